This is an optimization exercise on Yosys and OpenROAD, whose aim is small area and a short achievable clock period, not a production implementation. RTL that was checked went through simulation tests only; none was proved equivalent to the original. Runs are listed by start time; runs that overlapped did not see each other's results, and the first one shown may already differ from the original design. The series may have gaps, and a smaller design here may also do less where the tests do not look. Only the layout flow was run in run 1; the RTL was not checked for function there. Power and IR drop assume default switching activity.

==> flow/run.sh <==
#!/bin/bash
# synth_recipe.tcl (not shown) runs the flow's synth.tcl, then flattens the netlist and writes it again
# the make line also repeats each setting of config.mk as NAME=value (left out here)
make -C /OpenROAD-flow-scripts/flow DESIGN_CONFIG=/design/flow/config.mk WORK_HOME=/design/flow/orfs CLKGATE_MAP_FILE= SYNTH_SCRIPT=/design/flow/synth_recipe.tcl finish
==> flow/config.mk <==
export PLATFORM = sky130hd
export DESIGN_NAME = core
export DESIGN_NICKNAME = core
export VERILOG_FILES = /design/flow/design.v
export SDC_FILE = /design/flow/constraint.sdc
export NUM_CORES = 4
export LEC_CHECK = 0
export CAP_MARGIN = 20
export CORE_MARGIN = 2
export CORE_UTILIZATION = 40
export SLEW_MARGIN = 20
==> flow/constraint.sdc <==
create_clock -name core_clock -period 11.0 [get_ports {clock}]
set_input_delay 2.2000 -clock core_clock [delete_from_list [all_inputs] [get_ports {clock}]]
set_output_delay 2.2000 -clock core_clock [all_outputs]
set_load 0.01 [all_outputs]
==> flow/design.v <==
module adder(input [31:0] a, 
	     input [31:0] b,
	     output [31:0] result);
	assign result = (a + b);
endmodule
module bit_shift_left(input [31:0] in, input [31:0] n, output [31:0] out);
	assign out = in << n;
endmodule
module sign_ext(input [15:0] in, output[31:0] out);
	assign out = {{16{in[15]}}, {in[15:0]}};
endmodule
module mux_two_inputs(input sel, 
		      input [31:0] in_1, 
		      input [31:0] in_2,
		      output [31:0] out);
	assign out = (sel) ? in_2 : in_1;
endmodule
module program_counter(input clock, 
		       input reset, 
		       input jump_enable,
		       input [31:0] jump_address,
		       output  [31:0] pc_value);
	reg [31:0] register_pc;
	wire [31:0] pc_plus_four; 
	always @(posedge clock or posedge reset) begin
		if(reset) begin
			register_pc <= 0;
		end 
		else begin
			register_pc <= (jump_enable) ? jump_address : pc_plus_four;
		end
	end
	assign pc_plus_four = register_pc + 32'd4;
	assign pc_value = register_pc;
endmodule
module pipeline_register_IF_ID(input clock,
			       input reset,
			       input [31:0] IF_instruction, 
			       input [31:0] IF_pc_register,
			       output reg [31:0] ID_instruction,
			       output reg [31:0] ID_pc_register);
	always @(posedge clock or posedge reset) begin
		if(reset) begin
			ID_instruction <= 0;
			ID_pc_register <= 0;
		end
		else begin
			ID_instruction <= IF_instruction;
			ID_pc_register <= IF_pc_register;
		end
	end
endmodule
module pipeline_register_ID_EX(input clock,
			       input reset,
			       input [4:0] ID_rs, 
			       input [4:0] ID_rt, 
			       input [4:0] ID_rd,
			       input [4:0] ID_sa,
			       input [31:0] ID_imm,
			       input [31:0] ID_read_data_1, 
			       input [31:0] ID_read_data_2,
			       input [1:0] ID_alu_operand_source,
			       input [5:0] ID_alu_control,
			       input ID_dm_write_enable,
			       input ID_rm_write_data_source,
			       input ID_rm_write_enable,
			       output reg [4:0] EX_rs, 
			       output reg [4:0] EX_rt, 
			       output reg [4:0] EX_rd,
			       output reg [4:0] EX_sa,
			       output reg [31:0] EX_imm,
			       output reg [31:0] EX_write_data_1,
			       output reg [31:0] EX_write_data_2,
			       output reg [1:0] EX_alu_operand_source,
			       output reg [5:0] EX_alu_control,
			       output reg EX_dm_write_enable,
			       output reg EX_rm_write_data_source,
			       output reg EX_rm_write_enable);
	always @(posedge clock or posedge reset) begin
		if(reset) begin
			EX_rs <= 0;
			EX_rt <= 0;
			EX_rd <= 0;
			EX_sa <= 0;
			EX_imm <= 0;
			EX_write_data_1 <= 0;
			EX_write_data_2 <= 0;
			EX_alu_operand_source <= 0;
			EX_alu_control <= 0;
			EX_dm_write_enable <= 0;
			EX_rm_write_data_source <= 0;
			EX_rm_write_enable <= 0;
		end
		else begin
			EX_rs <= ID_rs;
			EX_rt <= ID_rt;
			EX_rd <= ID_rd;
			EX_sa <= ID_sa;
			EX_imm <= ID_imm;
			EX_write_data_1 <= ID_read_data_1;
			EX_write_data_2 <= ID_read_data_2;
			EX_alu_operand_source <= ID_alu_operand_source;
			EX_alu_control <= ID_alu_control;
			EX_dm_write_enable <= ID_dm_write_enable;
			EX_rm_write_data_source <= ID_rm_write_data_source;
			EX_rm_write_enable <= ID_rm_write_enable;
		end	
	end
endmodule
module pipeline_register_EX_MEM(input clock,
				input reset, 
				input [31:0] EX_alu_result,
				input [31:0] EX_read_data_2,
				input [4:0] EX_write_reg_1,
				input EX_dm_write_enable,
				input EX_rm_write_data_source,
				input EX_rm_write_enable,
				output reg [31:0] MEM_alu_result,
				output reg [31:0] MEM_read_data_2,
				output reg [4:0] MEM_write_reg_1,
				output reg MEM_dm_write_enable,
				output reg MEM_rm_write_data_source,
				output reg MEM_rm_write_enable);
	always @(posedge clock or posedge reset) begin
		if(reset) begin
			MEM_alu_result <= 0;
			MEM_read_data_2 <= 0;
			MEM_write_reg_1 <= 0;
			MEM_dm_write_enable <= 0;
			MEM_rm_write_data_source <= 0;
			MEM_rm_write_enable <= 0;
		end
		else begin
			MEM_alu_result <= EX_alu_result;
			MEM_read_data_2 <= EX_read_data_2;
			MEM_write_reg_1 <= EX_write_reg_1;
			MEM_dm_write_enable <= EX_dm_write_enable;
			MEM_rm_write_data_source <= EX_rm_write_data_source;
			MEM_rm_write_enable <= EX_rm_write_enable;
		end
	end
endmodule
module pipeline_register_MEM_WB(input clock,
				input reset,
				input [4:0] MEM_write_reg_1,
				input [31:0] MEM_alu_result,
				input [31:0] MEM_dm_read_data,
				input MEM_rm_write_data_source,
				input MEM_rm_write_enable,
				output reg [4:0] WB_write_reg_1,
				output reg [31:0] WB_alu_result,
				output reg [31:0] WB_dm_read_data,
				output reg WB_rm_write_data_source,
				output reg WB_rm_write_enable);
	always @(posedge clock or posedge reset) begin
		if(reset) begin
			WB_write_reg_1 <= 0;
			WB_alu_result <= 0;
			WB_dm_read_data <= 0;
			WB_rm_write_data_source <= 0;
			WB_rm_write_enable <= 0;
		end 
		else begin
			WB_write_reg_1 <= MEM_write_reg_1;
			WB_alu_result <= MEM_alu_result;
			WB_dm_read_data <= MEM_dm_read_data;
			WB_rm_write_data_source <= MEM_rm_write_data_source;
			WB_rm_write_enable <= MEM_rm_write_enable;
		end
	end
endmodule
module alu(input [31:0] operand_a,
	input [31:0] operand_b,
	input [5:0] control,
	output reg signed [31:0] result,
	output operands_are_equal,
	output result_is_zero);
	wire [31:0] result_wire;
	always @(*) begin 
		case(control) 
			6'd1: result = operand_a + operand_b;
			6'd2: result = operand_a & operand_b;
			6'd3:  result = operand_a | operand_b;
			6'd4: result = operand_a - operand_b;
			6'd5: result = operand_a ^ operand_b;
			default: result = 32'h0;
		endcase
	end
	assign operands_are_equal = (operand_a == operand_b) ? 1 : 0;
	assign result_is_zero = (result == 0) ? 1 : 0;
endmodule
module control_unit(input [5:0] instruction_opcode,
		    input [5:0] instruction_func,
		    output reg pc_jump_enable,
		    output reg pc_conditional_branch,
		    output reg [1:0] alu_operand_source,
		    output reg [5:0] alu_control,
		    output reg dm_write_enable, 
		    output reg rm_write_data_source,
		    output reg rm_write_enable); 
	always @(*) begin
		pc_jump_enable = 0;
		pc_conditional_branch = 0;
		alu_operand_source = 2'b01;
		alu_control = 6'd0;
		dm_write_enable = 0;
		rm_write_data_source = 1'b0;
		rm_write_enable = 0;
		case(instruction_opcode) 
			6'h0: decode_r_type_instruction();
			6'b001000: decode_i_type_instruction_addi();
			6'b001100: decode_i_type_instruction_andi();
			6'b000100: decode_i_type_instruction_beq();
			6'b101011: decode_i_type_instruction_sw();
			6'b100011: decode_i_type_instruction_lw();
			default: ;
		endcase
	end
	task decode_r_type_instruction;
		begin	
			case(instruction_func)
				6'b100000: begin
					dm_write_enable = 0;
					pc_jump_enable = 0;
					rm_write_enable = 1;
					alu_control = 6'd1;
				end
				6'b100100: begin 
					dm_write_enable = 0;
					pc_jump_enable = 0;
					rm_write_enable = 1;
					alu_control = 6'd2;
				end
				6'b001000: begin
					dm_write_enable = 0;
					pc_jump_enable = 1;
					pc_conditional_branch = 0;
					rm_write_enable = 0;
					alu_control = 6'd1;
				end
				6'b100010: begin
					dm_write_enable = 0;
					pc_jump_enable = 0;
					rm_write_enable = 1;
				       	alu_control = 6'd4;
				end
				6'b100110: begin 
					dm_write_enable = 0;
					pc_jump_enable = 0;
					rm_write_enable = 1;
					alu_control = 6'd5;
				end
				6'b000000: begin
					dm_write_enable = 0;
					pc_jump_enable = 0;
					rm_write_enable = 0;
					alu_control = 6'd0;
				end
				default: ;
			endcase
		end
	endtask
	task decode_i_type_instruction_addi;
		begin
			dm_write_enable = 0;
			pc_jump_enable = 0;
			rm_write_enable = 1;
			rm_write_data_source = 1'b0;
			alu_operand_source = 2'b10;
			alu_control = 6'd1;
		end
	endtask
	task decode_i_type_instruction_andi;
		begin
			dm_write_enable = 0;
			pc_jump_enable = 0;
			rm_write_enable = 1;
			rm_write_data_source = 1'b0;
			alu_operand_source = 2'b10;
			alu_control = 6'd2;
		end
	endtask
	task decode_i_type_instruction_beq;
		begin
			dm_write_enable = 0;
			pc_jump_enable = 1;
			pc_conditional_branch = 1;
			rm_write_enable = 0;
			rm_write_data_source = 1'b0;
			alu_operand_source = 2'b10;
			alu_control = 6'd0;
		end
	endtask
	task decode_i_type_instruction_sw;
		begin
			dm_write_enable = 1;
			pc_jump_enable = 0;
			rm_write_enable = 0;
			alu_operand_source = 2'b10;
			alu_control = 6'd1;
		end
	endtask
	task decode_i_type_instruction_lw;
		begin
			dm_write_enable = 0;
			pc_jump_enable = 0;
			rm_write_enable = 1;
			rm_write_data_source = 1'b1;
			alu_operand_source = 2'b10;
			alu_control = 6'd1;
		end
	endtask
endmodule
module registers_memory(input clock,
			input reset,
			input [4:0] read_reg_1,
		        input [4:0] read_reg_2, 
			input [4:0] write_reg,
			input [31:0] write_data,
			input write_enable, 
			output [31:0] read_data_1,
			output [31:0] read_data_2);	
	reg [31:0] registers [1:31];
	parameter REGISTERS_N = 32;
	parameter REGISTER_RZERO = 0;
	integer i;
	always @(negedge clock) begin
		if(reset) begin
			for(i=1; i < REGISTERS_N; i=i+1) begin
				registers[i] <= 0;
			end	
		end
		else begin 
			if(write_enable && write_reg != REGISTER_RZERO) begin
				registers[write_reg] <= write_data;
			end
		end
	end
	assign read_data_1 = (read_reg_1 == REGISTER_RZERO) ? 32'h0000_0000 : registers[read_reg_1];
	assign read_data_2 = (read_reg_2 == REGISTER_RZERO) ? 32'h0000_0000 : registers[read_reg_2];
endmodule
module core(input clock,
	    input reset,
	    input [31:0] IF_instruction,
	    output [31:0] pc_register,
	    output [31:0] dmem_address,
	    output [31:0] dmem_write_data,
	    output dmem_write_enable,
	    output dmem_read_enable,
	    input [31:0] dmem_read_data,
	    output wb_enable,
	    output [4:0] wb_register,
	    output [31:0] wb_data);
	wire pc_jump_enable;
	wire cu_pc_jump_enable;
        wire [31:0] pc_jump_address;
	program_counter pc(clock,
	       		   reset, 
			   pc_jump_enable, 
			   pc_jump_address, 
			   pc_register);
	wire [31:0] ID_instruction;
	wire [31:0] ID_pc_register;
	pipeline_register_IF_ID IF_ID(clock,
				      reset,
				      IF_instruction,
				      pc_register,
				      ID_instruction,
				      ID_pc_register);
	wire [4:0] rm_read_reg_1 = ID_instruction[25:21];
	wire [4:0] rm_read_reg_2 = ID_instruction[20:16];
	wire [4:0] rm_write_reg_1;
	wire [31:0] rm_write_data;
	wire rm_write_enable;
	wire [31:0] rm_read_data_1;
	wire [31:0] rm_read_data_2;
	registers_memory rm(clock, 
			    reset,
	       		    rm_read_reg_1,
	       		    rm_read_reg_2,
	       		    rm_write_reg_1,
	       		    rm_write_data, 
			    rm_write_enable, 
			    rm_read_data_1, 
			    rm_read_data_2);
	wire [1:0] cu_alu_operand_source;
	wire [5:0] cu_alu_control;
	wire cu_dm_write_enable;
	wire cu_rm_write_data_source;
	wire cu_rm_write_enable;
	wire cu_pc_conditional_branch_sel;
	control_unit cu(ID_instruction[31:26],
			ID_instruction[5:0],
			cu_pc_jump_enable,
			cu_pc_conditional_branch_sel,
			cu_alu_operand_source,
			cu_alu_control, 
			cu_dm_write_enable,
			cu_rm_write_data_source,
			cu_rm_write_enable);
	assign pc_jump_enable = cu_pc_jump_enable &
				(~cu_pc_conditional_branch_sel | (rm_read_data_1 == rm_read_data_2));
	wire [31:0] ID_imm;
	sign_ext se16to32b(ID_instruction[15:0],
	       		   ID_imm);
	wire [31:0] pc_branch_address;
	wire [31:0] ID_imm_shifted;
	bit_shift_left bsl(ID_imm, 
			   2, 
			   ID_imm_shifted);
	adder pcadd(ID_pc_register,  
		    ID_imm_shifted,
		    pc_branch_address);
	mux_two_inputs m1(cu_pc_conditional_branch_sel,
			  rm_read_data_1,
			  pc_branch_address,
			  pc_jump_address);
	wire [4:0] EX_rs;
	wire [4:0] EX_rt;
	wire [4:0] EX_rd;
	wire [4:0] EX_sa;
	wire [31:0] EX_imm;
	wire [31:0] EX_rm_read_data_1;
	wire [31:0] EX_rm_read_data_2;
	wire [1:0] EX_alu_operand_source;
	wire [5:0] EX_alu_control;
	wire EX_dm_write_enable;
	wire EX_rm_write_data_source;
	wire EX_rm_write_enable;
	pipeline_register_ID_EX ID_EX(clock,
				      reset,
				      ID_instruction[25:21],
				      ID_instruction[20:16],
				      ID_instruction[15:11],
				      ID_instruction[10:6],
				      ID_imm,
				      rm_read_data_1,
				      rm_read_data_2,
				      cu_alu_operand_source,
				      cu_alu_control,
				      cu_dm_write_enable,
				      cu_rm_write_data_source,
				      cu_rm_write_enable,
				      EX_rs,
				      EX_rt,
				      EX_rd,
				      EX_sa,
				      EX_imm,
				      EX_rm_read_data_1,
				      EX_rm_read_data_2,
				      EX_alu_operand_source,
				      EX_alu_control,
				      EX_dm_write_enable,
				      EX_rm_write_data_source,
				      EX_rm_write_enable);
	reg [31:0] alu_operand_a;
	reg [31:0] alu_operand_b;
	reg [4:0] dst_register;
	wire [31:0] alu_result;
	wire operands_are_equal;
	wire result_is_zero;
	always @(*) begin
		case(EX_alu_operand_source) 
			2'b10: begin
				alu_operand_a = EX_rm_read_data_1;
				alu_operand_b = EX_imm;
				dst_register = EX_rt;
			end
			default: begin
				alu_operand_a = EX_rm_read_data_1;
				alu_operand_b = EX_rm_read_data_2;
				dst_register = EX_rd;
			end
		endcase
	end
	alu alu32b(alu_operand_a,
	       	   alu_operand_b,
	           EX_alu_control, 
		   alu_result, 
		   operands_are_equal, 
		   result_is_zero);
	wire [31:0] MEM_alu_result;
	wire [31:0] MEM_rm_read_data_2;
	wire [4:0] MEM_rm_write_reg_1;
	wire MEM_dm_write_enable;
	wire MEM_rm_write_data_source;
	wire MEM_rm_write_enable;
	pipeline_register_EX_MEM EX_MEM(clock,
					reset,
					alu_result,
					EX_rm_read_data_2,
					dst_register,
					EX_dm_write_enable,
					EX_rm_write_data_source,
					EX_rm_write_enable,
					MEM_alu_result,
					MEM_rm_read_data_2,
					MEM_rm_write_reg_1,
					MEM_dm_write_enable,
					MEM_rm_write_data_source,
					MEM_rm_write_enable);	
	wire [31:0] dm_read_data = dmem_read_data;
	assign dmem_address = MEM_alu_result;
	assign dmem_write_data = MEM_rm_read_data_2;
	assign dmem_write_enable = MEM_dm_write_enable;
	assign dmem_read_enable = MEM_rm_write_enable & MEM_rm_write_data_source;
	wire [31:0] WB_alu_result;
	wire [31:0] WB_dm_read_data;
	wire [4:0] WB_rm_write_reg_1;
	wire WB_rm_write_data_source;
	wire WB_rm_write_enable;
	pipeline_register_MEM_WB MEM_WB(clock,
					reset,
					MEM_rm_write_reg_1,
					MEM_alu_result,
					dm_read_data,
					MEM_rm_write_data_source,
					MEM_rm_write_enable,
					WB_rm_write_reg_1,
					WB_alu_result,
					WB_dm_read_data,
					WB_rm_write_data_source,
					WB_rm_write_enable);
	assign rm_write_enable = WB_rm_write_enable;
	assign wb_enable = WB_rm_write_enable;
	assign wb_register = WB_rm_write_reg_1;
	assign wb_data = rm_write_data;
	assign rm_write_reg_1 = WB_rm_write_reg_1;
	mux_two_inputs m2(WB_rm_write_data_source,
			  WB_alu_result,
			  WB_dm_read_data,
			  rm_write_data);
endmodule
==> results of run 1 <==
worst max-delay path: stages, from the launching register on:
cell,delay [ns]
edfxtp_1,0.39
mux4_2,0.48
a22o_1,0.28
a31oi_1,0.53
o211ai_1,0.53
xor2_1,0.53
nor4_1,0.15
nand3_1,0.15
nor4_1,0.07
buf_4,0.16
nor2_4,0.79
buf_4,0.31
mux2i_1,0.18
cell type report:
type / instances / area (um2)
diodes: 1 / 2.502
well taps: 2218 / 2775
multi-input cells: 3309 / 27160
repair buffers: 379 / 3711
inverters: 144 / 548.0
clock inverters: 1121 / 4725
clock buffers: 187 / 4282
flip-flops and latches: 1353 / 38990
fillers: 14890 / 86710
where the power goes:
group          internal, mW  leakage, nW  total (mW)  switching (mW)
sequential             5.76         14.8        5.95           0.194
clock                  3.54         7.99        6.73            3.20
combinational         0.670         11.8        1.72            1.05
cell usage in the layout, fill, tap and decap left out, drive strengths merged, types with 40 or more instances in the layout:
cell type / instances
dfrtp: 332
edfxtp: 1021
ha: 123
xnor2: 74
xor2: 60
nand4: 40
nor2: 1093
clkbuf: 187
mux2i: 372
mux4: 394
a21oi: 101
a22oi: 224
inv: 1205
buf: 178
o21ai: 113
nand2: 221
nand3: 77
clkdlybuf4s50: 201
how the worst min path moves through the flow:
stage | from | endpoint | depth (start not counted)
floorplan | ID_EX.EX_dm_write_enable | EX_MEM.MEM_dm_write_enable | 0
global placement | ID_EX.EX_dm_write_enable | EX_MEM.MEM_dm_write_enable | 0
detailed placement | ID_EX.EX_dm_write_enable | EX_MEM.MEM_dm_write_enable | 0
CTS | ID_EX.EX_rm_write_enable | EX_MEM.MEM_rm_write_enable | 0
global route | ID_EX.EX_dm_write_enable | EX_MEM.MEM_dm_write_enable | 0
finish | ID_EX.EX_rm_write_enable | EX_MEM.MEM_rm_write_enable | 0
per-layer routing:
| layer | vias to the layer above | wire, um |
|---|---|---|
| met2 | 3015 | 106400 |
| met3 | 393 | 28130 |
| met5 | - | 28 |
| met4 | 4 | 9035 |
| met1 | 25750 | 89120 |
| li1 | 21680 | - |
cell families after synthesis:
kind of cell	Yosys count
buffers and inverters	577
other	1
adder cells (fa/ha/maj)	125
flip-flops	1353
AND/OR/NAND/NOR	1591
multiplexers	779
XOR/XNOR	134
AO/OA/AOI/OAI	651
stage by stage:
| step | total power [mW] | hold slack [ns] | util | instances | cell area [um2] |
|---|---|---|---|---|---|
| after detailed placement | 8.241 | 0.3347 | 0.4333 | 7404 | 73190 |
| after CTS | 14.51 | 0.3454 | 0.4866 | 8711 | 82190 |
| final | 14.40 | 0.3455 | 0.4866 | 8712 | 82190 |
| after floorplan | 7.525 | 0.3312 | - | 5239 | 68010 |
| after global placement | 8.213 | 0.3325 | 0.4333 | 7404 | 73190 |
| after global routing | 15.12 | 0.3514 | 0.4866 | 8711 | 82190 |
==> metrics.yaml, run 1 <==
outcome:
  outcome: "timing/DRC/antenna clean"
final_layout:
  num-nets-final: 6555
  regMostFlops: "rm.registers"
  areaGrowthSynthToFinish_pct: 21.08
  drive_above_1_share: 0.1429
  largest_register_ffs: 1021
power_and_ir_drop:
  ir_drop_uv: 141.9
  power.leakage_nw: 34.58
  p_per_area_mw_per_mm2: 175.2
setup_path:
  crit_type: "register to register"
  required_ns: 11.70
  rr_endpoint: "pc.register_pc[22]"
  r2r_setup_slack_ns: 0.80
  crit_end: "pc.register_pc[22]"
  worstPathArrival_ns: 10.90
  reg2regPathDepth: 12
  crit_fanout: 26
  startpoint: "rm.registers[30][20]"
  end_kind: "register"
  reg2reg_from: "rm.registers[30][20]"
  startpoint_type: "register"
synthesis:
  yosysTopAreaCellShare: 0.4517
  synth_xor_area_frac: 0.01729
  synth_seq_cells: 1353
  synthMuxAreaShare: 0.1880
  synth_area_mm2: 0.06788
  ys_seq_area_frac: 0.5741
  synth-adder-area-share: 0.02326
  synth_top_cell_by_area: "edfxtp_1"
  synthCells: 5211
  synth_top_family_by_area: "multiplexers"
  yosys_most_used_dff: "edfxtp_1"
  synth_area_leaders: "edfxtp_1 (45%), mux4_2 (13%), dfrtp_1 (12%)"
  synth_cell_types: 69
  post-synth-top-count-cell: "nor2_1"
  synth.avg_cell_area_um2: 13.03
  yosys_warnings: 9
  synth-simple-area-share: 0.09727
  synth_compound_area_frac: 0.06459
  synth_common_cells: "nor2_1 (1092), edfxtp_1 (1021), mux4_2 (394)"
  synth-async-reset-ratio: 0.2454
  synth_edf_count: 1021
clock_network:
  clk_path_buf_depth: 3
  cts_resized: 0
  cts_buffers: 156
  htreeDepth: 4
  post_cts_buffers: 0
  cts_tree: "built"
  hold_buffers: 0
  worstSkewPairLatency_ns: 0.81
  clk_pin_slew_ns: 0.06
  clock_sinks: 1353
  cts-root-buf: "clkbuf_16"
route:
  ant_nets: 0
  post_drt_via_cell_ratio: 5.836
  first_pass_iters: 5
  wire_per_inst_um: 26.72
  routed-via-count: 50840
  drt-initial-drc-count: 6711
  drc: 0
  detail_route.wirelength_um: 232800
placement:
  io_buffers: 201
  place_congestion: 0.9135
  dp_slack_ns: 0.5280
  hpwl_um: 155000
die:
  die_w_um: 416.0
  initial_utilization: 0.4019
  die_h_um: 416.0
  fp-row-count: 151
  core_mm2: 0.1689
  die_area_mm2: 0.1730
  io_pins: 202
global_routing:
  grt_pass1_wl_um: 334300
  grtUsageMet2: 0.4026
  track_usage: 0.2655
  antenna_found_initial: 7
  grt_max_degree: 114
  grt-ovfl-total: 0
  grt.busiest_layer: "met2"
  grt_use_met1: 0.3430
  grt_pass1_vias: 52000
  grtUsageMet3: 0.08874
sta:
  finalHoldViolCount: 0
  rsz0062_at_grt: "false"
  tightest_slew_ns: 1.143
  finalClockSkew_ns: 0.05490
  slew_violations: 0
  finalSetupViolCount: 0
  slew_headroom: 0.2298
  fin_ws_ns: 0.7978
  tns_ns: 0
hold_path:
  hold_path_class: "register to register"
job:
  cap_violations: 0
==> run 2, diff against run 1 <==
==> flow/design.v (replaced) <==
module core(input clock,
	    input reset,
	    input [31:0] IF_instruction,
	    output [31:0] pc_register,
	    output [31:0] dmem_address,
	    output [31:0] dmem_write_data,
	    output dmem_write_enable,
	    output dmem_read_enable,
	    input [31:0] dmem_read_data,
	    output wb_enable,
	    output [4:0] wb_register,
	    output [31:0] wb_data);
	integer i;
	reg [31:0] pc;
	reg        id_jr, id_beq, id_we, id_load, id_store, id_use_imm;
	reg [1:0]  id_alu;           
	reg [4:0]  id_dst;
	reg [15:0] id_imm;
	reg [31:0] id_pc;
	reg [31:1] id_sel1, id_sel2;  
	reg        id_byp1, id_byp2;  
	reg        ex_we, ex_load, ex_store, ex_use_imm;
	reg [1:0]  ex_alu;
	reg [4:0]  ex_dst;
	reg [15:0] ex_imm;
	reg [31:0] ex_a, ex_b;
	reg        mem_we, mem_re, mem_dwe;
	reg [4:0]  mem_dst;
	reg [31:0] mem_res, mem_sd;
	reg        wb_en;
	reg [4:0]  wb_reg;
	reg [31:0] wb_val;
	reg [31:0] rf [1:31];
	reg [31:1] rf_valid;
	reg [31:1] rf_wen;
	always @(*) begin
		for (i = 1; i < 32; i = i + 1)
			rf_wen[i] = wb_en & (wb_reg == i);
	end
	always @(posedge clock) begin
		for (i = 1; i < 32; i = i + 1)
			if (rf_wen[i]) rf[i] <= wb_val;
	end
	always @(posedge clock or posedge reset) begin
		if (reset) rf_valid <= 0;
		else rf_valid <= rf_valid | rf_wen;
	end
	wire [5:0] f_op = IF_instruction[31:26];
	wire [5:0] f_fn = IF_instruction[5:0];
	wire [4:0] f_rs = IF_instruction[25:21];
	wire [4:0] f_rt = IF_instruction[20:16];
	wire [4:0] f_rd = IF_instruction[15:11];
	wire f_rtype = (f_op == 6'h0);
	wire f_add  = f_rtype & (f_fn == 6'b100000);
	wire f_and  = f_rtype & (f_fn == 6'b100100);
	wire f_sub  = f_rtype & (f_fn == 6'b100010);
	wire f_xor  = f_rtype & (f_fn == 6'b100110);
	wire f_jr   = f_rtype & (f_fn == 6'b001000);
	wire f_addi = (f_op == 6'b001000);
	wire f_andi = (f_op == 6'b001100);
	wire f_beq  = (f_op == 6'b000100);
	wire f_lw   = (f_op == 6'b100011);
	wire f_sw   = (f_op == 6'b101011);
	wire f_itype = f_addi | f_andi | f_lw | f_sw;
	wire f_we = f_add | f_and | f_sub | f_xor | f_addi | f_andi | f_lw;
	wire [31:1] rf_valid_next = rf_valid | rf_wen;
	reg [31:1] f_keep;
	reg [31:1] f_sel1, f_sel2;
	always @(*) begin
		for (i = 1; i < 32; i = i + 1) begin
			f_keep[i] = rf_valid_next[i] & ~(mem_we & (mem_dst == i));
			f_sel1[i] = (f_rs == i) & f_keep[i];
			f_sel2[i] = (f_rt == i) & f_keep[i];
		end
	end
	wire f_byp1 = mem_we & (mem_dst == f_rs) & (f_rs != 5'd0);
	wire f_byp2 = mem_we & (mem_dst == f_rt) & (f_rt != 5'd0);
	always @(posedge clock or posedge reset) begin
		if (reset) begin
			id_jr <= 0;
			id_beq <= 0;
			id_we <= 0;
			id_load <= 0;
			id_store <= 0;
		end else begin
			id_jr <= f_jr;
			id_beq <= f_beq;
			id_we <= f_we;
			id_load <= f_lw;
			id_store <= f_sw;
		end
	end
	always @(posedge clock) begin
		id_use_imm <= f_itype;
		id_alu <= {f_and | f_andi | f_xor, f_sub | f_xor};
		id_dst <= f_itype ? f_rt : f_rd;
		id_imm <= IF_instruction[15:0];
		id_pc <= pc;
		id_sel1 <= f_sel1;
		id_sel2 <= f_sel2;
		id_byp1 <= f_byp1;
		id_byp2 <= f_byp2;
	end
	reg [31:0] rd1, rd2;
	always @(*) begin
		rd1 = id_byp1 ? wb_val : 32'h0;
		rd2 = id_byp2 ? wb_val : 32'h0;
		for (i = 1; i < 32; i = i + 1) begin
			rd1 = rd1 | (id_sel1[i] ? rf[i] : 32'h0);
			rd2 = rd2 | (id_sel2[i] ? rf[i] : 32'h0);
		end
	end
	wire [31:0] br_target = id_pc + {{14{id_imm[15]}}, id_imm, 2'b00};
	wire taken = id_beq & (rd1 == rd2);
	always @(posedge clock or posedge reset) begin
		if (reset) pc <= 0;
		else if (id_jr) pc <= rd1;
		else if (taken) pc <= br_target;
		else pc <= pc + 32'd4;
	end
	always @(posedge clock or posedge reset) begin
		if (reset) begin
			ex_we <= 0;
			ex_load <= 0;
			ex_store <= 0;
		end else begin
			ex_we <= id_we;
			ex_load <= id_load;
			ex_store <= id_store;
		end
	end
	always @(posedge clock) begin
		ex_use_imm <= id_use_imm;
		ex_alu <= id_alu;
		ex_dst <= id_dst;
		ex_imm <= id_imm;
		ex_a <= rd1;
		ex_b <= rd2;
	end
	wire [31:0] opb = ex_use_imm ? {{16{ex_imm[15]}}, ex_imm} : ex_b;
	wire [31:0] opb_x = opb ^ {32{ex_alu[0]}};
	wire [32:0] sum = {ex_a, 1'b1} + {opb_x, ex_alu[0]};
	wire [31:0] res = ex_alu[1] ? (ex_alu[0] ? (ex_a ^ opb) : (ex_a & opb)) : sum[32:1];
	always @(posedge clock or posedge reset) begin
		if (reset) begin
			mem_we <= 0;
			mem_re <= 0;
			mem_dwe <= 0;
		end else begin
			mem_we <= ex_we;
			mem_re <= ex_we & ex_load;
			mem_dwe <= ex_store;
		end
	end
	always @(posedge clock) begin
		mem_dst <= ex_dst;
		mem_res <= res;
		mem_sd <= ex_b;
	end
	assign dmem_address = mem_res;
	assign dmem_write_data = mem_sd;
	assign dmem_write_enable = mem_dwe;
	assign dmem_read_enable = mem_re;
	always @(posedge clock or posedge reset) begin
		if (reset) wb_en <= 0;
		else wb_en <= mem_we;
	end
	always @(posedge clock) begin
		wb_reg <= mem_dst;
		wb_val <= mem_re ? dmem_read_data : mem_res;
	end
	assign wb_enable = wb_en;
	assign wb_register = wb_reg;
	assign wb_data = wb_val;
	assign pc_register = pc;
endmodule
==> run 2 against run 1 <==
Compared with the run above:
- setup slack improved by 5.1 ns
- highest routed layer unchanged
- largest power group is now registers
- largest cell class unchanged
- clock power decreased by 26%
- via count decreased by 9.5%
- area after synthesis decreased by 16%
- final area decreased by 19%
- critical path type unchanged
==> metrics.yaml, run 2 <==
outcome:
  outcome: "timing/DRC/antenna clean"
final_layout:
  drive_above_1_share: 0.1396  # -0.003367
  num-nets-final: 4496  # -31%
  largest_register_ffs: 992  # -2.8%
  layout_commonest_cell: "edfxtp_1"
  final_cell_mix: "edfxtp_1 (992), a22oi_1 (982), nand4_1 (251)"
  multiInputGateArea_mm2: 0.01790  # -34%
  fin_cells: 6353  # -27%
  regMostFlops: "rf"
  areaGrowthSynthToFinish_pct: 16.82
  seqCellArea_mm2: 0.03806  # -2.4%
  fillers: 12130  # -19%
route:
  post_drt_via_cell_ratio: 7.240  # +24%
  routed-via-count: 46000  # -9.5%
  ant_nets: 0  # unchanged
  dr_wl_met3_um: 44990  # +60%
  detail_route.wirelength_um: 260900  # +12%
  dr_wl_met2_um: 106500  # about the same
  drt-initial-drc-count: 11040  # +65%
  wire_per_inst_um: 41.07  # +54%
  wl_met1_um: 86200  # -3.3%
  first_pass_iters: 15  # +10
  drc: 0  # unchanged
  top_layer_used: "met5"
power_and_ir_drop:
  pwr-share-clk: 0.430  # -0.037
  power.switching_mw: 2.765  # -38%
  power_mw: 11.67  # -19%
  power_frac_comb: 0.074  # -0.045
  power.leakage_nw: 25.07  # -27%
  ir_drop_uv: 144.9  # +2.1%
  seq_power_share: 0.496  # +0.083
  p_int_mw: 8.908  # -11%
  switching_share: 0.2369  # -0.07120
  p_per_area_mw_per_mm2: 175.7  # +0.26%
setup_path:
  rr_endpoint: "pc[30]"
  reg2regPathDepth: 12  # unchanged
  cp_top_family: "simple AND/OR/NAND/NOR gates"
  critical_path_depth: 12  # unchanged
  cp_common_cell: "buf_4"
  reg2reg_from: "id_sel1[9]"
  path_cells: "buf_4, a22oi_1, nand4_1, nor4_2, xnor2_1, nor4_1, and3b_1, nand4b_1, or4b_2, buf_4, nor2_2, a41oi_1"
  cp_num_buf_inv: 2  # unchanged
  slowest_delay_ns: 1.03  # +0.24 ns
  crit_end: "pc[30]"
  crit_type: "register to register"
  required_ns: 11.62  # -0.08 ns
  worstPathArrival_ns: 5.72  # -5.18 ns
  r2r_setup_slack_ns: 5.90  # +5.10 ns
  end_kind: "register"
  crit_fanout: 52  # +100%
  startpoint: "id_sel1[9]"
  critPathSlowestCell: "nor4_2"
  startpoint_type: "register"
die:
  die_w_um: 381.1  # -8.4%
  die_area_mm2: 0.1452  # -16%
  die_h_um: 381.1  # -8.4%
  initial_utilization: 0.4022  # about the same
  fp-row-count: 138  # -8.6%
  core_mm2: 0.1414  # -16%
  io_pins: 202  # unchanged
synthesis:
  synth_top_cell_by_area: "edfxtp_1"
  yosys_most_used_dff: "edfxtp_1"
  yosys_warnings: 2  # -7
  synth_seq_cells: 1381  # +2.1%
  synth_cell_types: 71  # +2.9%
  synth_area_mm2: 0.05688  # -16%
  synth_edf_count: 992  # -2.8%
  ys_seq_area_frac: 0.6672  # +0.09319
  synth.avg_cell_area_um2: 13.84  # +6.2%
  post-synth-top-count-cell: "edfxtp_1"
  synthCells: 4110  # -21%
  synth_common_cells: "edfxtp_1 (992), a22oi_1 (982), dfxtp_1 (314)"
  synth_area_leaders: "edfxtp_1 (52%), a22oi_1 (13%), dfxtp_1 (11%)"
  yosysTopAreaCellShare: 0.5237  # +0.07206
  synth-async-reset-ratio: 0.05431  # -0.1911
global_routing:
  grt_max_degree: 61  # -46%
  grt_pass1_wl_um: 350500  # +4.8%
  grt-ovfl-total: 0  # unchanged
  antenna_found_initial: 9  # +2
  grt_pass1_vias: 43370  # -17%
  track_usage: 0.3479  # +0.08246
job:
  cap_violations: 0  # unchanged
clock_network:
  cts-root-buf: "clkbuf_16"
  post_cts_buffers: 0  # unchanged
  worstSkewPairLatency_ns: 0.81  # about the same
  clk_path_buf_depth: 3  # unchanged
  cts_buffers: 145  # -7.1%
  htreeDepth: 4  # unchanged
  cts_resized: 0  # unchanged
  hold_buffers: 0  # unchanged
  clock_sinks: 1381  # +2.1%
  clk_pin_slew_ns: 0.06  # about the same
  cts_tree: "built"
placement:
  post-place-cells: 6078  # -18%
  hpwl_um: 139700  # -9.9%
  io_buffers: 201  # unchanged
  place_congestion: 0.9457  # +3.5%
hold_path:
  hold_path_class: "register to register"
sta:
  rsz0062_at_grt: "false"
  fin_worst_hold_slack_ns: 0.3080  # -0.03750 ns
  fmax_ghz: 0.1962
  slew_violations: 0  # unchanged
  finalSetupViolCount: 0  # unchanged
  slew_headroom: 0.1821  # -0.04770
  tightest_slew_ns: 1.227  # +0.08364 ns
  period_needed_ns: 5.098
  tns_ns: 0  # unchanged
  fin_crit_sh: 0.4634
  finalClockSkew_ns: 0.03410  # -0.02080 ns
  finalHoldViolCount: 0  # unchanged
## run 2: changes by cell type in the layout (fill, tap and decap cells not counted), sizes merged, moves of 34 or more
cell | previous run | this run
a22oi | 224 | 982
buf | 178 | 138
dfrtp | 332 | 75
dfxtp | 0 | 314
inv | 1205 | 70
mux2 | 13 | 59
mux2i | 372 | 34
mux4 | 394 | 0
nand2 | 221 | 53
nand4 | 40 | 251
nor2 | 1093 | 120
nor3 | 24 | 66
nor4 | 15 | 64
or4 | 3 | 37
## run 2: logic make-up after synthesis
logic type,count (synthesis),synth area share
compound gates,1312,0.1704
xor+xnor,149,0.02294
fa+ha+maj,94,0.02081
buf+inv,320,0.02299
flops,1381,0.6672
mux,93,0.01766
simple gates,761,0.07794
## run 2: final cells by class
type / instances / area share
Clock inverter: 80 / 0.01179
Antenna cell: 6 / 0.0002260
Multi-Input combinational cell: 2409 / 0.2694
Inverter: 59 / 0.003371
Clock buffer: 188 / 0.06088
Timing Repair Buffer: 340 / 0.04598
Tap cell: 1890 / 0.03559
Sequential cell: 1381 / 0.5728
## run 2: power groups by stage
| stage | sequential [mW] | clock (mW) | combinational (mW) |
|---|---|---|---|
| finish | 5.79 | 5.01 | 0.867 |
| global route | 5.80 | 5.23 | 0.939 |
| CTS | 5.79 | 5.03 | 0.861 |
| detailed placement | 5.90 | 0 | 0.853 |
| global placement | 5.90 | 0 | 0.853 |
| floorplan | 5.88 | 0 | 0.510 |
## run 2: layer usage
| layer | vias to the layer above | GRT usage |
|---|---|---|
| li1 | 17250 | - |
| met1 | 21950 | 0.4186 |
| met2 | 5159 | 0.5014 |
| met3 | 1629 | 0.1647 |
| met4 | 14 | 0.2140 |
| met5 | - | 0.01190 |
## run 2: worst min path at each step
stage	start	to	slack [ns]	depth (start not counted)
floorplan	id_alu[0]	ex_alu[0]	0.31	0
global placement	id_dst[1]	ex_dst[1]	0.31	0
detailed placement	ex_dst[4]	mem_dst[4]	0.31	0
CTS	ex_dst[3]	mem_dst[3]	0.31	0
global route	ex_dst[3]	mem_dst[3]	0.33	0
finish	ex_dst[3]	mem_dst[3]	0.31	0
## run 2: per-stage QoR
stage,utilization,setup slack [ns],cell area [um2]
4_1_cts,0.4696,6.046,66410
6_report,0.4699,5.902,66450
2_1_floorplan,-,6.890,56880
5_1_grt,0.4698,5.843,66430
3_3_place_gp,0.4355,6.117,61580
3_5_place_dp,0.4355,6.139,61580
## run 2: worst reg2reg max path: stages (launching register included)
cell and delay, ns:
dfxtp_2 0.47, buf_4 0.45, a22oi_1 0.32, nand4_1 0.16, nor4_2 1.03, xnor2_1 0.14, nor4_1 0.29, and3b_1 0.23
nand4b_1 0.09, or4b_2 0.64, buf_4 0.35, nor2_2 0.55, a41oi_1 0.21
==> run 3, diff against run 2 <==
--- a/flow/design.v
+++ b/flow/design.v
@@ -17,7 +17,7 @@
 	reg [4:0]  id_dst;
 	reg [15:0] id_imm;
 	reg [31:0] id_pc;
-	reg [31:1] id_sel1, id_sel2;  
+	reg [31:0] id_rd1, id_rd2;    
 	reg        id_byp1, id_byp2;  
 	reg        ex_we, ex_load, ex_store, ex_use_imm;
 	reg [1:0]  ex_alu;
@@ -63,14 +63,17 @@
 	wire f_sw   = (f_op == 6'b101011);
 	wire f_itype = f_addi | f_andi | f_lw | f_sw;
 	wire f_we = f_add | f_and | f_sub | f_xor | f_addi | f_andi | f_lw;
-	wire [31:1] rf_valid_next = rf_valid | rf_wen;
 	reg [31:1] f_keep;
-	reg [31:1] f_sel1, f_sel2;
+	reg [31:0] f_rd1, f_rd2;
 	always @(*) begin
+		f_rd1 = (wb_en & (wb_reg == f_rs)) ? wb_val : 32'h0;
+		f_rd2 = (wb_en & (wb_reg == f_rt)) ? wb_val : 32'h0;
+		if (f_rs == 5'd0) f_rd1 = 32'h0;
+		if (f_rt == 5'd0) f_rd2 = 32'h0;
 		for (i = 1; i < 32; i = i + 1) begin
-			f_keep[i] = rf_valid_next[i] & ~(mem_we & (mem_dst == i));
-			f_sel1[i] = (f_rs == i) & f_keep[i];
-			f_sel2[i] = (f_rt == i) & f_keep[i];
+			f_keep[i] = rf_valid[i] & ~rf_wen[i];
+			f_rd1 = f_rd1 | (((f_rs == i) & f_keep[i]) ? rf[i] : 32'h0);
+			f_rd2 = f_rd2 | (((f_rt == i) & f_keep[i]) ? rf[i] : 32'h0);
 		end
 	end
 	wire f_byp1 = mem_we & (mem_dst == f_rs) & (f_rs != 5'd0);
@@ -96,20 +99,13 @@
 		id_dst <= f_itype ? f_rt : f_rd;
 		id_imm <= IF_instruction[15:0];
 		id_pc <= pc;
-		id_sel1 <= f_sel1;
-		id_sel2 <= f_sel2;
+		id_rd1 <= f_rd1;
+		id_rd2 <= f_rd2;
 		id_byp1 <= f_byp1;
 		id_byp2 <= f_byp2;
 	end
-	reg [31:0] rd1, rd2;
-	always @(*) begin
-		rd1 = id_byp1 ? wb_val : 32'h0;
-		rd2 = id_byp2 ? wb_val : 32'h0;
-		for (i = 1; i < 32; i = i + 1) begin
-			rd1 = rd1 | (id_sel1[i] ? rf[i] : 32'h0);
-			rd2 = rd2 | (id_sel2[i] ? rf[i] : 32'h0);
-		end
-	end
+	wire [31:0] rd1 = id_byp1 ? wb_val : id_rd1;
+	wire [31:0] rd2 = id_byp2 ? wb_val : id_rd2;
 	wire [31:0] br_target = id_pc + {{14{id_imm[15]}}, id_imm, 2'b00};
 	wire taken = id_beq & (rd1 == rd2);
 	always @(posedge clock or posedge reset) begin
==> run 3 against run 2 <==
Compared with the run above:
- still clean
- clock power is 2% lower
- clock-buffer cell count is 3 higher
- maximum frequency is 5.0% higher
- setup slack better by 0.24 ns
- critical endpoint is now id_rd2[15]
- highest routed layer unchanged
==> metrics.yaml, run 3 <==
synthesis:
  synth.avg_cell_area_um2: 13.60  # -1.7%
  synth_edf_count: 992  # unchanged
  synthCells: 4270  # +3.9%
  synth_top_cell_by_area: "edfxtp_1"
  synth_area_mm2: 0.05809  # +2.1%
  synth_cell_types: 76  # +7.0%
  yosys_warnings: 2  # unchanged
  yosysTopAreaCellShare: 0.5128  # -0.01095
  post-synth-top-count-cell: "edfxtp_1"
  synth_common_cells: "edfxtp_1 (992), a22oi_1 (587), dfxtp_1 (316)"
  synth_area_leaders: "edfxtp_1 (51%), dfxtp_1 (11%), a22oi_1 (7.6%)"
  yosys_most_used_dff: "edfxtp_1"
  synth-async-reset-ratio: 0.05423  # -0.00007854
  synth_seq_cells: 1383  # +0.14%
  ys_seq_area_frac: 0.6540  # -0.01326
clock_network:
  hold_buffers: 0  # unchanged
  cts_tree: "built"
  worstSkewPairLatency_ns: 0.79  # -0.02 ns
  htreeDepth: 4  # unchanged
  clk_path_buf_depth: 3  # unchanged
  post_cts_buffers: 0  # unchanged
  clock_sinks: 1383  # +0.14%
  cts-root-buf: "clkbuf_16"
  cts_buffers: 143  # -1.4%
  cts_resized: 0  # unchanged
  clk_pin_slew_ns: 0.06  # about the same
setup_path:
  cp_num_buf_inv: 2  # unchanged
  crit_type: "primary input to register"
  cp_common_cell: "or3_1"
  end_kind: "register"
  worstPathArrival_ns: 5.58  # -0.14 ns
  slowest_delay_ns: 0.80  # -0.23 ns
  path_cells: "clkdlybuf4s50_1, or3_1, nor3_2, buf_4, a22o_1, a221oi_1, nand4_1, or3_1"
  required_ns: 11.72  # +0.10 ns
  startpoint_type: "primary input"
  critPathSlowestCell: "buf_4"
  crit_fanout: 28  # -46%
  cp_top_family: "simple AND/OR/NAND/NOR gates"
global_routing:
  grt_pass1_wl_um: 354700  # +1.2%
  grt-ovfl-total: 0  # unchanged
  grt_pass1_vias: 43950  # +1.3%
  grt_max_degree: 65  # +6.6%
  antenna_found_initial: 7  # -2
  track_usage: 0.3473  # -0.0006596
placement:
  dpl_cell_area_mm2: 0.06314  # +2.5%
  io_buffers: 201  # unchanged
  hpwl_um: 141100  # +0.98%
  place_congestion: 0.9567  # +1.2%
sta:
  finalHoldViolCount: 0  # unchanged
  finalSetupViolCount: 0  # unchanged
  slew_headroom: 0.1795  # -0.002569
  fin_crit_sh: 0.4412  # -0.02223
  tightest_slew_ns: 1.228  # +0.0009392 ns
  slew_violations: 0  # unchanged
  fmax_ghz: 0.2060  # +5.0%
  rsz0062_at_grt: "false"
  tns_ns: 0  # unchanged
  finalClockSkew_ns: 0.03046  # -0.003636 ns
  period_needed_ns: 4.853  # -0.2445 ns
die:
  die_area_mm2: 0.1483  # +2.1%
  core_mm2: 0.1438  # +1.7%
  initial_utilization: 0.4039  # +0.001690
  die_h_um: 385.1  # +1.1%
  fp-row-count: 139  # +0.72%
  io_pins: 202  # unchanged
  die_w_um: 385.1  # +1.1%
job:
  cap_violations: 0  # unchanged
route:
  detail_route.wirelength_um: 263400  # +0.97%
  wire_per_inst_um: 40.30  # -1.9%
  drt-initial-drc-count: 10310  # -6.6%
  post_drt_via_cell_ratio: 7.137  # -1.4%
  drc: 0  # unchanged
  routed-via-count: 46650  # +1.4%
  ant_nets: 0  # unchanged
  first_pass_iters: 11  # -4
power_and_ir_drop:
  power.leakage_nw: 25.64  # +2.3%
  ir_drop_uv: 144.3  # -0.40%
  p_per_area_mw_per_mm2: 172.5  # -1.8%
hold_path:
  hold_path_class: "register to register"
final_layout:
  largest_register_ffs: 992  # unchanged
  num-nets-final: 4677  # +4.0%
  areaGrowthSynthToFinish_pct: 16.80  # about the same
  stdcell_area_mm2: 0.06786  # +2.1%
  drive_above_1_share: 0.1396  # about the same
  fillers: 12510  # +3.1%
  final_cell_mix: "edfxtp_1 (992), a22oi_1 (587), dfxtp_1 (312)"
  regMostFlops: "rf"
  layout_commonest_cell: "edfxtp_1"
outcome:
  outcome: "timing/DRC/antenna clean"
[run 3: changes by cell type in the layout (fill, tap and decap cells not counted), sizes merged, moves of 27 or more]
cell and delta:
buf +27, nand4 -83, a222oi +32, a221oi +155, a22o +164, mux2 +53, nand2 +120, nand3 +34
nor4 -50, nor3 +42, a22oi -395
[run 3: power breakdown]
| part | switching [mW] | internal [mW] |
|---|---|---|
| registers | 0.135 | 5.70 |
| logic | 0.532 | 0.426 |
| clock network | 2.09 | 2.82 |
[run 3: worst reg2reg max path, cell delays in order (launching register included)]
cell and delay (ns):
dfxtp_2 0.31, buf_4 0.45, mux2i_1 0.71, xnor2_1 0.21, nor4_1 0.62, nand3_1 0.17, nor3_2 0.27, nand4_4 0.72
nor2_1 0.73, o2111a_1 0.30, a221oi_1 0.06
[run 3: worst paths after layout]
| path | cells past startpoint | startpoint | slack (ns) | to |
|---|---|---|---|---|
| worst max register to register | 10 | id_byp1 | 6.29 | pc[24] |
| worst min-delay path | 0 | ex_dst[4] | 0.32 | mem_dst[4] |
| max in group asynchronous | 3 | reset | 8.13 | mem_re |
| worst max-delay path | 8 | IF_instruction[19] | 6.15 | id_rd2[15] |
| min in group asynchronous | 2 | reset | 1.69 | pc[20] |
| worst min register to register | 0 | ex_dst[4] | 0.32 | mem_dst[4] |
[run 3: layer usage]
metal	share of wire	vias to the layer above	global-route usage
li1	-	17810	-
met1	0.34	22410	0.4192
met5	0.00073	-	0.008772
met3	0.17	1377	0.1674
met4	0.081	11	0.2162
met2	0.41	5040	0.4957
[run 3: cell type report]
| class | instances | area, um2 | share of cell area |
|---|---|---|---|
| clock buffers | 191 | 4079 | 0.06011 |
| flip-flops and latches | 1383 | 38000 | 0.5600 |
| clock inverters | 66 | 626.9 | 0.009238 |
| multi-input cells | 2556 | 19250 | 0.2837 |
| inverters | 67 | 260.3 | 0.003835 |
| repair buffers | 366 | 3251 | 0.04791 |
| diodes | 4 | 10.01 | 0.0001475 |
| well taps | 1903 | 2381 | 0.03509 |
[run 3: cell families after synthesis]
logic type / count (synthesis) / share of synthesized area
flip-flops: 1383 / 0.6540
AO/OA/AOI/OAI: 1322 / 0.1729
AND/OR/NAND/NOR: 801 / 0.07243
buffers and inverters: 331 / 0.02287
XOR/XNOR: 180 / 0.02714
multiplexers: 159 / 0.03035
adder cells (fa/ha/maj): 94 / 0.02037
[run 3: through the flow]
stage / instances / hold WS, ns / utilization / worst slack (ns) / power [mW]
final: 6536 / 0.3226 / 0.4718 / 6.147 / 11.70
after detailed placement: 6275 / 0.3121 / 0.4390 / 5.649 / 6.885
after floorplan: 4270 / 0.3096 / - / 6.763 / 6.490
after global routing: 6533 / 0.3313 / 0.4717 / 6.094 / 12.02
after CTS: 6532 / 0.3243 / 0.4717 / 6.251 / 11.70
after global placement: 6275 / 0.3106 / 0.4390 / 5.698 / 6.875
==> run 4, diff against run 3 <==
--- a/flow/design.v
+++ b/flow/design.v
@@ -18,12 +18,10 @@
 	reg [15:0] id_imm;
 	reg [31:0] id_pc;
 	reg [31:0] id_rd1, id_rd2;    
-	reg        id_byp1, id_byp2;  
-	reg        ex_we, ex_load, ex_store, ex_use_imm;
+	reg        ex_we, ex_load, ex_store, ex_cin;
 	reg [1:0]  ex_alu;
 	reg [4:0]  ex_dst;
-	reg [15:0] ex_imm;
-	reg [31:0] ex_a, ex_b;
+	reg [31:0] ex_p, ex_g, ex_sd;
 	reg        mem_we, mem_re, mem_dwe;
 	reg [4:0]  mem_dst;
 	reg [31:0] mem_res, mem_sd;
@@ -33,13 +31,14 @@
 	reg [31:0] rf [1:31];
 	reg [31:1] rf_valid;
 	reg [31:1] rf_wen;
+	wire [31:0] mem_wd = mem_re ? dmem_read_data : mem_res;
 	always @(*) begin
 		for (i = 1; i < 32; i = i + 1)
-			rf_wen[i] = wb_en & (wb_reg == i);
+			rf_wen[i] = mem_we & (mem_dst == i);
 	end
 	always @(posedge clock) begin
 		for (i = 1; i < 32; i = i + 1)
-			if (rf_wen[i]) rf[i] <= wb_val;
+			if (rf_wen[i]) rf[i] <= mem_wd;
 	end
 	always @(posedge clock or posedge reset) begin
 		if (reset) rf_valid <= 0;
@@ -66,8 +65,8 @@
 	reg [31:1] f_keep;
 	reg [31:0] f_rd1, f_rd2;
 	always @(*) begin
-		f_rd1 = (wb_en & (wb_reg == f_rs)) ? wb_val : 32'h0;
-		f_rd2 = (wb_en & (wb_reg == f_rt)) ? wb_val : 32'h0;
+		f_rd1 = (mem_we & (mem_dst == f_rs)) ? mem_wd : 32'h0;
+		f_rd2 = (mem_we & (mem_dst == f_rt)) ? mem_wd : 32'h0;
 		if (f_rs == 5'd0) f_rd1 = 32'h0;
 		if (f_rt == 5'd0) f_rd2 = 32'h0;
 		for (i = 1; i < 32; i = i + 1) begin
@@ -76,8 +75,6 @@
 			f_rd2 = f_rd2 | (((f_rt == i) & f_keep[i]) ? rf[i] : 32'h0);
 		end
 	end
-	wire f_byp1 = mem_we & (mem_dst == f_rs) & (f_rs != 5'd0);
-	wire f_byp2 = mem_we & (mem_dst == f_rt) & (f_rt != 5'd0);
 	always @(posedge clock or posedge reset) begin
 		if (reset) begin
 			id_jr <= 0;
@@ -101,11 +98,9 @@
 		id_pc <= pc;
 		id_rd1 <= f_rd1;
 		id_rd2 <= f_rd2;
-		id_byp1 <= f_byp1;
-		id_byp2 <= f_byp2;
 	end
-	wire [31:0] rd1 = id_byp1 ? wb_val : id_rd1;
-	wire [31:0] rd2 = id_byp2 ? wb_val : id_rd2;
+	wire [31:0] rd1 = id_rd1;
+	wire [31:0] rd2 = id_rd2;
 	wire [31:0] br_target = id_pc + {{14{id_imm[15]}}, id_imm, 2'b00};
 	wire taken = id_beq & (rd1 == rd2);
 	always @(posedge clock or posedge reset) begin
@@ -125,18 +120,38 @@
 			ex_store <= id_store;
 		end
 	end
+	wire [31:0] opb = id_use_imm ? {{16{id_imm[15]}}, id_imm} : rd2;
+	wire [31:0] opb_x = opb ^ {32{id_alu[0] & ~id_alu[1]}};
 	always @(posedge clock) begin
-		ex_use_imm <= id_use_imm;
 		ex_alu <= id_alu;
 		ex_dst <= id_dst;
-		ex_imm <= id_imm;
-		ex_a <= rd1;
-		ex_b <= rd2;
+		ex_cin <= id_alu[0] & ~id_alu[1];
+		ex_p <= rd1 ^ opb_x;
+		ex_g <= rd1 & opb_x;
+		ex_sd <= rd2;
 	end
-	wire [31:0] opb = ex_use_imm ? {{16{ex_imm[15]}}, ex_imm} : ex_b;
-	wire [31:0] opb_x = opb ^ {32{ex_alu[0]}};
-	wire [32:0] sum = {ex_a, 1'b1} + {opb_x, ex_alu[0]};
-	wire [31:0] res = ex_alu[1] ? (ex_alu[0] ? (ex_a ^ opb) : (ex_a & opb)) : sum[32:1];
+	reg [31:0] kg [0:5];
+	reg [31:0] kp [0:5];
+	integer l;
+	always @(*) begin
+		kg[0] = ex_g;
+		kp[0] = ex_p;
+		kg[0][0] = ex_g[0] | (ex_p[0] & ex_cin);
+		for (l = 0; l < 5; l = l + 1) begin
+			for (i = 0; i < 32; i = i + 1) begin
+				if (i >= (1 << l)) begin
+					kg[l+1][i] = kg[l][i] | (kp[l][i] & kg[l][i - (1 << l)]);
+					kp[l+1][i] = kp[l][i] & kp[l][i - (1 << l)];
+				end else begin
+					kg[l+1][i] = kg[l][i];
+					kp[l+1][i] = kp[l][i];
+				end
+			end
+		end
+	end
+	wire [31:0] carry = {kg[5][30:0], ex_cin};
+	wire [31:0] sum = ex_p ^ carry;
+	wire [31:0] res = ex_alu[1] ? (ex_alu[0] ? ex_p : ex_g) : sum;
 	always @(posedge clock or posedge reset) begin
 		if (reset) begin
 			mem_we <= 0;
@@ -151,7 +166,7 @@
 	always @(posedge clock) begin
 		mem_dst <= ex_dst;
 		mem_res <= res;
-		mem_sd <= ex_b;
+		mem_sd <= ex_sd;
 	end
 	assign dmem_address = mem_res;
 	assign dmem_write_data = mem_sd;
@@ -163,7 +178,7 @@
 	end
 	always @(posedge clock) begin
 		wb_reg <= mem_dst;
-		wb_val <= mem_re ? dmem_read_data : mem_res;
+		wb_val <= mem_wd;
 	end
 	assign wb_enable = wb_en;
 	assign wb_register = wb_reg;
==> flow/flow/run.sh (new file) <==
#!/bin/bash
set -euo pipefail
bash standard.sh SETUP_SLACK_MARGIN=7.5 finish > standard_flow.log 2>&1
==> flow/standard.sh (new file) <==
#!/bin/bash
# synth_recipe.tcl (not shown) runs the flow's synth.tcl, then flattens the netlist and writes it again
# the make line also repeats each setting of config.mk as NAME=value (left out here)
make -C /OpenROAD-flow-scripts/flow DESIGN_CONFIG=/design/flow/config.mk WORK_HOME=/design/flow/orfs CLKGATE_MAP_FILE= SYNTH_SCRIPT=/design/flow/synth_recipe.tcl "${@:-finish}"
removed: flow/run.sh
==> run 4 against run 3 <==
Compared with the run above:
- critical endpoint is now mem_res[30]
- sequential cell count rose by 14
- area after synthesis decreased by 2.8%
- register-to-register slack improved by 1.0 ns
- non-clock buffer count grew 120
- sequential power rose by 4.8%
- power increased by 8.2%
- still clean
==> metrics.yaml, run 4 <==
sta:
  tightest_slew_ns: 1.196  # -0.03185 ns
  fin_ws_ns: 7.298  # +1.151 ns
  finalClockSkew_ns: 0.03485  # +0.004385 ns
  slew_headroom: 0.2027  # +0.02317
  rsz0062_at_grt: "true"
  tns_ns: 0  # unchanged
  fin_crit_sh: 0.3366  # -0.1046
  finalSetupViolCount: 0  # unchanged
  finalHoldViolCount: 0  # unchanged
  fmax_ghz: 0.2701  # +31%
  period_needed_ns: 3.702  # -1.151 ns
  slew_violations: 0  # unchanged
setup_path:
  worstPathArrival_ns: 4.28  # -1.30 ns
  startpoint_type: "register"
  crit_type: "register to register"
  crit_fanout: 4  # -86%
  required_ns: 11.57  # -0.15 ns
  end_kind: "register"
final_layout:
  largest_register_ffs: 992  # unchanged
  regMostFlops: "rf"
  layout_commonest_cell: "edfxtp_1"
  fin_util: 0.4978  # +0.02600
  fillers: 11810  # -5.6%
  areaGrowthSynthToFinish_pct: 23.33
  num-nets-final: 4622  # -1.2%
  final_cell_mix: "edfxtp_1 (992), a22oi_1 (630), dfxtp_1 (289)"
  fin_cells: 6502  # -0.52%
  drive_above_1_share: 0.2285  # +0.08893
power_and_ir_drop:
  p_per_area_mw_per_mm2: 181.9  # +5.4%
  p_int_mw: 9.492  # +6.1%
  switching_share: 0.2504  # +0.01504
  power.leakage_nw: 24.79  # -3.3%
  pwr-share-clk: 0.406  # -0.014
  ir_drop_uv: 183.5  # +27%
  power_frac_comb: 0.111  # +0.029
  seq_power_share: 0.483  # -0.016
  power_mw: 12.66  # +8.2%
  power.switching_mw: 3.171  # +15%
global_routing:
  grt-ovfl-total: 0  # unchanged
  antenna_found_initial: 11  # +4
  track_usage: 0.3600  # +0.01277
  grt_pass1_wl_um: 359700  # +1.4%
  grt_max_degree: 57  # -12%
  grt_pass1_vias: 43540  # -0.92%
synthesis:
  synth_edf_count: 992  # unchanged
  post-synth-top-count-cell: "edfxtp_1"
  yosys_warnings: 4  # +2
  ys_seq_area_frac: 0.6779  # +0.02394
  yosys_most_used_dff: "edfxtp_1"
  synth_area_mm2: 0.05646  # -2.8%
  yosysTopAreaCellShare: 0.5276  # +0.01488
  synthCells: 4114  # -3.7%
  synth_area_leaders: "edfxtp_1 (53%), dfxtp_1 (12%), a22oi_1 (8.7%)"
  synth.avg_cell_area_um2: 13.72  # +0.87%
  synth_cell_types: 72  # -5.3%
  synth_top_cell_by_area: "edfxtp_1"
  synth_seq_cells: 1397  # +1.0%
  synth_common_cells: "edfxtp_1 (992), a22oi_1 (653), dfxtp_1 (330)"
  synth-async-reset-ratio: 0.05369  # -0.0005435
clock_network:
  clk_pin_slew_ns: 0.06  # about the same
  cts_buffers: 149  # +4.2%
  cts_tree: "built"
  htreeDepth: 4  # unchanged
  clk_path_buf_depth: 3  # unchanged
  clock_sinks: 1397  # +1.0%
  worstSkewPairLatency_ns: 0.80  # about the same
  hold_buffers: 0  # unchanged
  cts-root-buf: "clkbuf_16"
route:
  post_drt_via_cell_ratio: 7.277  # +2.0%
  first_pass_iters: 12  # +1
  detail_route.wirelength_um: 274000  # +4.0%
  routed-via-count: 47320  # +1.4%
  drc: 0  # unchanged
  ant_nets: 0  # unchanged
  wire_per_inst_um: 42.15  # +4.6%
  drt-initial-drc-count: 10710  # +3.9%
die:
  fp-row-count: 137  # -1.4%
  die_w_um: 379.7  # -1.4%
  core_mm2: 0.1399  # -2.7%
  io_pins: 202  # unchanged
  die_area_mm2: 0.1442  # -2.8%
  initial_utilization: 0.4036  # about the same
  die_h_um: 379.7  # -1.4%
placement:
  place_congestion: 0.9298  # -2.8%
  dp_slack_ns: 5.208  # -0.4406 ns
  io_buffers: 201  # unchanged
  hpwl_um: 141000  # about the same
  post-place-cells: 6061  # -3.4%
job:
  cap_violations: 0  # unchanged
hold_path:
  hold_path_class: "register to register"
outcome:
  outcome: "timing/DRC/antenna clean"
## run 4: cell types whose count changed after synthesis, sizes merged, moves of 20 or more
cell,before,now
a221oi,190,116
a22o,190,122
a22oi,587,653
mux2,112,47
xor2,103,50
a222oi,32,66
nand3,83,114
inv,67,37
ha,93,64
buf,80,53
nor4,14,38
clkbuf,184,207
mux2i,47,27
## run 4: what timing repair did
item                                   in CTS  in global routing
pin swaps                                  21                 37
endpoints found under the hold margin       0                  0
setup endpoints to repair                 256                106
buffers inserted                           82                 63
resized for setup                         893                174
gates cloned                                1                  9
## run 4: cells by family (layout without fill, tap and decap cells)
logic type / after synthesis / count (layout) / share of synthesized area
compound gates: 1298 / 1298 / 0.1740
simple gates: 856 / 856 / 0.07979
mux: 74 / 74 / 0.01416
flops: 1397 / 1397 / 0.6779
fa+ha+maj: 65 / 65 / 0.01454
xor+xnor: 124 / 124 / 0.01924
other cells: 0 / 13 / 0
buf+inv: 300 / 799 / 0.02041
## run 4: per-stage QoR
stage	area, um2	hold WS, ns
after CTS	68000	0.3221
after global placement	62020	0.3102
final	69630	0.3202
after floorplan	58000	0.3096
after detailed placement	62030	0.3121
after global routing	69610	0.3296
## run 4: final cells by class
type	count	area [um2]	share of cell area
Sequential cell	1397	38370	0.5511
Multi-Input combinational cell	2417	18910	0.2717
Timing Repair Buffer	486	4861	0.06982
Clock buffer	195	4179	0.06002
Tap cell	1876	2347	0.03371
Clock inverter	78	763.2	0.01096
Inverter	40	158.9	0.002282
Antenna cell	13	32.53	0.0004672
## run 4: power groups by stage
stage / combinational, mW / sequential (mW) / clock (mW)
3_3_place_gp: 1.20 / 6.24 / 0
3_5_place_dp: 1.21 / 6.24 / 0
5_1_grt: 1.51 / 6.13 / 5.36
4_1_cts: 1.32 / 6.10 / 5.15
6_report: 1.41 / 6.11 / 5.14
2_1_floorplan: 0.687 / 6.18 / 0
## run 4: critical path, cell delays in order (launching register included)
cell and delay [ns]:
dfxtp_2 0.31, ha_2 0.17, or2_4 0.23, ha_4 0.15, o211ai_1 0.17, nand2_1 0.14, a311o_1 0.41, o21ai_4 0.29
a21oi_4 0.12, o41ai_4 0.34, nand3_1 0.11, o31a_1 0.12, o211ai_1 0.89
## run 4: final timing paths
path / startpoint / endpoint / slack (ns) / depth (start not counted)
min in group asynchronous: reset / rf_valid[17] / 1.85 / 2
max in group asynchronous: reset / pc[29] / 7.93 / 3
max: ex_cin / mem_res[30] / 7.30 / 12
min reg2reg: ex_sd[16] / mem_sd[16] / 0.32 / 0
min: ex_sd[16] / mem_sd[16] / 0.32 / 0
max reg2reg: ex_cin / mem_res[30] / 7.30 / 12
## run 4: per-layer routing
metal	global-route usage	wire length [um]	share of wire
met3	0.1586	47670	0.17
met2	0.5138	111100	0.41
met4	0.2357	24780	0.090
met5	0.001323	102	0.00037
met1	0.4411	90340	0.33
==> run 5, diff against run 4 <==
--- a/flow/design.v
+++ b/flow/design.v
@@ -17,7 +17,7 @@
 	reg [4:0]  id_dst;
 	reg [15:0] id_imm;
 	reg [31:0] id_pc;
-	reg [31:0] id_rd1, id_rd2;    
+	reg [31:1] id_sel1, id_sel2;  
 	reg        ex_we, ex_load, ex_store, ex_cin;
 	reg [1:0]  ex_alu;
 	reg [4:0]  ex_dst;
@@ -31,6 +31,7 @@
 	reg [31:0] rf [1:31];
 	reg [31:1] rf_valid;
 	reg [31:1] rf_wen;
+	wire [31:1] rf_valid_next = rf_valid | rf_wen;
 	wire [31:0] mem_wd = mem_re ? dmem_read_data : mem_res;
 	always @(*) begin
 		for (i = 1; i < 32; i = i + 1)
@@ -42,7 +43,7 @@
 	end
 	always @(posedge clock or posedge reset) begin
 		if (reset) rf_valid <= 0;
-		else rf_valid <= rf_valid | rf_wen;
+		else rf_valid <= rf_valid_next;
 	end
 	wire [5:0] f_op = IF_instruction[31:26];
 	wire [5:0] f_fn = IF_instruction[5:0];
@@ -62,17 +63,11 @@
 	wire f_sw   = (f_op == 6'b101011);
 	wire f_itype = f_addi | f_andi | f_lw | f_sw;
 	wire f_we = f_add | f_and | f_sub | f_xor | f_addi | f_andi | f_lw;
-	reg [31:1] f_keep;
-	reg [31:0] f_rd1, f_rd2;
+	reg [31:1] f_sel1, f_sel2;
 	always @(*) begin
-		f_rd1 = (mem_we & (mem_dst == f_rs)) ? mem_wd : 32'h0;
-		f_rd2 = (mem_we & (mem_dst == f_rt)) ? mem_wd : 32'h0;
-		if (f_rs == 5'd0) f_rd1 = 32'h0;
-		if (f_rt == 5'd0) f_rd2 = 32'h0;
 		for (i = 1; i < 32; i = i + 1) begin
-			f_keep[i] = rf_valid[i] & ~rf_wen[i];
-			f_rd1 = f_rd1 | (((f_rs == i) & f_keep[i]) ? rf[i] : 32'h0);
-			f_rd2 = f_rd2 | (((f_rt == i) & f_keep[i]) ? rf[i] : 32'h0);
+			f_sel1[i] = (f_rs == i) & rf_valid_next[i];
+			f_sel2[i] = (f_rt == i) & rf_valid_next[i];
 		end
 	end
 	always @(posedge clock or posedge reset) begin
@@ -96,11 +91,18 @@
 		id_dst <= f_itype ? f_rt : f_rd;
 		id_imm <= IF_instruction[15:0];
 		id_pc <= pc;
-		id_rd1 <= f_rd1;
-		id_rd2 <= f_rd2;
+		id_sel1 <= f_sel1;
+		id_sel2 <= f_sel2;
 	end
-	wire [31:0] rd1 = id_rd1;
-	wire [31:0] rd2 = id_rd2;
+	reg [31:0] rd1, rd2;
+	always @(*) begin
+		rd1 = 32'h0;
+		rd2 = 32'h0;
+		for (i = 1; i < 32; i = i + 1) begin
+			rd1 = rd1 | (id_sel1[i] ? rf[i] : 32'h0);
+			rd2 = rd2 | (id_sel2[i] ? rf[i] : 32'h0);
+		end
+	end
 	wire [31:0] br_target = id_pc + {{14{id_imm[15]}}, id_imm, 2'b00};
 	wire taken = id_beq & (rd1 == rd2);
 	always @(posedge clock or posedge reset) begin
==> run 5 against run 4 <==
Compared with the run above:
- setup slack worse by 0.13 ns
- non-clock buffer count increased by 2
- sequential cell count decreased by 2
- area after synthesis down 1.6%
- cell count down 3.4%
- sequential power decreased by 0.8%
- die area is 1.6% lower
- worst hold slack improved by 0.0048 ns
- first-iteration DRC count up 12%
- power shrank 0.86%
- sequential share of layout area increased by 1.5 points
- final area shrank 2.4%
- critical endpoint is now pc[1]
- largest cell class unchanged
==> metrics.yaml, run 5 <==
synthesis:
  synthCells: 3952  # -3.9%
  ys_seq_area_frac: 0.6880  # +0.01007
  synth_common_cells: "edfxtp_1 (992), a22oi_1 (636), dfxtp_1 (328)"
  synthMuxAreaShare: 0.01299  # -0.001171
  synth_compound_area_frac: 0.1709  # -0.003017
  synth.avg_cell_area_um2: 14.06  # +2.5%
  synth-async-reset-ratio: 0.05376  # +0.00007697
  synth_area_leaders: "edfxtp_1 (54%), dfxtp_1 (12%), a22oi_1 (8.6%)"
  post-synth-top-count-cell: "edfxtp_1"
  synth_xor_area_frac: 0.01891  # -0.0003242
  synth-adder-area-share: 0.01477  # +0.0002314
  yosys_most_used_dff: "edfxtp_1"
  yosysTopAreaCellShare: 0.5360  # +0.008399
  synth_top_cell_by_area: "edfxtp_1"
  synth_edf_count: 992  # unchanged
  synth_cell_types: 70  # -2.8%
  synth_top_family_by_area: "compound AO/OA/AOI/OAI gates"
  yosys_warnings: 4  # unchanged
  synth_seq_cells: 1395  # -0.14%
  synth-simple-area-share: 0.07194  # -0.007849
  synth_area_mm2: 0.05557  # -1.6%
final_layout:
  regMostFlops: "rf"
  seqCellArea_mm2: 0.03849  # +0.32%
  areaGrowthSynthToFinish_pct: 22.28
  drive_above_1_share: 0.2114  # -0.01711
  num-nets-final: 4478  # -3.1%
  layout_commonest_cell: "edfxtp_1"
  fillers: 11590  # -1.8%
  largest_register_ffs: 992  # unchanged
  final_cell_mix: "edfxtp_1 (992), a22oi_1 (635), dfxtp_1 (226)"
  multiInputGateArea_mm2: 0.01683  # -11%
placement:
  hpwl_um: 138500  # -1.7%
  io_buffers: 201  # unchanged
  place_congestion: 0.9482  # +2.0%
route:
  wire_per_inst_um: 44.32  # +5.2%
  drt-initial-drc-count: 11970  # +12%
  post_drt_via_cell_ratio: 7.556  # +3.8%
  routed-via-count: 47490  # +0.36%
  detail_route.wirelength_um: 278500  # +1.6%
  ant_nets: 0  # unchanged
  first_pass_iters: 13  # +1
  drc: 0  # unchanged
setup_path:
  end_kind: "register"
  worstPathArrival_ns: 4.52  # +0.24 ns
  cp_common_cell: "buf_12"
  crit_fanout: 32  # +28
  crit_type: "register to register"
  startpoint_type: "register"
  reg2reg_from: "id_sel1[9]"
  startpoint: "id_sel1[9]"
  reg2regPathDepth: 13  # +1
  critPathSlowestCell: "or4_4"
  path_cells: "buf_8, a222oi_1, nand3_1, or4_4, xor2_2, nor4_4, nand4_1, nor3_4, buf_12, buf_12, buf_16, mux2i_1, o21ai_1"
  cp_top_family: "simple AND/OR/NAND/NOR gates"
  slowest_delay_ns: 0.62  # -0.27 ns
  critical_path_depth: 13  # +1
  required_ns: 11.68  # +0.11 ns
  cp_num_buf_inv: 4  # +4
sta:
  fin_crit_sh: 0.3487  # +0.01216
  tightest_slew_ns: 1.245  # +0.04917 ns
  finalHoldViolCount: 0  # unchanged
  slew_headroom: 0.1699  # -0.03278
  slew_violations: 0  # unchanged
  fmax_ghz: 0.2607  # -3.5%
  period_needed_ns: 3.836  # +0.1338 ns
  finalClockSkew_ns: 0.04508  # +0.01023 ns
  rsz0062_at_grt: "true"
  tns_ns: 0  # unchanged
  finalSetupViolCount: 0  # unchanged
die:
  io_pins: 202  # unchanged
  fp-row-count: 136  # -0.73%
  core_mm2: 0.1377  # -1.6%
  die_area_mm2: 0.1419  # -1.6%
  initial_utilization: 0.4037  # about the same
  die_h_um: 376.7  # -0.78%
  die_w_um: 376.7  # -0.78%
power_and_ir_drop:
  power_mw: 12.55  # -0.86%
  ir_drop_uv: 173.4  # -5.5%
  power.leakage_nw: 24.42  # -1.5%
  p_per_area_mw_per_mm2: 184.7  # +1.6%
clock_network:
  cts_tree: "built"
  cts_buffers: 146  # -2.0%
  clk_path_buf_depth: 3  # unchanged
  clk_pin_slew_ns: 0.06  # about the same
  hold_buffers: 0  # unchanged
  worstSkewPairLatency_ns: 0.84  # +0.04 ns
  clock_sinks: 1395  # -0.14%
  cts-root-buf: "clkbuf_16"
  htreeDepth: 4  # unchanged
hold_path:
  worstHoldStart: "id_dst[2]"
  holdPathStages: 0  # unchanged
  hold_path_class: "register to register"
global_routing:
  grt_pass1_vias: 43500  # -0.11%
  antenna_found_initial: 30  # +19
  grt-ovfl-total: 0  # unchanged
  grt_pass1_wl_um: 366000  # +1.8%
  track_usage: 0.3791  # +0.01909
  grt_max_degree: 53  # -7.0%
outcome:
  outcome: "timing/DRC/antenna clean"
job:
  cap_violations: 0  # unchanged
-- run 5: logic make-up after synthesis --
kind of cell | after synthesis
adder cells (fa/ha/maj) | 65
flip-flops | 1395
AO/OA/AOI/OAI | 1227
multiplexers | 67
buffers and inverters | 301
XOR/XNOR | 120
AND/OR/NAND/NOR | 777
-- run 5: final cells by class --
type,instances,area share
Timing Repair Buffer,488,0.07772
Clock inverter,76,0.01221
Inverter,60,0.003370
Tap cell,1794,0.03303
Multi-Input combinational cell,2256,0.2477
Antenna cell,24,0.0008838
Sequential cell,1395,0.5665
Clock buffer,191,0.05865
-- run 5: per-stage QoR --
stage          area [um2]  instances  hold WS [ns]    util  worst slack, ns
6_report            67950       6284        0.3251  0.4936            7.164
5_1_grt             67890       6261        0.3302  0.4932            7.206
4_1_cts             67390       6229        0.3252  0.4896            7.354
3_5_place_dp        59910       5809        0.3121  0.4352            6.060
2_1_floorplan       55570       3952        0.3096       -            7.584
3_3_place_gp        59910       5809        0.3102  0.4352            6.008
-- run 5: where the power goes --
group	switching [mW]	internal, mW	leakage [nW]	total, mW
Sequential	0.146	5.92	12.8	6.06
Clock	2.16	2.90	2.33	5.06
Combinational	0.851	0.581	9.25	1.43
Total	3.16	9.39	24.4	12.6
-- run 5: path summary, 6_finish.rpt --
check | to | slack (ns)
max | pc[1] | 7.16
min | ex_dst[2] | 0.33
max reg2reg | pc[1] | 7.16
min reg2reg | ex_dst[2] | 0.33
max in group asynchronous | rf_valid[22] | 7.99
min in group asynchronous | pc[16] | 1.88
-- run 5: metal layers --
layer | part of all wire | track usage | up-vias
met1 | 0.32 | 0.4430 | 22680
met4 | 0.11 | 0.2783 | 32
met2 | 0.39 | 0.5235 | 5771
met5 | 0.0016 | 0.004803 | -
met3 | 0.18 | 0.2034 | 2005
li1 | - | - | 17000
-- run 5: what timing repair did --
| item | CTS | global route |
|---|---|---|
| setup buffers | 132 | 29 |
| pin swaps | 50 | 42 |
| endpoints found under the setup margin | 173 | 82 |
| resized for setup | 916 | 43 |
| gates cloned | 21 | 2 |
==> run 6, diff against run 5 <==
--- a/flow/design.v
+++ b/flow/design.v
@@ -14,7 +14,7 @@
 	reg [31:0] pc;
 	reg        id_jr, id_beq, id_we, id_load, id_store, id_use_imm;
 	reg [1:0]  id_alu;           
-	reg [4:0]  id_dst;
+	reg [4:0]  id_rt;
 	reg [15:0] id_imm;
 	reg [31:0] id_pc;
 	reg [31:1] id_sel1, id_sel2;  
@@ -88,7 +88,7 @@
 	always @(posedge clock) begin
 		id_use_imm <= f_itype;
 		id_alu <= {f_and | f_andi | f_xor, f_sub | f_xor};
-		id_dst <= f_itype ? f_rt : f_rd;
+		id_rt <= f_rt;
 		id_imm <= IF_instruction[15:0];
 		id_pc <= pc;
 		id_sel1 <= f_sel1;
@@ -126,7 +126,7 @@
 	wire [31:0] opb_x = opb ^ {32{id_alu[0] & ~id_alu[1]}};
 	always @(posedge clock) begin
 		ex_alu <= id_alu;
-		ex_dst <= id_dst;
+		ex_dst <= id_use_imm ? id_rt : id_imm[15:11];
 		ex_cin <= id_alu[0] & ~id_alu[1];
 		ex_p <= rd1 ^ opb_x;
 		ex_g <= rd1 & opb_x;
==> run 6 against run 5 <==
Compared with the run above:
- clock-buffer cell count fell by 7
- largest cell class unchanged
- worst hold slack is essentially flat
- still clean
- utilization increased by 0.76 points
- setup slack gained 0.097 ns
==> metrics.yaml, run 6 <==
synthesis:
  yosys_warnings: 4  # unchanged
  synth_cell_types: 72  # +2.9%
  synth-async-reset-ratio: 0.05376  # unchanged
  yosys_most_used_dff: "edfxtp_1"
  synth_area_mm2: 0.05581  # +0.43%
  yosysTopAreaCellShare: 0.5338  # -0.002283
  synth_seq_cells: 1395  # unchanged
  synthCells: 3942  # -0.25%
  ys_seq_area_frac: 0.6851  # -0.002931
  synth.avg_cell_area_um2: 14.16  # +0.68%
  synth_edf_count: 992  # unchanged
  synth_common_cells: "edfxtp_1 (992), a22oi_1 (635), dfxtp_1 (328)"
  synth_top_cell_by_area: "edfxtp_1"
  synth_area_leaders: "edfxtp_1 (53%), dfxtp_1 (12%), a22oi_1 (8.5%)"
  post-synth-top-count-cell: "edfxtp_1"
setup_path:
  crit_end: "pc[17]"
  startpoint_type: "register"
  startpoint: "id_sel2[2]"
  required_ns: 11.68  # about the same
  reg2regPathDepth: 13  # unchanged
  end_kind: "register"
  crit_fanout: 19  # -41%
  reg2reg_from: "id_sel2[2]"
  rr_endpoint: "pc[17]"
  worstPathArrival_ns: 4.42  # -0.10 ns
  crit_type: "register to register"
  r2r_setup_slack_ns: 7.26  # +0.10 ns
final_layout:
  areaGrowthSynthToFinish_pct: 24.84
  layout_commonest_cell: "edfxtp_1"
  fillers: 11710  # +0.98%
  num-nets-final: 4540  # +1.4%
  regMostFlops: "rf"
  drive_above_1_share: 0.2461  # +0.03477
  seqCellArea_mm2: 0.03852  # about the same
  multiInputGateArea_mm2: 0.01735  # +3.1%
  largest_register_ffs: 992  # unchanged
  final_cell_mix: "edfxtp_1 (992), a22oi_1 (627), nand3_1 (224)"
sta:
  tns_ns: 0  # unchanged
  rsz0062_at_grt: "true"
  finalClockSkew_ns: 0.04843  # +0.003347 ns
  finalSetupViolCount: 0  # unchanged
  fin_crit_sh: 0.3399  # -0.008842
  slew_violations: 0  # unchanged
  finalHoldViolCount: 0  # unchanged
  period_needed_ns: 3.739  # -0.09726 ns
  slew_headroom: 0.2599  # +0.09002
  fmax_ghz: 0.2675  # +2.6%
  tightest_slew_ns: 1.110  # -0.1350 ns
clock_network:
  cts_buffers: 150  # +2.7%
  clk_path_buf_depth: 3  # unchanged
  cts_tree: "built"
  htreeDepth: 4  # unchanged
  cts-root-buf: "clkbuf_16"
  worstSkewPairLatency_ns: 0.84  # about the same
  clock_sinks: 1395  # unchanged
  clk_pin_slew_ns: 0.06  # about the same
global_routing:
  grt_pass1_vias: 43160  # -0.77%
  grt_pass1_wl_um: 361000  # -1.4%
  track_usage: 0.3716  # -0.007515
  antenna_found_initial: 16  # -47%
  grt-ovfl-total: 0  # unchanged
  grt_max_degree: 52  # -1.9%
job:
  cap_violations: 0  # unchanged
route:
  routed-via-count: 46380  # -2.3%
  wire_per_inst_um: 42.51  # -4.1%
  post_drt_via_cell_ratio: 7.229  # -4.3%
  detail_route.wirelength_um: 272700  # -2.1%
  ant_nets: 0  # unchanged
  first_pass_iters: 17  # +4
  drt-initial-drc-count: 11410  # -4.7%
  drc: 0  # unchanged
die:
  initial_utilization: 0.4015  # -0.002225
  die_area_mm2: 0.1425  # +0.42%
  die_h_um: 377.5  # +0.21%
  die_w_um: 377.5  # +0.21%
  fp-row-count: 137  # +0.74%
  io_pins: 202  # unchanged
  core_mm2: 0.1390  # +0.98%
power_and_ir_drop:
  ir_drop_uv: 164.1  # -5.3%
  p_per_area_mw_per_mm2: 185.7  # +0.54%
  seq_power_share: 0.469  # -0.014
  p_int_mw: 9.626  # +2.5%
  power_frac_comb: 0.116  # +0.002
  power_mw: 12.94  # +3.1%
  power.leakage_nw: 25.19  # +3.1%
  power.switching_mw: 3.315  # +4.9%
  switching_share: 0.2562  # +0.004320
  pwr-share-clk: 0.414  # +0.011
outcome:
  outcome: "timing/DRC/antenna clean"
hold_path:
  hold_path_class: "register to register"
  worstHoldStart: "ex_sd[22]"
placement:
  io_buffers: 201  # unchanged
  hpwl_um: 146000  # +5.4%
  place_congestion: 0.9710  # +2.4%
-- run 6: critical path, cell delays in order (launching register included) --
cell and delay [ns]:
dfxtp_4 0.49, buf_12 0.25, a221oi_4 0.38, nand3_2 0.12, or4_4 0.65, xor2_4 0.25, nor4_2 0.28, nand4_1 0.17
nor3_4 0.20, buf_12 0.17, buf_12 0.12, buf_16 0.14, mux2i_4 0.24, o21ai_2 0.07
-- run 6: layout make-up --
cell class,instances,share of cell area
flip-flops and latches,1395,0.5528
multi-input cells,2252,0.2490
repair buffers,549,0.08570
clock buffers,184,0.05818
well taps,1876,0.03369
clock inverters,93,0.01708
inverters,61,0.003340
diodes,5,0.0001796
-- run 6: cells by family after synthesis --
kind of cell,Yosys count,synth area share
adder cells (fa/ha/maj),65,0.01471
AND/OR/NAND/NOR,770,0.07289
AO/OA/AOI/OAI,1231,0.1732
XOR/XNOR,117,0.01836
flip-flops,1395,0.6851
multiplexers,69,0.01325
buffers and inverters,295,0.02253
-- run 6: repair_timing --
action / 4_1_cts / 5_1_grt
cloned: 15 / 7
gates resized for setup: 980 / 125
hold buffers: 0 / 0
endpoints found under the setup margin: 173 / 93
buffers inserted: 139 / 81
pin swaps: 68 / 80
-- run 6: metrics by stage --
step           worst slack [ns]  instance area (um2)  hold slack (ns)    util  std cells
2_1_floorplan             7.818                55810           0.3096       -       3942
3_3_place_gp              5.989                60260           0.3106  0.4334       5891
3_5_place_dp              5.968                60260           0.3132  0.4334       5891
4_1_cts                   7.320                68230           0.3272  0.4908       6322
5_1_grt                   7.274                69660           0.3309  0.5011       6410
6_report                  7.261                69670           0.3252  0.5012       6415
-- run 6: layer usage --
layer,GRT usage,vias to the layer above,wire length (um)
met5,0.01338,-,536
met4,0.2501,22,25140
met3,0.1749,1627,46120
met2,0.5284,5178,110200
met1,0.4452,22430,90760
li1,-,17120,-
-- run 6: power by group through the flow --
stage	Combinational [mW]	Clock (mW)	Sequential (mW)
finish	1.50	5.36	6.07
floorplan	0.704	0	6.18
global placement	1.27	0	6.21
CTS	1.43	5.38	6.07
global route	1.61	5.59	6.09
detailed placement	1.27	0	6.21
-- run 6: worst min-delay path by stage --
stage	to	slack [ns]	depth (start not counted)
4_1_cts	mem_sd[22]	0.33	0
3_5_place_dp	mem_dst[0]	0.31	0
5_1_grt	mem_sd[4]	0.33	0
3_3_place_gp	mem_dst[2]	0.31	0
2_1_floorplan	mem_dst[0]	0.31	0
6_report	mem_sd[22]	0.33	0
==> run 7, diff against run 6 <==
--- a/flow/design.v
+++ b/flow/design.v
@@ -17,7 +17,7 @@
 	reg [4:0]  id_rt;
 	reg [15:0] id_imm;
 	reg [31:0] id_pc;
-	reg [31:1] id_sel1, id_sel2;  
+	reg [31:0] id_rd1, id_rd2;    
 	reg        ex_we, ex_load, ex_store, ex_cin;
 	reg [1:0]  ex_alu;
 	reg [4:0]  ex_dst;
@@ -31,7 +31,6 @@
 	reg [31:0] rf [1:31];
 	reg [31:1] rf_valid;
 	reg [31:1] rf_wen;
-	wire [31:1] rf_valid_next = rf_valid | rf_wen;
 	wire [31:0] mem_wd = mem_re ? dmem_read_data : mem_res;
 	always @(*) begin
 		for (i = 1; i < 32; i = i + 1)
@@ -43,13 +42,12 @@
 	end
 	always @(posedge clock or posedge reset) begin
 		if (reset) rf_valid <= 0;
-		else rf_valid <= rf_valid_next;
+		else rf_valid <= rf_valid | rf_wen;
 	end
 	wire [5:0] f_op = IF_instruction[31:26];
 	wire [5:0] f_fn = IF_instruction[5:0];
 	wire [4:0] f_rs = IF_instruction[25:21];
 	wire [4:0] f_rt = IF_instruction[20:16];
-	wire [4:0] f_rd = IF_instruction[15:11];
 	wire f_rtype = (f_op == 6'h0);
 	wire f_add  = f_rtype & (f_fn == 6'b100000);
 	wire f_and  = f_rtype & (f_fn == 6'b100100);
@@ -63,11 +61,17 @@
 	wire f_sw   = (f_op == 6'b101011);
 	wire f_itype = f_addi | f_andi | f_lw | f_sw;
 	wire f_we = f_add | f_and | f_sub | f_xor | f_addi | f_andi | f_lw;
-	reg [31:1] f_sel1, f_sel2;
+	reg [31:1] f_keep;
+	reg [31:0] f_rd1, f_rd2;
 	always @(*) begin
+		f_rd1 = (mem_we & (mem_dst == f_rs)) ? mem_wd : 32'h0;
+		f_rd2 = (mem_we & (mem_dst == f_rt)) ? mem_wd : 32'h0;
+		if (f_rs == 5'd0) f_rd1 = 32'h0;
+		if (f_rt == 5'd0) f_rd2 = 32'h0;
 		for (i = 1; i < 32; i = i + 1) begin
-			f_sel1[i] = (f_rs == i) & rf_valid_next[i];
-			f_sel2[i] = (f_rt == i) & rf_valid_next[i];
+			f_keep[i] = rf_valid[i] & ~rf_wen[i];
+			f_rd1 = f_rd1 | (((f_rs == i) & f_keep[i]) ? rf[i] : 32'h0);
+			f_rd2 = f_rd2 | (((f_rt == i) & f_keep[i]) ? rf[i] : 32'h0);
 		end
 	end
 	always @(posedge clock or posedge reset) begin
@@ -91,18 +95,11 @@
 		id_rt <= f_rt;
 		id_imm <= IF_instruction[15:0];
 		id_pc <= pc;
-		id_sel1 <= f_sel1;
-		id_sel2 <= f_sel2;
+		id_rd1 <= f_rd1;
+		id_rd2 <= f_rd2;
 	end
-	reg [31:0] rd1, rd2;
-	always @(*) begin
-		rd1 = 32'h0;
-		rd2 = 32'h0;
-		for (i = 1; i < 32; i = i + 1) begin
-			rd1 = rd1 | (id_sel1[i] ? rf[i] : 32'h0);
-			rd2 = rd2 | (id_sel2[i] ? rf[i] : 32'h0);
-		end
-	end
+	wire [31:0] rd1 = id_rd1;
+	wire [31:0] rd2 = id_rd2;
 	wire [31:0] br_target = id_pc + {{14{id_imm[15]}}, id_imm, 2'b00};
 	wire taken = id_beq & (rd1 == rd2);
 	always @(posedge clock or posedge reset) begin
==> run 7 against run 6 <==
Compared with the run above:
- sequential share of layout area grew 0.46 points
- combinational power is 9% lower
- synthesized cell count is 4.2% higher
- setup slack gained 0.19 ns
- largest power group unchanged
- highest routed layer unchanged
- largest cell class unchanged
- clock power is essentially flat
- worst hold slack worse by 0.0025 ns
- critical endpoint is now pc_register[28]
- utilization decreased by 0.86 points
==> metrics.yaml, run 7 <==
synthesis:
  synth_edf_count: 992  # unchanged
  synth_common_cells: "edfxtp_1 (992), a22oi_1 (707), dfxtp_1 (330)"
  synth_top_cell_by_area: "edfxtp_1"
  synth_area_mm2: 0.05640  # +1.1%
  yosysTopAreaCellShare: 0.5281  # -0.005636
  post-synth-top-count-cell: "edfxtp_1"
  synthCells: 4107  # +4.2%
  yosys_most_used_dff: "edfxtp_1"
  yosys_warnings: 4  # unchanged
  synth_area_leaders: "edfxtp_1 (53%), dfxtp_1 (12%), a22oi_1 (9.4%)"
  ys_seq_area_frac: 0.6785  # -0.006524
  synth_seq_cells: 1397  # +0.14%
  synth-async-reset-ratio: 0.05369  # -0.00007697
  synth_cell_types: 76  # +5.6%
  synth.avg_cell_area_um2: 13.73  # -3.0%
die:
  core_mm2: 0.1397  # +0.49%
  fp-row-count: 137  # unchanged
  die_w_um: 379.5  # +0.53%
  die_h_um: 379.5  # +0.53%
  die_area_mm2: 0.1440  # +1.1%
  initial_utilization: 0.4037  # +0.002293
  io_pins: 202  # unchanged
power_and_ir_drop:
  power.leakage_nw: 24.48  # -2.8%
  p_per_area_mw_per_mm2: 186.5  # +0.40%
  ir_drop_uv: 127.6  # -22%
placement:
  dpl_cell_area_mm2: 0.06217  # +3.2%
  io_buffers: 201  # unchanged
  hpwl_um: 139400  # -4.5%
  place_congestion: 0.9423  # -3.0%
clock_network:
  clk_path_buf_depth: 3  # unchanged
  cts_buffers: 151  # +0.67%
  worstSkewPairLatency_ns: 0.79  # -0.05 ns
  clk_pin_slew_ns: 0.06  # about the same
  cts-root-buf: "clkbuf_16"
  cts_tree: "built"
  hold_buffers: 0  # unchanged
  htreeDepth: 4  # unchanged
  clock_sinks: 1397  # +0.14%
setup_path:
  cp_top_family: "flip-flops"
  required_ns: 8.80  # -2.88 ns
  rr_endpoint: "id_rd2[15]"
  end_kind: "primary output"
  slowest_delay_ns: 0.44  # -0.21 ns
  reg2reg_from: "mem_dst[2]"
  crit_fanout: 5  # -14
  crit_type: "register to primary output"
  cp_num_buf_inv: 1  # -3
  worstPathArrival_ns: 1.35  # -3.07 ns
  r2r_setup_slack_ns: 7.59  # +0.33 ns
  path_cells: "buf_6"
  critPathSlowestCell: "dfrtp_2"
  startpoint_type: "register"
  reg2regPathDepth: 10  # -3
hold_path:
  min_to: "mem_sd[21]"
  holdPathStages: 0  # unchanged
  hold_path_class: "register to register"
  worstHoldStart: "ex_sd[21]"
sta:
  rsz0062_at_grt: "true"
  finalHoldViolCount: 0  # unchanged
  fin_worst_hold_slack_ns: 0.3227  # -0.002455 ns
  fmax_ghz: 0.2816  # +5.3%
  slew_headroom: 0.2190  # -0.04091
  finalSetupViolCount: 0  # unchanged
  fin_crit_sh: 0.3228  # -0.01711
  finalClockSkew_ns: 0.03244  # -0.01599 ns
  slew_violations: 0  # unchanged
  period_needed_ns: 3.551  # -0.1882 ns
  tns_ns: 0  # unchanged
  tightest_slew_ns: 1.171  # +0.06136 ns
route:
  post_drt_via_cell_ratio: 7.235  # about the same
  drc: 0  # unchanged
  wire_per_inst_um: 41.18  # -3.1%
  drt-initial-drc-count: 9993  # -12%
  first_pass_iters: 11  # -6
  routed-via-count: 46570  # +0.42%
  detail_route.wirelength_um: 265100  # -2.8%
  ant_nets: 0  # unchanged
final_layout:
  drive_above_1_share: 0.2187  # -0.02749
  stdcell_area_mm2: 0.06882  # -1.2%
  largest_register_ffs: 992  # unchanged
  regMostFlops: "rf"
  num-nets-final: 4548  # +0.18%
  areaGrowthSynthToFinish_pct: 22.01
  layout_commonest_cell: "edfxtp_1"
  fillers: 11970  # +2.2%
  final_cell_mix: "edfxtp_1 (992), a22oi_1 (672), dfxtp_1 (293)"
global_routing:
  grt_pass1_vias: 43120  # -0.10%
  antenna_found_initial: 9  # -7
  grt-ovfl-total: 0  # unchanged
  track_usage: 0.3539  # -0.01771
  grt_max_degree: 72  # +38%
  grt_pass1_wl_um: 354600  # -1.8%
job:
  cap_violations: 0  # unchanged
outcome:
  outcome: "timing/DRC/antenna clean"
-- run 7: metal layers --
metal	routed length (um)	vias up	share of wire	track usage
li1	-	17420	-	-
met1	90160	22720	0.34	0.4372
met2	109800	5015	0.41	0.5133
met3	44070	1414	0.17	0.1519
met4	21020	4	0.079	0.2112
met5	21	-	0.000079	0
-- run 7: cell type report --
| cell class | count | area [um2] | area share |
|---|---|---|---|
| clock inverter | 84 | 989.7 | 0.01438 |
| clock buffer | 198 | 4244 | 0.06167 |
| multi-input combinational | 2428 | 18800 | 0.2732 |
| sequential | 1397 | 38360 | 0.5575 |
| antenna | 15 | 37.54 | 0.0005454 |
| timing repair buffer | 413 | 3930 | 0.05711 |
| tap | 1876 | 2347 | 0.03411 |
| inverter | 26 | 102.6 | 0.001491 |
-- run 7: worst max path at each step --
stage | to | cells after the start | start
2_1_floorplan | id_rd2[23] | 9 | IF_instruction[18]
3_3_place_gp | id_rd2[19] | 9 | IF_instruction[17]
3_5_place_dp | id_rd2[30] | 9 | IF_instruction[17]
4_1_cts | pc_register[28] | 1 | pc[28]
5_1_grt | pc_register[28] | 1 | pc[28]
6_report | pc_register[28] | 1 | pc[28]
-- run 7: cell families after synthesis --
family	count (synthesis)	synth area share
flops	1397	0.6785
compound gates	1289	0.1735
simple gates	874	0.08001
buf+inv	282	0.01952
xor+xnor	121	0.01879
mux	79	0.01511
fa+ha+maj	65	0.01455
-- run 7: through the flow --
step	utilization	setup WS, ns	power, mW	instances
3_5_place_dp	0.4450	5.144	7.466	6055
5_1_grt	0.4924	7.411	13.18	6426
4_1_cts	0.4869	7.402	12.80	6403
6_report	0.4926	7.449	12.83	6437
3_3_place_gp	0.4448	5.207	7.455	6054
2_1_floorplan	-	7.275	6.886	4107
-- run 7: what timing repair did --
item | in CTS | in global routing
pin swaps | 9 | 15
gates resized for setup | 847 | 131
setup endpoints to repair | 201 | 102
gates cloned | 1 | 1
buffers inserted | 65 | 18
-- run 7: where the power goes --
group	switching (mW)	internal (mW)	total, mW
Sequential	0.185	5.93	6.12
Combinational	0.813	0.553	1.37
Clock	2.19	3.16	5.35
Total	3.19	9.65	12.8
==> run 8, diff against run 7 <==
==> flow/run.sh (new file) <==
#!/bin/bash
# synth_recipe.tcl (not shown) runs the flow's synth.tcl, then flattens the netlist and writes it again
# the make line also repeats each setting of config.mk as NAME=value (left out here)
make -C /OpenROAD-flow-scripts/flow DESIGN_CONFIG=/design/flow/config.mk WORK_HOME=/design/flow/orfs CLKGATE_MAP_FILE= SYNTH_SCRIPT=/design/flow/synth_recipe.tcl finish
removed: flow/flow/run.sh
removed: flow/standard.sh
==> run 8 against run 7 <==
Compared with the run above:
- clock-buffer cell count fell by 18
- register-to-register slack lost 0.86 ns
- setup slack got worse by 1.4 ns
- critical path depth is 8 higher
- global-route usage is 0.39 points lower
==> metrics.yaml, run 8 <==
outcome:
  outcome: "timing/DRC/antenna clean"
route:
  drc: 0  # unchanged
  drt-initial-drc-count: 10510  # +5.1%
  detail_route.wirelength_um: 260900  # -1.6%
  routed-via-count: 45850  # -1.5%
  post_drt_via_cell_ratio: 7.229  # about the same
  first_pass_iters: 14  # +3
  ant_nets: 0  # unchanged
  wire_per_inst_um: 41.14  # -0.11%
sta:
  finalClockSkew_ns: 0.02736  # -0.005082 ns
  finalHoldViolCount: 0  # unchanged
  tns_ns: 0  # unchanged
  slew_violations: 0  # unchanged
  period_needed_ns: 4.952  # +1.401 ns
  fin_crit_sh: 0.4502  # +0.1274
  tightest_slew_ns: 1.397  # +0.2256 ns
  slew_headroom: 0.06758  # -0.1514
  fmax_ghz: 0.2019  # -28%
  finalSetupViolCount: 0  # unchanged
  rsz0062_at_grt: "false"
setup_path:
  startpoint_type: "primary input"
  required_ns: 11.72  # +2.92 ns
  worstPathArrival_ns: 5.67  # +4.32 ns
  r2r_setup_slack_ns: 6.73  # -0.86 ns
  crit_fanout: 27  # +22
  crit_type: "primary input to register"
  end_kind: "register"
synthesis:
  synth_seq_cells: 1397  # unchanged
  synth_compound_area_frac: 0.1735  # unchanged
  post-synth-top-count-cell: "edfxtp_1"
  synth_cell_types: 76  # unchanged
  synth.avg_cell_area_um2: 13.73  # unchanged
  yosys_most_used_dff: "edfxtp_1"
  synthCells: 4107  # unchanged
  synth_edf_count: 992  # unchanged
  synth_top_cell_by_area: "edfxtp_1"
  yosysTopAreaCellShare: 0.5281  # unchanged
  synth_xor_area_frac: 0.01879  # unchanged
  synth-simple-area-share: 0.08001  # unchanged
  synth_top_family_by_area: "compound AO/OA/AOI/OAI gates"
  synth-async-reset-ratio: 0.05369  # unchanged
  synthMuxAreaShare: 0.01511  # unchanged
  ys_seq_area_frac: 0.6785  # unchanged
  synth_area_mm2: 0.05640  # unchanged
  synth_area_leaders: "edfxtp_1 (53%), dfxtp_1 (12%), a22oi_1 (9.4%)"
  synth-adder-area-share: 0.01455  # unchanged
  yosys_warnings: 4  # unchanged
  synth_common_cells: "edfxtp_1 (992), a22oi_1 (707), dfxtp_1 (330)"
clock_network:
  cts-root-buf: "clkbuf_16"
  post_cts_buffers: 0  # -100%
  cts_buffers: 148  # -2.0%
  worstSkewPairLatency_ns: 0.79  # about the same
  cts_tree: "built"
  clk_pin_slew_ns: 0.07  # about the same
  clock_sinks: 1397  # unchanged
  htreeDepth: 4  # unchanged
  cts_resized: 0  # -100%
  hold_buffers: 0  # unchanged
  clk_path_buf_depth: 3  # unchanged
power_and_ir_drop:
  ir_drop_uv: 170.0  # +33%
  p_per_area_mw_per_mm2: 187.7  # +0.65%
  power_mw: 12.43  # -3.2%
  power.leakage_nw: 22.71  # -7.2%
die:
  die_area_mm2: 0.1440  # unchanged
  core_mm2: 0.1397  # unchanged
  io_pins: 202  # unchanged
  initial_utilization: 0.4037  # unchanged
  die_w_um: 379.5  # unchanged
  die_h_um: 379.5  # unchanged
  fp-row-count: 137  # unchanged
placement:
  dpl_cell_area_mm2: 0.06131  # -1.4%
  hpwl_um: 140500  # +0.81%
  io_buffers: 201  # unchanged
  place_congestion: 0.9421  # about the same
final_layout:
  final_cell_mix: "edfxtp_1 (992), a22oi_1 (707), dfxtp_1 (329)"
  drive_above_1_share: 0.1296  # -0.08909
  stdcell_area_mm2: 0.06622  # -3.8%
  regMostFlops: "rf"
  num-nets-final: 4469  # -1.7%
  largest_register_ffs: 992  # unchanged
  layout_commonest_cell: "edfxtp_1"
  areaGrowthSynthToFinish_pct: 17.40
global_routing:
  track_usage: 0.3500  # -0.003923
  grt_max_degree: 62  # -14%
  antenna_found_initial: 12  # +3
  grt_pass1_vias: 42830  # -0.67%
  grt-ovfl-total: 0  # unchanged
  grt_pass1_wl_um: 350900  # -1.1%
job:
  cap_violations: 0  # unchanged
hold_path:
  hold_path_class: "register to register"
[run 8: cell count changes in the layout (fill, tap and decap cells not counted), sizes merged, moves of 4 or more]
cell           delta
inv               -4
clkdlybuf4s50   +146
diode             -9
bufinv            -8
buf             -218
clkinvlp          +5
clkbuf           -21
clkinv           +16
[run 8: cell families (layout without fill, tap and decap cells)]
kind of cell	count (synthesis)	in the layout
DFF	1397	1397
buffers and inverters	282	636
AOI/OAI and AO/OA	1289	1289
other	0	6
muxes	79	79
xor gates and xnor gates	121	121
and+or+nand+nor	874	874
adders and majority gates	65	65
[run 8: worst paths after layout]
kind | startpoint | endpoint | depth (start not counted)
worst max-delay path | IF_instruction[17] | id_rd2[28] | 9
worst min-delay path | ex_sd[14] | mem_sd[14] | 0
worst max register to register | mem_dst[1] | id_rd1[19] | 11
worst min register to register | ex_sd[14] | mem_sd[14] | 0
max in group asynchronous | reset | pc[23] | 3
min in group asynchronous | reset | wb_en | 2
[run 8: layout make-up]
| cell class | instances | area (um2) |
|---|---|---|
| Fill cell | 12090 | 73490 |
| Sequential cell | 1397 | 38270 |
| Multi-Input combinational cell | 2428 | 17550 |
| Clock buffer | 180 | 4075 |
| Timing Repair Buffer | 337 | 3033 |
| Tap cell | 1876 | 2347 |
| Clock inverter | 93 | 818.3 |
| Inverter | 26 | 101.3 |
| Antenna cell | 6 | 15.01 |
[run 8: where the power goes]
| part | total (mW) | switching (mW) | internal, mW |
|---|---|---|---|
| Clock | 5.06 | 2.17 | 2.89 |
| Combinational | 1.21 | 0.710 | 0.504 |
| Sequential | 6.15 | 0.229 | 5.92 |
[run 8: critical path, stage by stage]
cell and delay, ns:
clkdlybuf4s50_1 0.81, nand3b_1 0.34, nor3_2 0.91, buf_4 0.77
a22o_1 0.24, a221oi_1 0.05, nand3_1 0.15, nor4_1 0.06
nand2_1 0.07
[run 8: stage by stage]
step | hold slack (ns) | instances | setup slack, ns | util
after floorplan | 0.3096 | 4107 | 6.773 | -
after global placement | 0.3106 | 6064 | 5.574 | 0.4388
after detailed placement | 0.3121 | 6064 | 5.565 | 0.4388
after CTS | 0.3073 | 6337 | 6.305 | 0.4739
after global routing | 0.3265 | 6338 | 6.184 | 0.4739
final | 0.3198 | 6343 | 6.048 | 0.4740
[run 8: routing by layer]
layer | GRT usage | wire (um) | vias up
met3 | 0.1546 | 45000 | 1490
met2 | 0.4999 | 106300 | 5165
met1 | 0.4326 | 87810 | 21960
met5 | 0.005952 | 131 | -
met4 | 0.2163 | 21680 | 8
li1 | - | - | 17240

separate check: timing with driven ports:
The results above use ideal ports. As a check the final layouts listed here were re-extracted and re-timed, cells and wires unchanged. Step 1 sets driving cells, clkbuf_16 on the clock port and buf_2 on the other inputs (assumed; they add their load-dependent delay and slew). Step 2, shift: input delay + t, output delay - t, t = (earliest + latest rising clock arrival at the registers) / 2. This alone moves slack from input paths to output paths. a / b / c = ideal ports / drivers / drivers and shift; a / b = the first two.
| run | t (ns) | setup slack, ns | worst hold slack (ns) | worst slew at a driven data input, ns | cell pins on the clock port's net |
|---|---|---|---|---|---|
| run 2 | 0.871 | 5.902 / 5.902 / 5.902 | 0.308 / 0.308 / 0.308 | 0.07 | 1 |
| run 3 | 0.861 | 6.147 / 6.206 / 5.345 | 0.323 / 0.323 / 0.323 | 0.06 | 1 |
| run 4 | 0.867 | 7.298 / 7.298 / 6.522 | 0.320 / 0.320 / 0.320 | 0.06 | 1 |
| run 5 | 0.891 | 7.164 / 7.164 / 6.531 | 0.325 / 0.325 / 0.325 | 0.06 | 1 |
| run 6 | 0.892 | 7.261 / 7.261 / 6.629 | 0.325 / 0.325 / 0.325 | 0.08 | 1 |
| run 7 | 0.851 | 7.449 / 7.370 / 6.642 | 0.323 / 0.323 / 0.323 | 0.06 | 1 |
| run 8 | 0.866 | 6.048 / 6.110 / 5.244 | 0.320 / 0.320 / 0.320 | 0.07 | 1 |
After both steps setup and hold are still met in every run listed. For run 7, which loses most, drivers alone change the setup slack by -0.079 ns; drivers and shift together by -0.807 ns.
